This is an optimization exercise on Yosys and OpenROAD, whose aim is small area, a short achievable clock period and few clock cycles per item, not a production implementation. RTL that was checked went through simulation tests only; none was proved equivalent to the original. Order is by start time. A run may have started before the one above it ended, and the first run may already hold edits. The series may have gaps, and a smaller design here may also do less where the tests do not look. Function not checked in runs 1 to 4 and 7: the RTL went through the layout flow alone. Power is estimated from default activity; no workload was simulated.

==> flow/design.v <==
`timescale 1ns / 1ps
module ALU_unit( ctrl_sig,in1,in2,result,clk);
    input clk;
    input [3:0] ctrl_sig;
    input signed [31:0] in1;
    input signed [31:0] in2;
    output reg signed [31:0] result;
    always@(posedge clk)
        case(ctrl_sig)
            4'b0001: result<=in1 + in2;
            4'b0010: result<=in1 - in2;
            4'b0011: result<=in1 << in2[4:0];
            4'b0100:    begin
                            if(in1[31]==0 && in2[31]==0)
                                begin
                                    if(in1 < in2)
                                    result<=32'b1;
                                    else
                                    result<=32'b0;
                                end
                                else if(in1[31]==1 && in2[31]==0)
                                      result<=32'b1;
                                else if(in1[31]==0 && in2[31]==1)
                                      result<=32'b0;
                                 else if(in1[31]==1&&in2[31]==1)
                                    begin
                                    if(in1[30:0] > in2[30:0])
                                    result<=32'b1;
                                    else
                                    result<=32'b0;
                                    end
                         end
            4'b0101:  if(in1[31:0] < in2[31:0])
                        result<=32'b1;
                        else
                        result<=32'b0;
            4'b0110: result<=in1 ^ in2;
            4'b0111: result<=in1 >> in2[4:0];
            4'b1000: result<=in1 >>> in2[4:0];
            4'b1001: result<=in1 | in2;
            4'b1010: result<=in1 & in2;
        endcase
endmodule
`timescale 1ns / 1ps
module control_unit(instr,func,opcode,ctrl_sig);
    input [31:0] instr;
    input [2:0] func;
    input [6:0] opcode; 
    output reg [3:0] ctrl_sig;   
    always@(*)
        if( instr[31:25]==7'b0)
            case(func) 
                3'b000: ctrl_sig=4'b0001;
                3'b001: ctrl_sig=4'b0011;
                3'b010: ctrl_sig=4'b0100;
                3'b011: ctrl_sig=4'b0101;
                3'b100: ctrl_sig=4'b0110;
                3'b101: ctrl_sig=4'b0111;
                3'b110: ctrl_sig=4'b1001;
                3'b111: ctrl_sig=4'b1010;
                default:ctrl_sig=4'b0000;
             endcase
         else
            if( func==3'b000)
             ctrl_sig=4'b0010;
             else
             ctrl_sig=4'b1000;
endmodule
`timescale 1ns / 1ps
module reg_bank(rs1_addr,rs2_addr,rs1_data,rs2_data,rd_addr,rd_data,rd_we,clk);
input  clk;  	
input [4:0] rs1_addr;	
input [4:0] rs2_addr;	
output [31:0] rs1_data;	
output [31:0] rs2_data;	
input [4:0] rd_addr;	
input [31:0] rd_data;	
input rd_we;
 reg [31:0] Reg[0:31];
		assign rs1_data = Reg[rs1_addr];
		assign rs2_data = Reg[rs2_addr];
	always@ (posedge clk)
		begin
		 if (rd_we)
		   Reg[rd_addr] <= rd_data;
		end	
endmodule
`timescale 1ns / 1ps
module fetch_decode_unit(clk,rst,in_valid,in_load,in_instr,in_data,
                         instr,d_valid,d_load,d_data,opcode,rs1_addr,rs2_addr,rd_addr,func,f7);
    input clk;
    input rst;
    input in_valid;
    input in_load;
    input [31:0] in_instr;
    input [31:0] in_data;
    output reg [31:0] instr;
    output reg d_valid;
    output reg d_load;
    output reg [31:0] d_data;
    output reg [6:0] opcode;
    output reg [4:0] rs1_addr;
    output reg [4:0] rs2_addr;
    output reg [4:0] rd_addr;
    output reg [2:0] func;
    output reg [6:0] f7;
     reg f_valid;
     reg f_load;
     reg [31:0] f_data;
     always@(posedge clk)
     begin
      if (rst)
        f_valid <= 1'b0;
      else
        f_valid <= in_valid;
      f_load <= in_load;
      instr <= in_instr;
      f_data <= in_data;
     end
 always@(posedge clk)
 begin
    if (rst)
      d_valid <= 1'b0;
    else
      d_valid <= f_valid;
    d_load <= f_load;
    d_data <= f_data;
    opcode <= instr[6:0];
	rs1_addr <= instr[19:15];
	rs2_addr <= instr[24:20];
	rd_addr <= instr[11:7];
	func <= instr[14:12];
	f7 <= instr[31:25];
 end
endmodule
`timescale 1ns / 1ps
module mips_rtype_core(clk,rst,in_valid,in_ready,in_load,in_instr,in_data,
                       out_valid,out_rd,out_data);
    input clk;
    input rst;
    input in_valid;
    output in_ready;
    input in_load;
    input [31:0] in_instr;
    input [31:0] in_data;
    output out_valid;
    output [4:0] out_rd;
    output [31:0] out_data;
    wire [31:0] instr;
    wire d_valid;
    wire d_load;
    wire [31:0] d_data;
    wire [6:0] opcode;
    wire [4:0] rs1_addr;
    wire [4:0] rs2_addr;
    wire [4:0] rd_addr;
    wire [2:0] func;
    wire [6:0] f7;
    wire [3:0] ctrl_sig;
    wire [31:0] rs1_data;
    wire [31:0] rs2_data;
    wire [31:0] rd_data;
    reg e_valid;
    reg [4:0] e_rd;
    fetch_decode_unit IF_ID(clk,rst,in_valid,in_load,in_instr,in_data,
                            instr,d_valid,d_load,d_data,opcode,rs1_addr,rs2_addr,rd_addr,func,f7);
    control_unit IC({f7,25'b0},func,opcode,ctrl_sig);
    reg_bank Register(rs1_addr,rs2_addr,rs1_data,rs2_data,e_rd,rd_data,e_valid,clk);
    wire [31:0] op1 = (e_valid && e_rd == rs1_addr) ? rd_data : rs1_data;
    wire [31:0] op2 = (e_valid && e_rd == rs2_addr) ? rd_data : rs2_data;
    wire [31:0] alu_in1 = d_load ? d_data : op1;
    wire [31:0] alu_in2 = d_load ? 32'b0 : op2;
    wire [3:0] alu_ctrl = d_load ? 4'b0001 : ctrl_sig;
    ALU_unit IE(alu_ctrl,alu_in1,alu_in2,rd_data,clk);
    always@(posedge clk)
    begin
      if (rst)
        e_valid <= 1'b0;
      else
        e_valid <= d_valid;
      e_rd <= rd_addr;
    end
    assign in_ready = 1'b1;
    assign out_valid = e_valid;
    assign out_rd = e_rd;
    assign out_data = rd_data;
endmodule
==> flow/run.sh <==
#!/bin/bash
# synth_recipe.tcl (not shown) runs the flow's synth.tcl, then flattens the netlist and writes it again
# the make line also repeats each setting of config.mk as NAME=value (left out here)
make -C /OpenROAD-flow-scripts/flow DESIGN_CONFIG=/design/flow/config.mk WORK_HOME=/design/flow/orfs CLKGATE_MAP_FILE= SYNTH_SCRIPT=/design/flow/synth_recipe.tcl finish
==> flow/config.mk <==
export PLATFORM = sky130hd
export DESIGN_NAME = mips_rtype_core
export DESIGN_NICKNAME = mips_rtype_core
export VERILOG_FILES = /design/flow/design.v
export SDC_FILE = /design/flow/constraint.sdc
export NUM_CORES = 4
export LEC_CHECK = 0
export CAP_MARGIN = 20
export CORE_MARGIN = 2
export CORE_UTILIZATION = 40
export SLEW_MARGIN = 20
==> flow/constraint.sdc <==
create_clock -name core_clock -period 8.0 [get_ports {clk}]
set_input_delay 1.6000 -clock core_clock [delete_from_list [all_inputs] [get_ports {clk}]]
set_output_delay 1.6000 -clock core_clock [all_outputs]
set_load 0.01 [all_outputs]
==> run_results.csv, run 1 <==
group,metric,value,unit
synth,synth_area_per_cell,14.8,um^2
synth,yosysWarnings,5,
clocking,cts_root_buf,"clkbuf_16",
routing,dr.pass1.iters,6,
synth,yosys.area.top_type_share,52.2,%
sta,setup-tns-final,0,ns
clocking,htree_levels,3,
place,place.port_buffers,98,
die,fp.dieH,394,um
worst_setup_path,worstReg2RegEnd,"IE.result[30]",
die,row_count,142,
die,die_w,394,um
finish,drive_gt1_share,22.0,%
outcome,status,"timing/DRC/antenna clean",
finish,n_antenna_cell,0,
power,combPwrFrac,18.4,%
worst_setup_path,r2r_cells,17,
min_path,hp-class,"register to register",
clocking,cts_buffers,121,
routing,wl,220000,um
worst_setup_path,critPathArrivalTime,7.55,ns
die,io_pins,107,
power,p_int,11.4,mW
power,seqPwrFrac,45.7,%
worst_setup_path,start_kind,"register",
worst_setup_path,crit_chain,"xnor2_1 -> and4_1 -> a21oi_1 -> buf_4 -> nand4_1 -> o311ai_0 -> inv_1 -> ha_1 -> or3_1 -> nand2b_1 -> nor2_1 -> nand3_1 -> o22a_1 -> o21ai_0 -> o41ai_1 -> o41ai_1 -> o211ai_1",
worst_setup_path,cp_max_fo,29,
global_routing,grt-ovfl-total,0,
power,swShare,28.8,%
power,power_switching,4.62,mW
worst_setup_path,cp_slowest_cell,"dfxtp_2",
power,total_power,16.1,mW
synth,synth_top_cells_by_area,"edfxtp_1 52%, mux4_2 16%, mux2i_1 6.6%",
synth,synth_edf_count,1056,
power,p_leak,23.7,nW
routing,antenna_left,0,
clocking,cts.clk_slew.worst_paths,0.07,ns
worst_setup_path,end_kind,"register",
worst_setup_path,reg2reg_slack,0.87,ns
synth,synth_top_cell_by_area,"edfxtp_1",
power,power_density,232,nW/um^2
clocking,cts_resized,0,
finish,num-nets-final,4410,
clocking,hold_buffers,0,
sta,finalSetupViolCount,0,
routing,drt-initial-drc-count,6063,
global_routing,grt_pass1_wl,306000,um
clocking,cts_tree,"done",
global_routing,grtUsageTotal,27.7,%
clocking,clk_latency,0.79,ns
sta,slew_headroom,18.7,%
die,die_area,155000,um^2
global_routing,antenna_found_initial,10,
die,start_util,40.4,%
synth,synthTopCellsByCount,"1,056 x edfxtp_1, 419 x mux4_2, 400 x mux2i_1",
clocking,clock_path_buffers,3,
min_path,hold_start,"IF_ID.f_data[7]",
finish,stdcell_area,69200,um^2
min_path,holdPathEnd,"IF_ID.d_data[7]",
die,core_area,150000,um^2
worst_setup_path,cpMostUsedCell,"o41ai_1",
worst_setup_path,reg2reg_from,"IF_ID.rs1_addr[4]",
worst_setup_path,cp_slowest_stage_delay,0.89,ns
worst_setup_path,cp.required,8.41,ns
routing,vias_per_cell,6.51,
sta,finalCritPeriodShare,89.2,%
sta,fmax,0.140,GHz
power,clkPwrFrac,35.9,%
finish,syn_to_final_growth,14.0,%
sta,min_period,7.13,ns
synth,yosysMostFrequentCell,"edfxtp_1",
global_routing,grt_max_degree,82,
sta,slew_violations,0,
min_path,min_path_cells,0,
synth,synth.distinct_cells,102,
synth,syn_inst,4093,
global_routing,grt_pass1_vias,40500,
routing,wl_per_cell,34.6,um
worst_setup_path,path_class,"register to register",
place,dpl_cell_area,65100,um^2
sta,rsz0062_at_grt,"no",
synth,synth-seq-area-share,56.5,%
synth,ys_ff_latch,1184,
place,gp_congestion,0.997,
synth,async_reset_ff_share,0,%
place,dp_hpwl,144000,um
sta,hold_violations,0,
power,ir_worst_vdd,0.183,mV
sta,finClkSkew,0.0869,ns
routing,vias,41400,
job,maxCapViolCount,0,
routing,route.detailed.drc,0,
sta,tightest_slew,1.21,ns
clocking,postCtsSetupRepairBufs,0,
synth,netlist_area,60700,um^2
synth,synthFlopType,"edfxtp_1",
clocking,clock-sinks,1184,
[per-layer routing]
metal / track usage, % / up-vias / wire length, um
met5: 0 / - / 34
met4: 11.7 / 6 / 10700
met3: 6.18 / 536 / 23900
met2: 44.4 / 2597 / 103000
met1: 36.4 / 21300 / 83000
li1: - / 16900 / -
[registers in the layout (all words and copies together) (netlist names), named ones only]
register / cells
IF_ID.func: 3
IF_ID.rs2_addr: 5
IF_ID.rd_addr: 5
IF_ID.d_data: 32
Register.Reg: 1024
IF_ID.instr: 25
e_valid: 1
IF_ID.f_load: 1
e_rd: 5
IF_ID.f_valid: 1
IF_ID.rs1_addr: 5
IF_ID.f_data: 32
IE.result: 32
IF_ID.d_load: 1
IF_ID.d_valid: 1
IF_ID.f7: 7
[kinds of logic after synthesis]
logic type | Yosys count | synth area share [%]
AND/OR/NAND/NOR | 688 | 5.54
multiplexers | 853 | 23.0
other | 1 | 0.00618
XOR/XNOR | 44 | 0.635
buffers and inverters | 416 | 3.04
adder cells (fa/ha/maj) | 106 | 2.21
flip-flops | 1184 | 56.5
AO/OA/AOI/OAI | 801 | 9.07
[stage by stage]
stage / utilization, % / std cells / hold WS [ns] / worst slack [ns]
floorplan: - / 4093 / 0.310 / 1.81
global placement: 43.3 / 6125 / 0.311 / 1.28
detailed placement: 43.3 / 6126 / 0.312 / 1.20
CTS: 46.0 / 6353 / 0.323 / 1.06
global route: 46.0 / 6356 / 0.329 / 0.653
finish: 46.0 / 6356 / 0.322 / 0.866
[layout by cell type, fill, tap and decap left out, types with 24 or more instances in the layout]
cell / n
nand3_1: 100
o21ai_0: 116
ha_1: 104
nor3_1: 31
buf_4: 208
clkinv_1: 24
o22ai_1: 74
nor2_1: 176
a22oi_1: 127
clkdlybuf4s50_1: 98
a211oi_1: 44
clkbuf_16: 128
dfxtp_1: 119
nor2b_1: 25
clkinv_2: 27
nand4_1: 30
mux2i_1: 400
nor2_4: 33
edfxtp_1: 1056
inv_1: 101
a21oi_1: 140
or3_1: 29
xnor2_1: 31
o211ai_1: 37
mux4_2: 419
nand2_1: 142
a31oi_1: 24
[worst max path at each step]
stage | from | end | slack, ns | cells past startpoint
2_1_floorplan | IF_ID.rs2_addr[0] | IE.result[17] | 1.81 | 23
3_3_place_gp | IF_ID.rs1_addr[0] | IE.result[22] | 1.28 | 20
3_5_place_dp | IF_ID.rs1_addr[0] | IE.result[0] | 1.20 | 18
4_1_cts | IF_ID.rs1_addr[0] | IE.result[30] | 1.06 | 18
5_1_grt | IF_ID.rs1_addr[0] | IE.result[30] | 0.65 | 18
6_report | IF_ID.rs1_addr[4] | IE.result[30] | 0.87 | 17
[power by group through the flow]
stage          clock network [mW]  logic (mW)  registers, mW
2_1_floorplan                   0        1.37           7.68
6_report                     5.76        2.95           7.34
3_3_place_gp                    0        2.78           7.51
5_1_grt                      6.06        3.08           7.35
4_1_cts                      5.82        2.82           7.37
3_5_place_dp                    0        2.81           7.50
[area by class of cell]
| type | count | area [um^2] |
|---|---|---|
| inverters | 109 | 422 |
| well taps | 2016 | 2520 |
| clock buffers | 149 | 3320 |
| repair buffers | 327 | 2960 |
| flip-flops and latches | 1184 | 34300 |
| fillers | 13200 | 81100 |
| multi-input cells | 2493 | 24900 |
| clock inverters | 78 | 739 |
[worst max-delay path, delay by kind of cell (launching register included)]
| family | cells | cell delay [ns] |
|---|---|---|
| buffers and inverters | 2 | 0.65 |
| DFF | 1 | 0.89 |
| xor gates and xnor gates | 1 | 0.17 |
| AOI/OAI and AO/OA | 7 | 2.46 |
| adders and majority gates | 1 | 0.46 |
| and+or+nand+nor | 6 | 2.12 |
==> run 2: changes to the inputs <==
==> flow/design.v (replaced) <==
`timescale 1ns / 1ps
module ALU_unit(ctrl_sig,in1,in2,result);
    input [10:0] ctrl_sig;
    input [31:0] in1;
    input [31:0] in2;
    output [31:0] result;
    wire sub   = ctrl_sig[0];
    wire s_add = ctrl_sig[1];
    wire s_lt  = ctrl_sig[2];
    wire s_ltu = ctrl_sig[3];
    wire s_sh  = ctrl_sig[4];
    wire left  = ctrl_sig[5];
    wire arith = ctrl_sig[6];
    wire [3:0] tt = ctrl_sig[10:7];
    wire [32:0] sum = {1'b0,in1} + {1'b0,in2 ^ {32{sub}}} + {32'b0,sub};
    wire ltu = !sum[32];
    wire eq = in1 == in2;
    wire lt = (in1[31] != in2[31]) ? in1[31] : (in1[31] ? (!ltu && !eq) : ltu);
    wire cmp = (s_lt && lt) || (s_ltu && ltu);
    wire [31:0] logic_r = ({32{tt[3]}} & in1 & in2) | ({32{tt[2]}} & in1 & ~in2) |
                          ({32{tt[1]}} & ~in1 & in2);
    wire [31:0] in1_rev;
    genvar i;
    generate
      for (i = 0; i < 32; i = i + 1) begin : rev_in
        assign in1_rev[i] = in1[31-i];
      end
    endgenerate
    wire [31:0] sh_in = left ? in1_rev : in1;
    wire fill = arith && in1[31];
    wire [63:0] sh_wide = {{32{fill}}, sh_in} >> in2[4:0];
    wire [31:0] sh_r = sh_wide[31:0];
    wire [31:0] sh_rev;
    generate
      for (i = 0; i < 32; i = i + 1) begin : rev_out
        assign sh_rev[i] = sh_r[31-i];
      end
    endgenerate
    wire [31:0] sh_out = left ? sh_rev : sh_r;
    assign result = ({32{s_add}} & sum[31:0]) | ({32{s_sh}} & sh_out) |
                    logic_r | {31'b0, cmp};
endmodule
`timescale 1ns / 1ps
module control_unit(load,f7nz,func,ctrl_sig);
    input load;
    input f7nz;
    input [2:0] func;
    output reg [10:0] ctrl_sig;
    always@(*)
      if (load)
        ctrl_sig = {4'b1110,7'b0000000};         
      else if (!f7nz)
        case (func)
          3'b000: ctrl_sig = {4'b0000,7'b0000010};   
          3'b001: ctrl_sig = {4'b0000,7'b0110000};   
          3'b010: ctrl_sig = {4'b0000,7'b0000101};   
          3'b011: ctrl_sig = {4'b0000,7'b0001001};   
          3'b100: ctrl_sig = {4'b0110,7'b0000000};   
          3'b101: ctrl_sig = {4'b0000,7'b0010000};   
          3'b110: ctrl_sig = {4'b1110,7'b0000000};   
          default: ctrl_sig = {4'b1000,7'b0000000};  
        endcase
      else if (func == 3'b000)
        ctrl_sig = {4'b0000,7'b0000011};             
      else
        ctrl_sig = {4'b0000,7'b1010000};             
endmodule
`timescale 1ns / 1ps
module reg_bank(clk,rs1_addr,rs2_addr,rd1_en,rd2_en,ld_en,ld_data,fw1_en,fw2_en,
                rs1_data,rs2_data,rd_addr,rd_data,rd_we);
input  clk;
input [4:0] rs1_addr;
input [4:0] rs2_addr;
input rd1_en;
input rd2_en;
input ld_en;
input [31:0] ld_data;
input fw1_en;
input fw2_en;
output reg [31:0] rs1_data;
output reg [31:0] rs2_data;
input [4:0] rd_addr;
input [31:0] rd_data;
input rd_we;
 reg [31:0] Reg[0:31];
 integer k;
 always@(*)
   begin
     rs1_data = ({32{ld_en}} & ld_data) | ({32{fw1_en}} & rd_data);
     rs2_data = {32{fw2_en}} & rd_data;
     for (k = 0; k < 32; k = k + 1)
       begin
         rs1_data = rs1_data | ({32{rd1_en && rs1_addr == k}} & Reg[k]);
         rs2_data = rs2_data | ({32{rd2_en && rs2_addr == k}} & Reg[k]);
       end
   end
 always@ (posedge clk)
   begin
     if (rd_we)
       Reg[rd_addr] <= rd_data;
   end
endmodule
`timescale 1ns / 1ps
module fetch_decode_unit(clk,rst,in_valid,in_load,in_instr,in_data,
                         f_valid,f_load,f_data,f_rs1,f_rs2,f_rd,f_func,f_f7nz);
    input clk;
    input rst;
    input in_valid;
    input in_load;
    input [31:0] in_instr;
    input [31:0] in_data;
    output reg f_valid;
    output reg f_load;
    output reg [31:0] f_data;
    output reg [4:0] f_rs1;
    output reg [4:0] f_rs2;
    output reg [4:0] f_rd;
    output reg [2:0] f_func;
    output reg f_f7nz;
    always@(posedge clk)
    begin
      if (rst)
        f_valid <= 1'b0;
      else
        f_valid <= in_valid;
      f_load <= in_load;
      f_data <= in_data;
      f_rs1 <= in_instr[19:15];
      f_rs2 <= in_instr[24:20];
      f_rd <= in_instr[11:7];
      f_func <= in_instr[14:12];
      f_f7nz <= |in_instr[31:25];
    end
endmodule
`timescale 1ns / 1ps
module mips_rtype_core(clk,rst,in_valid,in_ready,in_load,in_instr,in_data,
                       out_valid,out_rd,out_data);
    input clk;
    input rst;
    input in_valid;
    output in_ready;
    input in_load;
    input [31:0] in_instr;
    input [31:0] in_data;
    output out_valid;
    output [4:0] out_rd;
    output [31:0] out_data;
    wire f_valid;
    wire f_load;
    wire [31:0] f_data;
    wire [4:0] f_rs1;
    wire [4:0] f_rs2;
    wire [4:0] f_rd;
    wire [2:0] f_func;
    wire f_f7nz;
    fetch_decode_unit IF_ID(clk,rst,in_valid,in_load,in_instr,in_data,
                            f_valid,f_load,f_data,f_rs1,f_rs2,f_rd,f_func,f_f7nz);
    reg x_valid;
    reg [4:0] x_rd;
    reg x_byp1;
    reg x_byp2;
    wire [31:0] r_op1;
    wire [31:0] r_op2;
    reg [31:0] x_op1;
    reg [31:0] x_op2;
    wire [10:0] ctrl_sig;
    reg [10:0] x_ctrl;
    reg w_valid;
    reg [4:0] w_rd;
    reg [31:0] w_data;
    wire m1x = x_valid && x_rd == f_rs1;
    wire m2x = x_valid && x_rd == f_rs2;
    wire m1w = w_valid && w_rd == f_rs1;
    wire m2w = w_valid && w_rd == f_rs2;
    wire use_d1 = f_load;
    wire use_w1 = !f_load && !m1x && m1w;
    wire use_r1 = !f_load && !m1x && !m1w;
    wire use_w2 = !f_load && !m2x && m2w;
    wire use_r2 = !f_load && !m2x && !m2w;
    reg_bank Register(clk,f_rs1,f_rs2,use_r1,use_r2,use_d1,f_data,use_w1,use_w2,
                      r_op1,r_op2,w_rd,w_data,w_valid);
    control_unit IC(f_load,f_f7nz,f_func,ctrl_sig);
    always@(posedge clk)
    begin
      if (rst)
        x_valid <= 1'b0;
      else
        x_valid <= f_valid;
      x_rd <= f_rd;
      x_byp1 <= !f_load && m1x;
      x_byp2 <= !f_load && m2x;
      x_ctrl <= ctrl_sig;
      x_op1 <= r_op1;
      x_op2 <= r_op2;
    end
    wire [31:0] a = x_op1 | (w_data & {32{x_byp1}});
    wire [31:0] b = x_op2 | (w_data & {32{x_byp2}});
    wire [31:0] result;
    ALU_unit IE(x_ctrl,a,b,result);
    always@(posedge clk)
    begin
      if (rst)
        w_valid <= 1'b0;
      else
        w_valid <= x_valid;
      w_rd <= x_rd;
      w_data <= result;
    end
    assign in_ready = 1'b1;
    assign out_valid = w_valid;
    assign out_rd = w_rd;
    assign out_data = w_data;
endmodule
==> run_results.csv, run 2 <==
group,metric,value,unit
routing,drt-initial-drc-count,10400,
sta,finClkSkew,0.0258,ns
clocking,cts_root_buf,"clkbuf_16",
routing,vias_per_cell,7.78,
die,io_pins,107,
sta,finalSetupViolCount,0,
power,combPwrFrac,14.8,%
finish,num-nets-final,4008,
place,gp_congestion,1.01,
finish,largest-register,"Register.Reg",
place,place.port_buffers,98,
worst_setup_path,startpoint,"x_byp2",
synth,synth-seq-area-share,63.6,%
worst_setup_path,end_kind,"register",
clocking,postCtsSetupRepairBufs,0,
sta,fmax,0.212,GHz
routing,wl_per_cell,45.3,um
min_path,holdPathEnd,"x_rd[3]",
synth,yosysWarnings,4,
power,power_density,262,nW/um^2
worst_setup_path,critPathArrivalTime,5.43,ns
worst_setup_path,start_kind,"register",
global_routing,grtUsageTotal,37.2,%
synth,netlist_area,53700,um^2
min_path,min_path_cells,0,
sta,slew_violations,0,
synth,synth_area_per_cell,14.1,um^2
routing,wl,262000,um
sta,hold_violations,0,
min_path,hold_start,"IF_ID.f_rd[3]",
clocking,cts.clk_slew.worst_paths,0.06,ns
die,fp.dieH,371,um
power,ir_worst_vdd,0.197,mV
place,place_ws,3.51,ns
global_routing,grt_pass1_wl,350000,um
synth,ys_ff_latch,1196,
synth,yosysMostFrequentCell,"edfxtp_1",
worst_setup_path,reg2reg_from,"x_byp2",
sta,slew_headroom,15.2,%
global_routing,antenna_found_initial,9,
finish,drive_gt1_share,14.9,%
power,p_leak,19.9,nW
clocking,hold_buffers,0,
finish,fillers,11800,
outcome,status,"timing/DRC/antenna clean",
power,clkPwrFrac,39.1,%
sta,whs,0.327,ns
routing,route.detailed.drc,0,
finish,syn_to_final_growth,15.5,%
synth,synth.distinct_cells,75,
clocking,cts_buffers,130,
power,p_int,11.8,mW
routing,vias,45000,
die,start_util,40.3,%
power,seqPwrFrac,46.1,%
worst_setup_path,r2r_cells,12,
worst_setup_path,reg2reg_slack,3.28,ns
synth,syn_inst,3810,
sta,rsz0062_at_grt,"no",
synth,yosys.area.top_type_share,57.2,%
global_routing,grt_pass1_vias,41800,
clocking,clk_latency,0.79,ns
synth,synth_top_cell_by_area,"edfxtp_1",
clocking,cts_tree,"done",
clocking,cts_resized,0,
clocking,clock-sinks,1196,
min_path,hp-class,"register to register",
sta,min_period,4.72,ns
place,placed_cells,5543,
finish,final_common_cell,"edfxtp_1",
synth,async_reset_ff_share,0,%
synth,synth_top_cells_by_area,"edfxtp_1 57%, dfxtp_1 6.4%, a22o_1 6.0%",
sta,setup-tns-final,0,ns
finish,layout_common_cells,"1,024 x edfxtp_1, 371 x a22o_1, 332 x a221oi_1, 303 x a22oi_1, 168 x buf_4",
global_routing,grt_max_degree,53,
place,dp_hpwl,133000,um
worst_setup_path,path_class,"register to register",
global_routing,grt-ovfl-total,0,
sta,tightest_slew,1.27,ns
power,power_switching,4.46,mW
worst_setup_path,cp_max_fo,24,
sta,finalCritPeriodShare,59.0,%
routing,dr.pass1.iters,9,
sta,layout_setup_ws,3.28,ns
synth,synthTopCellsByCount,"1,024 x edfxtp_1, 371 x a22o_1, 332 x a221oi_1",
die,die_area,137000,um^2
die,die_w,371,um
finish,largest_reg_flops,1024,
worst_setup_path,cp.required,8.71,ns
clocking,clock_path_buffers,3,
synth,synth_edf_count,1024,
die,core_area,133000,um^2
die,row_count,134,
finish,stdcell_count,5789,
job,maxCapViolCount,0,
worst_setup_path,worstReg2RegEnd,"w_data[0]",
synth,synthFlopType,"edfxtp_1",
clocking,htree_levels,4,
routing,antenna_left,0,
power,swShare,27.5,%
-- run 2: cell count changes in the layout (fill, tap and decap cells not counted), sizes merged, moves of 65 or more --
cell | before | now
a221oi | 23 | 334
mux4 | 430 | 55
ha | 104 | 31
a22oi | 127 | 303
nand4 | 30 | 134
o22ai | 74 | 6
nor2 | 211 | 107
nand2 | 145 | 80
a22o | 4 | 371
mux2i | 400 | 24
-- run 2: layer usage --
| layer | vias up | wire length [um] | GRT usage, % |
|---|---|---|---|
| met3 | 1612 | 46700 | 16.3 |
| met5 | - | 195 | 0 |
| met2 | 5195 | 107000 | 52.9 |
| met4 | 10 | 24700 | 26.1 |
| met1 | 21800 | 84300 | 45.2 |
| li1 | 16400 | - | - |
-- run 2: power by group through the flow --
stage	clock, mW	combinational [mW]	sequential, mW
after floorplan	0	0.989	7.84
after global placement	0	2.28	7.59
after detailed placement	0	2.29	7.59
after CTS	6.34	2.29	7.46
after global routing	6.56	2.49	7.48
final	6.35	2.41	7.48
-- run 2: layout make-up --
type	instances	area, um^2	share of cell area (%)
clock inverters	66	783	1.26
well taps	1768	2210	3.56
repair buffers	267	2270	3.66
multi-input cells	2270	18800	30.2
diodes	6	15.0	0.0242
inverters	43	161	0.260
flip-flops and latches	1196	34200	55.1
clock buffers	173	3670	5.92
-- run 2: worst max path at each step --
stage | slack [ns] | depth (start not counted) | to
3_5_place_dp | 3.51 | 12 | w_data[0]
4_1_cts | 3.48 | 12 | w_data[0]
5_1_grt | 3.34 | 12 | w_data[0]
6_report | 3.28 | 12 | w_data[0]
3_3_place_gp | 3.52 | 12 | w_data[0]
2_1_floorplan | 4.20 | 15 | w_data[29]
-- run 2: worst max-delay path: stages (launching register included) --
cell	delay (ns)
dfxtp_2	0.68
buf_4	0.38
a21oi_1	0.23
xnor2_1	0.19
ha_1	0.44
and4_1	0.23
nor3b_1	0.50
a21oi_1	0.17
a211oi_1	0.47
o31ai_1	0.27
o31ai_1	0.77
nand3_1	0.15
o211ai_1	0.11
-- run 2: metrics by stage --
step / utilization (%) / cell area (um^2) / power (mW)
after floorplan: - / 53700 / 8.83
after global placement: 43.1 / 57600 / 9.87
after detailed placement: 43.1 / 57600 / 9.88
after CTS: 46.5 / 62000 / 16.1
after global routing: 46.5 / 62100 / 16.5
final: 46.5 / 62100 / 16.2
-- run 2: logic make-up after synthesis --
family | share of synthesized area, %
flip-flops | 63.6
XOR/XNOR | 1.68
adder cells (fa/ha/maj) | 0.759
AO/OA/AOI/OAI | 20.8
AND/OR/NAND/NOR | 7.09
multiplexers | 2.98
buffers and inverters | 3.01
other | 0.00698
==> run 3: changes to the inputs <==
--- a/flow/design.v
+++ b/flow/design.v
@@ -67,4 +67,31 @@
 endmodule
 `timescale 1ns / 1ps
+module rd_group(d0,s0,d1,s1,d2,s2,y_n);
+input d0,s0,d1,s1,d2,s2;
+output y_n;
+assign y_n = ~((d0 & s0) | (d1 & s1) | (d2 & s2));
+endmodule
+module rd_port(regs,sel,x0,xs0,x1,xs1,data);
+input [1023:0] regs;
+input [31:0] sel;
+input [31:0] x0;
+input xs0;
+input [31:0] x1;
+input xs1;
+output [31:0] data;
+genvar j, g;
+generate
+  for (j = 0; j < 32; j = j + 1) begin : bit_
+    wire [11:0] gn;
+    for (g = 0; g < 10; g = g + 1) begin : grp
+      rd_group G(regs[(3*g)*32+j],sel[3*g],regs[(3*g+1)*32+j],sel[3*g+1],
+                 regs[(3*g+2)*32+j],sel[3*g+2],gn[g]);
+    end
+    rd_group G10(regs[30*32+j],sel[30],regs[31*32+j],sel[31],x0[j],xs0,gn[10]);
+    assign gn[11] = ~(x1[j] & xs1);
+    assign data[j] = ~&gn;
+  end
+endgenerate
+endmodule
 module reg_bank(clk,rs1_addr,rs2_addr,rd1_en,rd2_en,ld_en,ld_data,fw1_en,fw2_en,
                 rs1_data,rs2_data,rd_addr,rd_data,rd_we);
@@ -78,21 +105,23 @@
 input fw1_en;
 input fw2_en;
-output reg [31:0] rs1_data;
-output reg [31:0] rs2_data;
+output [31:0] rs1_data;
+output [31:0] rs2_data;
 input [4:0] rd_addr;
 input [31:0] rd_data;
 input rd_we;
  reg [31:0] Reg[0:31];
- integer k;
- always@(*)
-   begin
-     rs1_data = ({32{ld_en}} & ld_data) | ({32{fw1_en}} & rd_data);
-     rs2_data = {32{fw2_en}} & rd_data;
-     for (k = 0; k < 32; k = k + 1)
-       begin
-         rs1_data = rs1_data | ({32{rd1_en && rs1_addr == k}} & Reg[k]);
-         rs2_data = rs2_data | ({32{rd2_en && rs2_addr == k}} & Reg[k]);
-       end
+ wire [1023:0] regs;
+ wire [31:0] sel1;
+ wire [31:0] sel2;
+ genvar i;
+ generate
+   for (i = 0; i < 32; i = i + 1) begin : flat
+     assign regs[i*32+31:i*32] = Reg[i];
+     assign sel1[i] = rd1_en && rs1_addr == i;
+     assign sel2[i] = rd2_en && rs2_addr == i;
    end
+ endgenerate
+ rd_port P1(regs,sel1,rd_data,fw1_en,ld_data,ld_en,rs1_data);
+ rd_port P2(regs,sel2,rd_data,fw2_en,32'b0,1'b0,rs2_data);
  always@ (posedge clk)
    begin
@@ -158,6 +187,5 @@
     reg x_valid;
     reg [4:0] x_rd;
-    reg x_byp1;
-    reg x_byp2;
+    wire [31:0] result;
     wire [31:0] r_op1;
     wire [31:0] r_op2;
@@ -188,14 +216,9 @@
         x_valid <= f_valid;
       x_rd <= f_rd;
-      x_byp1 <= !f_load && m1x;
-      x_byp2 <= !f_load && m2x;
       x_ctrl <= ctrl_sig;
-      x_op1 <= r_op1;
-      x_op2 <= r_op2;
-    end
-    wire [31:0] a = x_op1 | (w_data & {32{x_byp1}});
-    wire [31:0] b = x_op2 | (w_data & {32{x_byp2}});
-    wire [31:0] result;
-    ALU_unit IE(x_ctrl,a,b,result);
+      x_op1 <= r_op1 | (result & {32{!f_load && m1x}});
+      x_op2 <= r_op2 | (result & {32{!f_load && m2x}});
+    end
+    ALU_unit IE(x_ctrl,x_op1,x_op2,result);
     always@(posedge clk)
     begin
--- a/flow/config.mk
+++ b/flow/config.mk
@@ -8,4 +8,8 @@
 export CAP_MARGIN = 20
 export CORE_MARGIN = 2
-export CORE_UTILIZATION = 40
+export CORE_UTILIZATION = 50
+export CTS_BUF_LIST = sky130_fd_sc_hd__clkbuf_4 sky130_fd_sc_hd__clkbuf_8
+export CTS_CLUSTER_SIZE = 20
+export SETUP_SLACK_MARGIN = 4.8
 export SLEW_MARGIN = 20
+export SYNTH_HIERARCHICAL = 1
==> run_results.csv, run 3 <==
group,metric,value,unit
sta,slew_headroom,30.8,%
finish,drive_gt1_share,27.7,%
clocking,htree_levels,4,
worst_setup_path,worstReg2RegEnd,"x_op2[4]",
sta,finClkSkew,0.0690,ns
worst_setup_path,cp_max_fo,8,
global_routing,grt_max_degree,48,
die,row_count,117,
outcome,status,"timing/DRC/antenna clean",
clocking,cts.clk_slew.worst_paths,0.06,ns
die,core_area,102000,um^2
global_routing,grtUsageTotal,44.2,%
min_path,hp-class,"register to register",
sta,finalCritPeriodShare,48.0,%
worst_setup_path,r2r_cells,12,
sta,min_period,3.84,ns
worst_setup_path,reg2reg_slack,4.16,ns
routing,drt-initial-drc-count,10800,
worst_setup_path,reg2reg_from,"IF_ID.f_rs2[3]",
clocking,clock-sinks,1195,
worst_setup_path,end_kind,"register",
power,p_leak,22.7,nW
place,dp_hpwl,119000,um
finish,layout_common_cells,"1,024 x edfxtp_1, 704 x a222oi_1, 252 x buf_4, 219 x clkbuf_8, 148 x nand4_1",
worst_setup_path,cp_slowest_cell,"nand4_1",
min_path,holdPathEnd,"x_rd[3]",
clocking,hold_buffers,0,
clocking,cts_root_buf,"clkbuf_8",
finish,fillers,7375,
power,ir_worst_vdd,0.182,mV
sta,hold_violations,0,
clocking,cts_buffers,191,
synth,syn_inst,3282,
worst_setup_path,crit_chain,"xor2_1 -> nor4_1 -> nand3_1 -> nor3b_4 -> nand4b_1 -> buf_4 -> nor2_4 -> buf_12 -> a222oi_1 -> nand4_1 -> a2111o_1 -> a21o_1",
place,gp_congestion,0.970,
synth,synth_area_per_cell,15.6,um^2
routing,wl,238000,um
routing,antenna_left,0,
finish,num-nets-final,4073,
global_routing,grt_pass1_vias,40700,
die,fp.dieH,324,um
routing,vias,43300,
synth,netlist_area,51200,um^2
global_routing,antenna_found_initial,23,
worst_setup_path,path_class,"register to register",
routing,dr.pass1.iters,15,
finish,largest-register,"Register.Reg",
min_path,hold_start,"IF_ID.f_rd[3]",
power,total_power,16.3,mW
worst_setup_path,cp.required,8.77,ns
power,power_density,250,nW/um^2
job,maxCapViolCount,0,
sta,tightest_slew,1.04,ns
finish,largest_reg_flops,1024,
die,die_area,105000,um^2
finish,final_common_cell,"edfxtp_1",
clocking,cts_tree,"done",
clocking,clk_latency,0.94,ns
global_routing,grt_pass1_wl,318000,um
place,place.port_buffers,98,
die,io_pins,107,
global_routing,grt-ovfl-total,0,
clocking,clock_path_buffers,3,
routing,route.detailed.drc,0,
sta,finalSetupViolCount,0,
finish,multi_input_area,17800,um^2
routing,wl_per_cell,43.2,um
worst_setup_path,start_kind,"register",
routing,vias_per_cell,7.84,
die,die_w,324,um
sta,slew_violations,0,
sta,fmax,0.260,GHz
worst_setup_path,critPathArrivalTime,4.61,ns
sta,setup-tns-final,0,ns
die,start_util,50.4,%
finish,syn_to_final_growth,27.2,%
worst_setup_path,cp_slowest_stage_delay,0.66,ns
min_path,min_path_cells,0,
synth,yosysWarnings,10,
sta,rsz0062_at_grt,"yes",
finish,regArea,34400,um^2
## run 3: worst max path at each step
stage                              start  slack [ns]                  end  cells past startpoint
final                     IF_ID.f_rs2[3]        4.16             x_op2[4]                     12
after global routing             x_rd[2]        4.17             x_op2[4]                     13
after CTS                      x_ctrl[0]        4.51             x_op1[0]                     13
after detailed placement        x_op2[0]        3.24            x_op2[24]                     13
after global placement          x_op2[0]        3.24            x_op2[24]                     13
after floorplan                  w_rd[3]        4.38  Register.Reg[28][0]                      3
## run 3: worst max-delay path, delay by kind of cell (launching register included)
kind                   cells  cell delay [ns]
AND/OR/NAND/NOR            6             1.69
flip-flops                 1             0.36
buffers and inverters      2             0.32
XOR/XNOR                   1             0.16
AO/OA/AOI/OAI              3             1.20
## run 3: layout make-up
type	instances	area share, %
flip-flops and latches	1195	52.7
multi-input cells	2006	27.4
repair buffers	563	10.9
clock buffers	302	5.58
well taps	1368	2.63
clock inverters	45	0.670
inverters	16	0.0921
diodes	20	0.0768
## run 3: where the power goes
| part | total [mW] | internal, mW | switching (mW) |
|---|---|---|---|
| Sequential | 7.48 | 7.26 | 0.225 |
| Clock | 5.57 | 3.01 | 2.56 |
| Combinational | 3.24 | 1.30 | 1.94 |
## run 3: per-layer routing
metal / up-vias / track usage, % / part of all wire, %
li1: 16600 / - / -
met1: 21400 / 54.6 / 33
met2: 4314 / 64.2 / 42
met3: 921 / 19.0 / 17
met4: 18 / 27.1 / 7.8
met5: - / 0 / 0.065
## run 3: repair_timing
item,CTS,global route
gates resized for setup,576,80
buffers inserted,184,73
endpoints found under the setup margin,129,73
pin swaps,240,139
gates cloned,60,5
## run 3: stage by stage
stage	instances	instance area, um^2	setup WS [ns]	hold WS [ns]	utilization, %
finish	5515	65200	4.16	0.322	64.1
global route	5498	65200	4.17	0.333	64.0
CTS	5417	64000	4.51	0.326	63.0
detailed placement	4826	55100	3.24	0.312	54.2
global placement	4826	55100	3.24	0.315	54.2
floorplan	3318	51700	4.38	0.310	-
==> run 4: changes to the inputs <==
--- a/flow/design.v
+++ b/flow/design.v
@@ -13,8 +13,8 @@
     wire arith = ctrl_sig[6];
     wire [3:0] tt = ctrl_sig[10:7];
-    wire [32:0] sum = {1'b0,in1} + {1'b0,in2 ^ {32{sub}}} + {32'b0,sub};
+    wire [32:0] sum = {1'b0,in1} + {1'b0,in2} + {32'b0,sub};
     wire ltu = !sum[32];
-    wire eq = in1 == in2;
-    wire lt = (in1[31] != in2[31]) ? in1[31] : (in1[31] ? (!ltu && !eq) : ltu);
+    wire eq = &(in1 ^ in2);
+    wire lt = (in1[31] == in2[31]) ? in1[31] : (in1[31] ? (!ltu && !eq) : ltu);
     wire cmp = (s_lt && lt) || (s_ltu && ltu);
     wire [31:0] logic_r = ({32{tt[3]}} & in1 & in2) | ({32{tt[2]}} & in1 & ~in2) |
@@ -197,13 +197,21 @@
     reg [4:0] w_rd;
     reg [31:0] w_data;
-    wire m1x = x_valid && x_rd == f_rs1;
-    wire m2x = x_valid && x_rd == f_rs2;
-    wire m1w = w_valid && w_rd == f_rs1;
-    wire m2w = w_valid && w_rd == f_rs2;
+    wire [4:0] in_rs1 = in_instr[19:15];
+    wire [4:0] in_rs2 = in_instr[24:20];
+    wire p1x = f_valid && f_rd == in_rs1;
+    wire p2x = f_valid && f_rd == in_rs2;
+    wire p1w = x_valid && x_rd == in_rs1;
+    wire p2w = x_valid && x_rd == in_rs2;
+    reg m1x, m2x, use_w1, use_w2, use_r1, use_r2;
+    always@(posedge clk)
+    begin
+      m1x <= !in_load && p1x;
+      m2x <= !in_load && p2x;
+      use_w1 <= !in_load && !p1x && p1w;
+      use_w2 <= !in_load && !p2x && p2w;
+      use_r1 <= !in_load && !p1x && !p1w;
+      use_r2 <= !in_load && !p2x && !p2w;
+    end
     wire use_d1 = f_load;
-    wire use_w1 = !f_load && !m1x && m1w;
-    wire use_r1 = !f_load && !m1x && !m1w;
-    wire use_w2 = !f_load && !m2x && m2w;
-    wire use_r2 = !f_load && !m2x && !m2w;
     reg_bank Register(clk,f_rs1,f_rs2,use_r1,use_r2,use_d1,f_data,use_w1,use_w2,
                       r_op1,r_op2,w_rd,w_data,w_valid);
@@ -217,6 +225,6 @@
       x_rd <= f_rd;
       x_ctrl <= ctrl_sig;
-      x_op1 <= r_op1 | (result & {32{!f_load && m1x}});
-      x_op2 <= r_op2 | (result & {32{!f_load && m2x}});
+      x_op1 <= r_op1 | (result & {32{m1x}});
+      x_op2 <= (r_op2 | (result & {32{m2x}})) ^ {32{ctrl_sig[0]}};
     end
     ALU_unit IE(x_ctrl,x_op1,x_op2,result);
--- a/flow/config.mk
+++ b/flow/config.mk
@@ -8,5 +8,5 @@
 export CAP_MARGIN = 20
 export CORE_MARGIN = 2
-export CORE_UTILIZATION = 50
+export CORE_UTILIZATION = 40
 export CTS_BUF_LIST = sky130_fd_sc_hd__clkbuf_4 sky130_fd_sc_hd__clkbuf_8
 export CTS_CLUSTER_SIZE = 20
==> run_results.csv, run 4 <==
group,metric,value,unit
power,power_density,262,nW/um^2
job,maxCapViolCount,0,
power,p_leak,21.0,nW
sta,fmax,0.297,GHz
global_routing,grt_max_degree,41,
clocking,hold_buffers,0,
place,place_ws,3.72,ns
clocking,clk_latency,0.96,ns
finish,layout_common_cells,"1,024 x edfxtp_1, 705 x a222oi_1, 213 x buf_4, 209 x clkbuf_8, 139 x nand4_1",
global_routing,met1_usage,41.1,%
worst_setup_path,reg2reg_from,"x_op2[0]",
place,dp_hpwl,113000,um
global_routing,grt_pass1_vias,39800,
synth,syn_inst,3233,
sta,slew_violations,0,
routing,dr.pass1.iters,13,
worst_setup_path,reg2reg_slack,4.63,ns
place,place.port_buffers,98,
global_routing,met2_usage,46.5,%
clocking,cts_buffers,195,
sta,finalSetupViolCount,0,
power,swShare,28.9,%
worst_setup_path,start_kind,"register",
finish,stdcell_count,5575,
min_path,holdPathEnd,"w_rd[1]",
synth,netlist_area,50900,um^2
clocking,cts_tree,"done",
die,start_util,40.4,%
clocking,cts_root_buf,"clkbuf_8",
clocking,clock-sinks,1201,
finish,largest-register,"Register.Reg",
sta,tightest_slew,0.952,ns
die,core_area,126000,um^2
routing,vias,41300,
die,die_area,130000,um^2
outcome,status,"timing/DRC/antenna clean",
routing,antenna_left,0,
sta,layout_setup_ws,4.63,ns
finish,final_common_cell,"edfxtp_1",
finish,num-nets-final,3859,
routing,drt-initial-drc-count,9847,
sta,finalCritPeriodShare,42.1,%
min_path,min_path_cells,0,
synth,yosysWarnings,10,
die,die_w,361,um
die,fp.dieH,361,um
sta,setup-tns-final,0,ns
sta,rsz0062_at_grt,"yes",
finish,drive_gt1_share,24.3,%
die,row_count,130,
power,combPwrFrac,20.0,%
global_routing,busiest_layer,"met2",
power,ir_worst_vdd,0.197,mV
global_routing,use_met3,14.8,%
worst_setup_path,path_class,"register to register",
place,placed_cells,5069,
finish,syn_to_final_growth,22.4,%
routing,wl,217000,um
global_routing,antenna_found_initial,17,
worst_setup_path,r2r_cells,17,
sta,finClkSkew,0.0810,ns
clocking,htree_levels,4,
routing,route.detailed.drc,0,
power,seqPwrFrac,46.3,%
min_path,hp-class,"register to register",
clocking,clock_path_buffers,3,
die,io_pins,107,
clocking,cts.clk_slew.worst_paths,0.06,ns
worst_setup_path,worstReg2RegEnd,"x_op2[0]",
power,p_int,11.6,mW
worst_setup_path,cp.required,8.76,ns
sta,min_period,3.37,ns
sta,hold_violations,0,
place,gp_congestion,0.912,
synth,synth_area_per_cell,15.7,um^2
power,power_switching,4.71,mW
power,clkPwrFrac,33.8,%
global_routing,grt-ovfl-total,0,
worst_setup_path,end_kind,"register",
routing,wl_per_cell,38.9,um
min_path,hold_start,"x_rd[1]",
finish,largest_reg_flops,1024,
power,total_power,16.3,mW
worst_setup_path,cp_max_fo,3,
sta,slew_headroom,36.5,%
worst_setup_path,critPathArrivalTime,4.13,ns
global_routing,grt_pass1_wl,298000,um
routing,vias_per_cell,7.40,
global_routing,grtUsageTotal,32.3,%
==> run 4: repair_timing <==
item / 4_1_cts / 5_1_grt
endpoints found under the hold margin: 0 / 0
setup buffers: 86 / 19
gates resized for setup: 383 / 71
cloned: 35 / 1
endpoints found under the setup margin: 129 / 70
pin swaps: 20 / 32
==> run 4: how the worst max path moves through the flow <==
stage	start	end	slack (ns)	cells past startpoint
after global placement	x_op2[0]	x_op2[28]	3.81	14
after global routing	x_op2[0]	x_op2[0]	4.55	17
final	x_op2[0]	x_op2[0]	4.63	17
after CTS	x_op2[0]	x_op2[0]	4.60	17
after floorplan	w_rd[3]	Register.Reg[12][0]	4.45	3
after detailed placement	x_op2[0]	x_op2[28]	3.72	14
==> run 4: cell type report <==
type                       count  area (um^2)
clock inverter                72          527
timing repair inverter         1         5.00
tap                         1650         2060
multi-input combinational   1957        17200
timing repair buffer         383         4400
antenna                       10         25.0
inverter                      18         88.8
sequential                  1201        34500
fill                       10800        63700
clock buffer                 283         3430
==> run 4: metal layers <==
metal  vias to the layer above  routed length, um  share of wire [%]
met2                      3779              91400                 42
met1                     20600              75500                 35
li1                      16200                  -                  -
met4                        12              11600                5.3
met3                       752              38400                 18
met5                         -                 71              0.033
==> run 4: critical path, stage by stage (launching register included) <==
cell	delay (ns)
dfxtp_4	0.35
buf_12	0.12
fa_2	0.39
inv_2	0.06
fa_2	0.21
nor2b_2	0.05
o31a_1	0.32
nor3_2	0.14
o211ai_1	0.10
buf_4	0.16
a311oi_4	0.25
buf_6	0.17
o31ai_4	0.09
buf_4	0.16
a311o_1	0.32
nand3_2	0.12
a21oi_2	0.07
xnor2_1	0.14
==> run 4: power by group through the flow <==
stage,sequential [mW],clock [mW],combinational (mW)
after CTS,7.53,5.51,3.03
after global routing,7.55,5.80,3.35
after global placement,7.61,0,2.17
after floorplan,7.79,0,1.02
final,7.54,5.50,3.25
after detailed placement,7.61,0,2.18
==> run 4: metrics by stage <==
| step | utilization [%] | area (um^2) | hold WS [ns] |
|---|---|---|---|
| 3_3_place_gp | 43.9 | 55300 | 0.379 |
| 3_5_place_dp | 44.0 | 55400 | 0.385 |
| 2_1_floorplan | - | 51000 | 0.373 |
| 6_report | 49.4 | 62200 | 0.383 |
| 4_1_cts | 49.1 | 61800 | 0.382 |
| 5_1_grt | 49.4 | 62200 | 0.382 |
==> run 5: changes to the inputs <==
--- a/flow/design.v
+++ b/flow/design.v
@@ -13,5 +13,6 @@
     wire arith = ctrl_sig[6];
     wire [3:0] tt = ctrl_sig[10:7];
-    wire [32:0] sum = {1'b0,in1} + {1'b0,in2} + {32'b0,sub};
+    wire [33:0] sum_w = {1'b0,in1,1'b1} + {1'b0,in2,sub};
+    wire [32:0] sum = sum_w[33:1];
     wire ltu = !sum[32];
     wire eq = &(in1 ^ in2);
--- a/flow/config.mk
+++ b/flow/config.mk
@@ -11,5 +11,5 @@
 export CTS_BUF_LIST = sky130_fd_sc_hd__clkbuf_4 sky130_fd_sc_hd__clkbuf_8
 export CTS_CLUSTER_SIZE = 20
-export SETUP_SLACK_MARGIN = 4.8
+export SETUP_SLACK_MARGIN = 4.4
 export SLEW_MARGIN = 20
 export SYNTH_HIERARCHICAL = 1
==> run_results.csv, run 5 <==
group,metric,value,unit
finish,num-nets-final,3756,
finish,layout_common_cells,"1,024 x edfxtp_1, 706 x a222oi_1, 197 x clkbuf_8, 146 x dfxtp_1, 141 x nand4_1",
global_routing,grt-ovfl-total,0,
sta,min_period,3.58,ns
sta,finClkSkew,0.0928,ns
finish,syn_to_final_growth,18.0,%
worst_setup_path,cp_max_fo,2,
worst_setup_path,cp.required,6.40,ns
worst_setup_path,cp_slowest_cell,"clkdlybuf4s50_1",
place,gp_congestion,0.951,
worst_setup_path,path_class,"register to output pin",
synth,syn_inst,3255,
routing,wl_per_cell,37.8,um
routing,antenna_left,0,
power,ir_worst_vdd,0.194,mV
global_routing,grt_max_degree,42,
global_routing,grtUsageTotal,30.7,%
synth,yosysWarnings,10,
power,p_int,11.1,mW
clocking,clk_latency,0.95,ns
sta,slew_headroom,36.8,%
finish,drive_gt1_share,18.9,%
worst_setup_path,path_buf_inv,1,
power,swShare,28.4,%
power,combPwrFrac,16.5,%
power,clkPwrFrac,34.9,%
sta,hold_violations,0,
clocking,cts_buffers,191,
clocking,hold_buffers,0,
global_routing,grt_pass1_wl,286000,um
finish,fillers,11100,
routing,drt-initial-drc-count,10000,
worst_setup_path,critPathArrivalTime,1.98,ns
finish,largest-register,"Register.Reg",
routing,route.detailed.drc,0,
global_routing,antenna_found_initial,13,
routing,vias_per_cell,7.30,
die,die_w,362,um
clocking,cts_tree,"done",
min_path,hold_start,"x_rd[0]",
routing,dr.pass1.iters,15,
die,die_area,131000,um^2
sta,setup-tns-final,0,ns
clocking,clock-sinks,1201,
job,maxCapViolCount,0,
clocking,cts_root_buf,"clkbuf_8",
place,dp_hpwl,115000,um
place,place.port_buffers,98,
sta,finalSetupViolCount,0,
worst_setup_path,startpoint,"w_data[11]",
worst_setup_path,start_kind,"register",
finish,largest_reg_flops,1024,
power,seqPwrFrac,48.6,%
clocking,clock_path_buffers,3,
synth,synth_area_per_cell,15.7,um^2
finish,utilization,47.5,%
sta,rsz0062_at_grt,"yes",
worst_setup_path,end_kind,"output pin",
routing,vias,40100,
clocking,htree_levels,4,
worst_setup_path,reg2reg_from,"x_op2[4]",
die,core_area,127000,um^2
outcome,status,"timing/DRC/antenna clean",
finish,stdcell_count,5488,
power,total_power,15.5,mW
clocking,cts.clk_slew.worst_paths,0.06,ns
sta,slew_violations,0,
worst_setup_path,crit_chain,"clkdlybuf4s50_1",
die,start_util,40.2,%
routing,wl,207000,um
sta,tightest_slew,0.948,ns
synth,netlist_area,51200,um^2
die,row_count,131,
global_routing,grt_pass1_vias,38400,
min_path,hp-class,"register to register",
worst_setup_path,cp_slowest_stage_delay,0.60,ns
power,p_leak,20.1,nW
worst_setup_path,path_delay_family,"buffers and inverters",
sta,finalCritPeriodShare,44.7,%
power,power_switching,4.42,mW
sta,fmax,0.279,GHz
die,io_pins,107,
die,fp.dieH,362,um
power,power_density,258,nW/um^2
finish,final_common_cell,"edfxtp_1",
place,placed_cells,5103,
-- run 5: worst paths after layout --
path	to	slack [ns]	depth (start not counted)
setup / recovery	out_data[11]	4.42	1
hold reg to reg	w_rd[0]	0.38	0
hold / removal	w_rd[0]	0.38	0
setup reg to reg	x_op2[24]	4.50	12
-- run 5: routing by layer --
metal | wire (um) | GRT usage (%) | up-vias
met3 | 34400 | 11.7 | 679
met1 | 73500 | 40.2 | 19900
met4 | 10400 | 13.3 | 14
li1 | - | - | 16000
met2 | 88900 | 45.4 | 3574
met5 | 281 | 0.185 | -
-- run 5: area by class of cell --
| cell class | count | area (um^2) | share of cell area [%] |
|---|---|---|---|
| Timing Repair Buffer | 262 | 2780 | 4.60 |
| Clock inverter | 111 | 858 | 1.42 |
| Inverter | 22 | 86.3 | 0.143 |
| Tap cell | 1662 | 2080 | 3.45 |
| Timing Repair inverter | 1 | 5.00 | 0.00829 |
| Clock buffer | 244 | 3060 | 5.08 |
| Sequential cell | 1201 | 34400 | 57.0 |
| Antenna cell | 9 | 22.5 | 0.0373 |
| Multi-Input combinational cell | 1976 | 17100 | 28.3 |
-- run 5: metrics by stage --
stage	setup slack [ns]	hold slack, ns	instance area, um^2
3_5_place_dp	3.77	0.386	55500
4_1_cts	4.27	0.383	60200
6_report	4.42	0.379	60400
3_3_place_gp	3.81	0.380	55500
5_1_grt	4.38	0.393	60300
2_1_floorplan	4.45	0.373	51300
-- run 5: what timing repair did --
| item | in CTS | in global routing |
|---|---|---|
| buffers inserted | 3 | 6 |
| pin swaps | 0 | 4 |
| cloned | 11 | 1 |
| resized for setup | 151 | 24 |
| setup endpoints to repair | 92 | 34 |
-- run 5: power groups by stage --
stage / clock (mW) / combinational [mW] / sequential [mW]
floorplan: 0 / 1.06 / 7.79
global placement: 0 / 2.20 / 7.64
detailed placement: 0 / 2.22 / 7.64
CTS: 5.46 / 2.44 / 7.55
global route: 5.73 / 2.66 / 7.56
finish: 5.43 / 2.56 / 7.56
Testbench counts for the RTL of run 5, summed over its fixed seeds: cycles 24,016, items 24,000.
==> run 6: changes to the inputs <==
--- a/flow/config.mk
+++ b/flow/config.mk
@@ -11,5 +11,5 @@
 export CTS_BUF_LIST = sky130_fd_sc_hd__clkbuf_4 sky130_fd_sc_hd__clkbuf_8
 export CTS_CLUSTER_SIZE = 20
-export SETUP_SLACK_MARGIN = 4.4
+export SETUP_SLACK_MARGIN = 4.8
 export SLEW_MARGIN = 20
 export SYNTH_HIERARCHICAL = 1
==> run_results.csv, run 6 <==
group,metric,value,unit
power,combPwrFrac,19.8,%
die,start_util,40.2,%
routing,wl_per_cell,38.9,um
sta,slew_headroom,37.4,%
worst_setup_path,path_depth,8,
worst_setup_path,critPathArrivalTime,3.96,ns
power,clkPwrFrac,33.6,%
clocking,clock-sinks,1201,
clocking,clock_path_buffers,3,
min_path,hp-class,"register to register",
clocking,cts_root_buf,"clkbuf_8",
sta,tightest_slew,0.940,ns
clocking,cts_buffers,191,
worst_setup_path,cp_slowest_stage_delay,0.62,ns
worst_setup_path,cp_slowest_cell,"a2111o_1",
clocking,cts.clk_slew.worst_paths,0.06,ns
power,p_int,11.5,mW
place,place_ws,3.77,ns
sta,min_period,3.24,ns
finish,syn_to_final_growth,21.5,%
routing,vias_per_cell,7.35,
global_routing,grt-ovfl-total,0,
worst_setup_path,startpoint,"IF_ID.f_rs2[4]",
clocking,cts_tree,"done",
place,place.port_buffers,98,
worst_setup_path,reg2reg_slack,4.76,ns
global_routing,grt_max_degree,42,
power,p_leak,20.9,nW
global_routing,grtUsageTotal,32.1,%
worst_setup_path,end_kind,"register",
sta,whs,0.380,ns
sta,finClkSkew,0.0913,ns
worst_setup_path,reg2reg_from,"IF_ID.f_rs2[4]",
outcome,status,"timing/DRC/antenna clean",
worst_setup_path,r2r_cells,8,
worst_setup_path,crit_chain,"nand4bb_2 -> nor2_2 -> buf_4 -> a222oi_1 -> nand4_1 -> a2111o_1 -> a21oi_2 -> xnor2_1",
power,swShare,29.0,%
sta,layout_setup_ws,4.76,ns
min_path,hold_start,"x_rd[0]",
finish,num-nets-final,3857,
sta,setup-tns-final,0,ns
routing,antenna_left,0,
finish,stdcell_area,62200,um^2
place,dp_hpwl,115000,um
clocking,clk_latency,0.93,ns
synth,synth_area_per_cell,15.7,um^2
routing,dr.pass1.iters,14,
worst_setup_path,worstReg2RegEnd,"x_op2[30]",
job,maxCapViolCount,0,
worst_setup_path,crit_path_end,"x_op2[30]",
sta,hold_violations,0,
place,gp_congestion,0.951,
die,die_w,362,um
sta,slew_violations,0,
die,fp.dieH,362,um
sta,fmax,0.309,GHz
routing,route.detailed.drc,0,
power,seqPwrFrac,46.6,%
clocking,htree_levels,4,
finish,largest-register,"Register.Reg",
routing,vias,41100,
die,core_area,127000,um^2
finish,layout_common_cells,"1,024 x edfxtp_1, 706 x a222oi_1, 199 x buf_4, 197 x clkbuf_8, 141 x nand4_1",
die,row_count,131,
finish,largest_reg_flops,1024,
worst_setup_path,path_delay_family,"compound AO/OA/AOI/OAI gates",
power,ir_worst_vdd,0.194,mV
global_routing,grt_pass1_wl,296000,um
worst_setup_path,path_buf_inv,1,
synth,yosysWarnings,10,
die,die_area,131000,um^2
power,power_switching,4.70,mW
sta,finalSetupViolCount,0,
worst_setup_path,start_kind,"register",
worst_setup_path,cp.required,8.72,ns
routing,drt-initial-drc-count,10600,
finish,drive_gt1_share,24.4,%
synth,netlist_area,51200,um^2
place,dpl_cell_area,55500,um^2
die,io_pins,107,
routing,wl,217000,um
global_routing,antenna_found_initial,25,
finish,final_common_cell,"edfxtp_1",
synth,syn_inst,3255,
global_routing,grt_pass1_vias,39100,
worst_setup_path,path_class,"register to register",
sta,rsz0062_at_grt,"yes",
power,power_density,261,nW/um^2
sta,finalCritPeriodShare,40.5,%
worst_setup_path,cp_max_fo,32,
[run 6: through the flow]
| step | cells | util, % | total power [mW] |
|---|---|---|---|
| global route | 5582 | 48.8 | 16.6 |
| floorplan | 3291 | - | 8.85 |
| finish | 5590 | 48.9 | 16.2 |
| global placement | 5103 | 43.7 | 9.84 |
| detailed placement | 5103 | 43.7 | 9.85 |
| CTS | 5555 | 48.4 | 16.0 |
[run 6: final cells by class]
cell class                      instances  area, um^2
Clock buffer                          244        3060
Fill cell                           10900       65000
Timing Repair inverter                  1        5.00
Multi-Input combinational cell       1976       17500
Inverter                               22        90.1
Tap cell                             1662        2080
Antenna cell                           10        25.0
Sequential cell                      1201       34500
Timing Repair Buffer                  363        4060
Clock inverter                        111         858
[run 6: power by group through the flow]
stage | combinational [mW] | clock [mW] | sequential (mW)
global route | 3.30 | 5.72 | 7.56
floorplan | 1.06 | 0 | 7.79
CTS | 2.96 | 5.46 | 7.54
detailed placement | 2.22 | 0 | 7.64
finish | 3.21 | 5.44 | 7.56
global placement | 2.20 | 0 | 7.64
[run 6: worst min path at each step]
stage                    to  slack [ns]  cells after the start
finish              w_rd[0]        0.38                      0
global route        w_rd[0]        0.39                      0
CTS                 w_rd[0]        0.38                      0
detailed placement  w_rd[3]        0.39                      0
global placement    w_rd[0]        0.38                      0
floorplan           w_rd[1]        0.37                      0
[run 6: what timing repair did]
| action | CTS | global route |
|---|---|---|
| endpoints found under the hold margin | 0 | 0 |
| resized for setup | 373 | 99 |
| pin swaps | 8 | 27 |
| hold buffers | 0 | 0 |
| setup buffers | 68 | 23 |
| gates cloned | 29 | 2 |
| setup endpoints to repair | 133 | 55 |
[run 6: metal layers]
| layer | part of all wire (%) | GRT usage [%] |
|---|---|---|
| met1 | 35 | 41.1 |
| met5 | 0.11 | 0.185 |
| met4 | 5.7 | 15.3 |
| met2 | 41 | 45.7 |
| met3 | 18 | 15.1 |
==> run 7: changes to the inputs <==
--- a/flow/design.v
+++ b/flow/design.v
@@ -239,7 +239,19 @@
       w_data <= result;
     end
+    reg o_valid;
+    reg [4:0] o_rd;
+    reg [31:0] o_data;
+    always@(posedge clk)
+    begin
+      if (rst)
+        o_valid <= 1'b0;
+      else
+        o_valid <= x_valid;
+      o_rd <= x_rd;
+      o_data <= result;
+    end
     assign in_ready = 1'b1;
-    assign out_valid = w_valid;
-    assign out_rd = w_rd;
-    assign out_data = w_data;
-endmodule
+    assign out_valid = o_valid;
+    assign out_rd = o_rd;
+    assign out_data = o_data;
+endmodule
==> flow/flow/run.sh (new file) <==
#!/bin/bash
# The standard layout, with clock tree synthesis told not to add dummy loads,
# to cluster more registers under each leaf buffer and to use a strong root.
cd "$(dirname "$0")/.."
sed -n '1,200p' standard.sh > standard_sh_copy.log
export CTS_ARGS="-sink_clustering_enable -repair_clock_nets -dont_use_dummy_load -sink_clustering_size 16 -sink_clustering_max_diameter 60 -buf_list {sky130_fd_sc_hd__clkbuf_8 sky130_fd_sc_hd__clkbuf_16} -root_buf sky130_fd_sc_hd__clkbuf_16 -sink_clustering_buffer sky130_fd_sc_hd__clkbuf_8"
bash standard.sh > standard.log 2>&1
==> flow/standard.sh (new file) <==
#!/bin/bash
# synth_recipe.tcl (not shown) runs the flow's synth.tcl, then flattens the netlist and writes it again
# the make line also repeats each setting of config.mk as NAME=value (left out here)
make -C /OpenROAD-flow-scripts/flow DESIGN_CONFIG=/design/flow/config.mk WORK_HOME=/design/flow/orfs CLKGATE_MAP_FILE= SYNTH_SCRIPT=/design/flow/synth_recipe.tcl "${@:-finish}"
removed: flow/run.sh
==> run_results.csv, run 7 <==
group,metric,value,unit
synth,yosysWarnings,10,
finish,drive_gt1_share,18.0,%
sta,finClkSkew,0.147,ns
worst_setup_path,end_kind,"register",
worst_setup_path,cp_max_fo,32,
place,place_ws,3.90,ns
finish,largest-register,"Register.Reg",
power,p_leak,19.2,nW
power,seqPwrFrac,55.8,%
die,core_area,127000,um^2
clocking,clk_latency,0.74,ns
sta,rsz0062_at_grt,"yes",
finish,utilization,46.5,%
global_routing,grt_max_degree,42,
place,dp_hpwl,115000,um
clocking,hold_buffers,0,
power,swShare,28.9,%
die,row_count,131,
finish,syn_to_final_growth,15.5,%
die,io_pins,107,
place,place.port_buffers,98,
routing,wl,210000,um
finish,layout_common_cells,"1,024 x edfxtp_1, 706 x a222oi_1, 150 x buf_4, 141 x nand4_1, 124 x a21oi_1",
sta,min_period,3.24,ns
sta,slew_violations,0,
clocking,cts_buffers,101,
routing,vias_per_cell,7.52,
finish,num-nets-final,3711,
die,die_area,131000,um^2
finish,multi_input_area,17500,um^2
worst_setup_path,critPathArrivalTime,3.75,ns
sta,setup-tns-final,0,ns
finish,regArea,34500,um^2
worst_setup_path,cp_slowest_stage_delay,0.61,ns
clocking,cts.clk_slew.worst_paths,0.08,ns
clocking,clock_path_buffers,3,
sta,hold_violations,0,
routing,dr.pass1.iters,14,
clocking,cts_tree,"done",
global_routing,antenna_found_initial,17,
outcome,status,"timing/DRC/antenna clean",
clocking,htree_levels,3,
place,gp_congestion,0.943,
finish,largest_reg_flops,1024,
worst_setup_path,path_class,"register to register",
global_routing,grt_pass1_vias,38000,
sta,slew_headroom,38.6,%
worst_setup_path,crit_chain,"or4b_4 -> nor2_4 -> buf_4 -> a222oi_1 -> nand4_1 -> a2111o_1 -> a21oi_1 -> xnor2_1",
routing,wl_per_cell,39.8,um
min_path,hp-class,"register to register",
power,power_density,230,nW/um^2
clocking,cts_root_buf,"clkbuf_16",
routing,drt-initial-drc-count,9085,
job,maxCapViolCount,0,
power,ir_worst_vdd,0.170,mV
power,p_int,9.66,mW
routing,route.detailed.drc,0,
power,power_switching,3.93,mW
power,clkPwrFrac,23.7,%
die,start_util,40.2,%
finish,fillers,11100,
sta,finalSetupViolCount,0,
routing,antenna_left,0,
die,fp.dieH,362,um
synth,synth_area_per_cell,15.7,um^2
worst_setup_path,cp.required,8.51,ns
global_routing,grt-ovfl-total,0,
finish,final_common_cell,"edfxtp_1",
sta,finalCritPeriodShare,40.5,%
sta,fmax,0.309,GHz
power,combPwrFrac,20.5,%
die,die_w,362,um
synth,syn_inst,3255,
global_routing,grtUsageTotal,30.8,%
worst_setup_path,cp_slowest_cell,"dfxtp_1",
clocking,clock-sinks,1201,
synth,netlist_area,51200,um^2
routing,vias,39700,
worst_setup_path,start_kind,"register",
sta,tightest_slew,0.919,ns
sta,layout_setup_ws,4.76,ns
global_routing,grt_pass1_wl,286000,um
[run 7: final timing paths]
| kind | from | endpoint | slack (ns) | depth (start not counted) |
|---|---|---|---|---|
| setup / recovery | use_r2 | x_op2[16] | 4.76 | 8 |
| hold / removal | x_rd[4] | w_rd[4] | 0.36 | 0 |
| setup reg to reg | use_r2 | x_op2[16] | 4.76 | 8 |
| hold reg to reg | x_rd[4] | w_rd[4] | 0.36 | 0 |
[run 7: power by group through the flow]
stage	Clock, mW	Combinational, mW	Sequential, mW
after floorplan	0	1.06	7.79
after global placement	0	2.16	7.65
after detailed placement	0	2.17	7.65
after CTS	3.23	2.57	7.56
after global routing	3.43	2.90	7.59
final	3.22	2.79	7.58
[run 7: repair_timing]
action | 4_1_cts | 5_1_grt
setup endpoints to repair | 133 | 68
gates cloned | 18 | 4
gates resized for setup | 262 | 87
buffers inserted | 23 | 23
pin swaps | 9 | 18
[run 7: layout make-up]
| cell class | instances | share of cell area (%) |
|---|---|---|
| sequential | 1201 | 58.3 |
| multi-input combinational | 1976 | 29.7 |
| timing repair buffer | 307 | 5.81 |
| tap | 1662 | 3.52 |
| clock buffer | 101 | 2.52 |
| inverter | 22 | 0.152 |
| antenna | 5 | 0.0212 |
| timing repair inverter | 1 | 0.00847 |
[run 7: metrics by stage]
step	hold WS (ns)	power (mW)	cell area [um^2]	std cells
final	0.364	13.6	59100	5275
after global routing	0.365	13.9	59100	5270
after global placement	0.379	9.81	55600	5099
after floorplan	0.373	8.85	51300	3291
after CTS	0.357	13.4	58600	5243
after detailed placement	0.380	9.83	55700	5101
[run 7: worst max-delay path, delay by kind of cell (launching register included)]
family                    cells  cell delay [ns]
buffers and inverters         1             0.49
xor gates and xnor gates      1             0.15
and+or+nand+nor               3             1.09
AOI/OAI and AO/OA             3             0.66
DFF                           1             0.61
[run 7: routing by layer]
metal  global-route usage (%)  wire length, um  vias up
met4                     13.9            10400       23
met2                     44.8            88800     3474
met3                     12.7            35400      679
met1                     40.1            74800    19800
met5                    0.333              261        -
li1                         -                -    15700
==> run 8: changes to the inputs <==
--- a/flow/design.v
+++ b/flow/design.v
@@ -95,11 +95,11 @@
 endgenerate
 endmodule
-module reg_bank(clk,rs1_addr,rs2_addr,rd1_en,rd2_en,ld_en,ld_data,fw1_en,fw2_en,
+module reg_bank(clk,rs1_hi,rs1_lo,rs2_hi,rs2_lo,ld_en,ld_data,fw1_en,fw2_en,
                 rs1_data,rs2_data,rd_addr,rd_data,rd_we);
 input  clk;
-input [4:0] rs1_addr;
-input [4:0] rs2_addr;
-input rd1_en;
-input rd2_en;
+input [3:0] rs1_hi;
+input [7:0] rs1_lo;
+input [3:0] rs2_hi;
+input [7:0] rs2_lo;
 input ld_en;
 input [31:0] ld_data;
@@ -119,6 +119,6 @@
    for (i = 0; i < 32; i = i + 1) begin : flat
      assign regs[i*32+31:i*32] = Reg[i];
-     assign sel1[i] = rd1_en && rs1_addr == i;
-     assign sel2[i] = rd2_en && rs2_addr == i;
+     assign sel1[i] = rs1_hi[i/8] && rs1_lo[i%8];
+     assign sel2[i] = rs2_hi[i/8] && rs2_lo[i%8];
    end
  endgenerate
@@ -133,5 +133,5 @@
 `timescale 1ns / 1ps
 module fetch_decode_unit(clk,rst,in_valid,in_load,in_instr,in_data,
-                         f_valid,f_load,f_data,f_rs1,f_rs2,f_rd,f_func,f_f7nz);
+                         f_valid,f_load,f_data,f_rd,f_func,f_f7nz);
     input clk;
     input rst;
@@ -143,6 +143,4 @@
     output reg f_load;
     output reg [31:0] f_data;
-    output reg [4:0] f_rs1;
-    output reg [4:0] f_rs2;
     output reg [4:0] f_rd;
     output reg [2:0] f_func;
@@ -156,6 +154,4 @@
       f_load <= in_load;
       f_data <= in_data;
-      f_rs1 <= in_instr[19:15];
-      f_rs2 <= in_instr[24:20];
       f_rd <= in_instr[11:7];
       f_func <= in_instr[14:12];
@@ -179,11 +175,9 @@
     wire f_load;
     wire [31:0] f_data;
-    wire [4:0] f_rs1;
-    wire [4:0] f_rs2;
     wire [4:0] f_rd;
     wire [2:0] f_func;
     wire f_f7nz;
     fetch_decode_unit IF_ID(clk,rst,in_valid,in_load,in_instr,in_data,
-                            f_valid,f_load,f_data,f_rs1,f_rs2,f_rd,f_func,f_f7nz);
+                            f_valid,f_load,f_data,f_rd,f_func,f_f7nz);
     reg x_valid;
     reg [4:0] x_rd;
@@ -204,5 +198,12 @@
     wire p1w = x_valid && x_rd == in_rs1;
     wire p2w = x_valid && x_rd == in_rs2;
-    reg m1x, m2x, use_w1, use_w2, use_r1, use_r2;
+    wire rd1 = !in_load && !p1x && !p1w;
+    wire rd2 = !in_load && !p2x && !p2w;
+    reg m1x, m2x, use_w1, use_w2;
+    reg [3:0] rs1_hi;
+    reg [7:0] rs1_lo;
+    reg [3:0] rs2_hi;
+    reg [7:0] rs2_lo;
+    integer k;
     always@(posedge clk)
     begin
@@ -211,9 +212,17 @@
       use_w1 <= !in_load && !p1x && p1w;
       use_w2 <= !in_load && !p2x && p2w;
-      use_r1 <= !in_load && !p1x && !p1w;
-      use_r2 <= !in_load && !p2x && !p2w;
+      for (k = 0; k < 4; k = k + 1)
+        begin
+          rs1_hi[k] <= rd1 && in_rs1[4:3] == k;
+          rs2_hi[k] <= rd2 && in_rs2[4:3] == k;
+        end
+      for (k = 0; k < 8; k = k + 1)
+        begin
+          rs1_lo[k] <= in_rs1[2:0] == k;
+          rs2_lo[k] <= in_rs2[2:0] == k;
+        end
     end
     wire use_d1 = f_load;
-    reg_bank Register(clk,f_rs1,f_rs2,use_r1,use_r2,use_d1,f_data,use_w1,use_w2,
+    reg_bank Register(clk,rs1_hi,rs1_lo,rs2_hi,rs2_lo,use_d1,f_data,use_w1,use_w2,
                       r_op1,r_op2,w_rd,w_data,w_valid);
     control_unit IC(f_load,f_f7nz,f_func,ctrl_sig);
==> run_results.csv, run 8 <==
group,metric,value,unit
global_routing,grt_pass1_wl,283000,um
finish,fillers,11100,
worst_setup_path,end_kind,"register",
min_path,hp-class,"register to register",
clocking,hold_buffers,0,
synth,syn_inst,3268,
sta,hold_violations,0,
clocking,clk_latency,0.73,ns
clocking,cts_root_buf,"clkbuf_16",
sta,layout_setup_ws,4.80,ns
die,core_area,128000,um^2
sta,finalSetupViolCount,0,
finish,final_common_cell,"edfxtp_1",
sta,slew_violations,0,
finish,stdcell_count,5262,
routing,wl,205000,um
worst_setup_path,critPathArrivalTime,3.71,ns
die,die_w,363,um
finish,layout_common_cells,"1,024 x edfxtp_1, 706 x a222oi_1, 142 x dfxtp_1, 140 x nand4_1, 134 x buf_4",
finish,largest_reg_flops,1024,
sta,slew_headroom,15.0,%
finish,largest-register,"Register.Reg",
power,power_density,231,nW/um^2
global_routing,grt_max_degree,41,
sta,min_period,3.20,ns
clocking,cts_tree,"done",
finish,num-nets-final,3698,
power,p_leak,19.2,nW
sta,tightest_slew,1.28,ns
die,die_area,132000,um^2
place,gp_congestion,0.943,
sta,rsz0062_at_grt,"yes",
global_routing,grt_pass1_vias,38000,
worst_setup_path,path_class,"register to register",
finish,drive_gt1_share,15.3,%
routing,vias_per_cell,7.51,
sta,fmax,0.312,GHz
die,row_count,131,
job,maxCapViolCount,0,
place,placed_cells,5107,
clocking,cts.clk_slew.worst_paths,0.10,ns
die,io_pins,107,
power,ir_worst_vdd,0.159,mV
routing,drt-initial-drc-count,9026,
sta,setup-tns-final,0,ns
die,fp.dieH,363,um
routing,antenna_left,0,
routing,wl_per_cell,39.0,um
routing,vias,39500,
die,start_util,40.4,%
worst_setup_path,cp_max_fo,10,
outcome,status,"timing/DRC/antenna clean",
global_routing,antenna_found_initial,11,
clocking,clock_path_buffers,3,
power,total_power,13.5,mW
sta,finalCritPeriodShare,40.0,%
synth,synth_area_per_cell,15.8,um^2
sta,finClkSkew,0.140,ns
clocking,htree_levels,3,
finish,syn_to_final_growth,13.8,%
worst_setup_path,cp.required,8.51,ns
clocking,cts_buffers,101,
place,dp_hpwl,114000,um
worst_setup_path,start_kind,"register",
place,place.port_buffers,98,
global_routing,grt-ovfl-total,0,
clocking,clock-sinks,1213,
synth,netlist_area,51500,um^2
routing,route.detailed.drc,0,
place,place_ws,3.89,ns
synth,yosysWarnings,10,
routing,dr.pass1.iters,12,
global_routing,grtUsageTotal,30.2,%
-- run 8: power breakdown --
group	switching, mW	internal [mW]
logic	1.66	1.04
registers	0.238	7.38
clock network	1.98	1.23
-- run 8: worst paths after layout --
| kind | endpoint | cells past startpoint | from | slack [ns] |
|---|---|---|---|---|
| worst min register to register | w_rd[3] | 0 | x_rd[3] | 0.39 |
| worst max-delay path | x_op2[6] | 10 | x_op1[8] | 4.80 |
| worst min-delay path | w_rd[3] | 0 | x_rd[3] | 0.39 |
| worst max register to register | x_op2[6] | 10 | x_op1[8] | 4.80 |
-- run 8: metal layers --
metal  global-route usage, %  vias up  share of wire, %
li1                        -    15700                 -
met1                    39.9    19800                36
met2                    44.7     3422                43
met3                    10.6      621                16
met4                    13.3       10               5.0
met5                   0.908        -              0.10
-- run 8: critical path: stages (launching register included) --
cell,delay [ns]
dfxtp_1,0.66
mux2i_1,0.13
mux4_2,0.51
mux2_2,0.33
nor2_1,0.13
a211oi_2,0.07
a21o_1,0.24
mux2_2,0.31
o21ai_2,0.37
a21oi_1,0.16
xnor2_1,0.16
-- run 8: through the flow --
stage,hold slack (ns),cell area [um^2],utilization (%)
3_3_place_gp,0.382,55600,43.5
2_1_floorplan,0.373,51700,-
3_5_place_dp,0.384,55600,43.5
5_1_grt,0.401,58600,45.9
6_report,0.386,58700,45.9
4_1_cts,0.388,58300,45.6
-- run 8: layout make-up --
class	instances	area (um^2)	share of cell area (%)
timing repair buffer	281	3090	5.26
sequential	1213	34700	59.1
timing repair inverter	1	5.00	0.00853
tap	1662	2080	3.55
multi-input combinational	1977	17200	29.4
antenna	5	12.5	0.0213
inverter	22	90.1	0.154
clock buffer	101	1490	2.54
-- run 8: what timing repair did --
item | in CTS | in global routing
endpoints found under the setup margin | 132 | 51
cloned | 15 | 2
buffers inserted | 15 | 17
resized for setup | 249 | 64
pin swaps | 7 | 10
Testbench counts for the RTL of run 8, summed over its fixed seeds: cycles 24,016, items 24,000.
==> run 9: changes to the inputs <==
--- a/flow/design.v
+++ b/flow/design.v
@@ -254,9 +254,15 @@
     begin
       if (rst)
-        o_valid <= 1'b0;
-      else
-        o_valid <= x_valid;
-      o_rd <= x_rd;
-      o_data <= result;
+        begin
+          o_valid <= 1'b0;
+          o_rd <= 5'b0;
+          o_data <= 32'b0;
+        end
+      else
+        begin
+          o_valid <= x_valid;
+          o_rd <= x_rd;
+          o_data <= result;
+        end
     end
     assign in_ready = 1'b1;
==> run_results.csv, run 9 <==
group,metric,value,unit
outcome,status,"timing/DRC/antenna clean",
finish,stdcell_area,59300,um^2
synth,synth_area_per_cell,15.7,um^2
routing,dr.pass1.iters,11,
power,p_leak,19.4,nW
worst_setup_path,critPathArrivalTime,3.81,ns
clocking,htree_levels,3,
finish,final_common_cell,"edfxtp_1",
worst_setup_path,path_class,"register to register",
power,ir_worst_vdd,0.157,mV
synth,netlist_area,52500,um^2
finish,largest-register,"Register.Reg",
global_routing,grt-ovfl-total,0,
clocking,clk_latency,0.74,ns
global_routing,grtUsageTotal,29.3,%
sta,whs,0.399,ns
sta,finalSetupViolCount,0,
synth,yosysWarnings,10,
routing,drt-initial-drc-count,9246,
routing,wl_per_cell,37.7,um
finish,drive_gt1_share,15.3,%
die,io_pins,107,
global_routing,grt_max_degree,42,
routing,vias,39700,
finish,num-nets-final,3776,
die,fp.dieH,366,um
sta,fmax,0.308,GHz
sta,setup-tns-final,0,ns
place,dpl_cell_area,56700,um^2
die,core_area,130000,um^2
routing,route.detailed.drc,0,
place,dp_hpwl,113000,um
worst_setup_path,start_kind,"register",
place,placed_cells,5265,
worst_setup_path,cp.required,8.56,ns
worst_setup_path,end_kind,"register",
min_path,min_path_cells,0,
clocking,clock_path_buffers,3,
finish,fillers,11400,
routing,vias_per_cell,7.33,
finish,largest_reg_flops,1024,
clocking,cts_tree,"done",
clocking,cts.clk_slew.worst_paths,0.10,ns
die,die_w,366,um
finish,stdcell_count,5422,
min_path,hp-class,"register to register",
sta,slew_headroom,17.4,%
global_routing,grt_pass1_wl,282000,um
sta,rsz0062_at_grt,"yes",
finish,layout_common_cells,"1,024 x edfxtp_1, 706 x a222oi_1, 190 x dfxtp_1, 175 x buf_4, 140 x nand4_1",
global_routing,antenna_found_initial,7,
global_routing,grt_pass1_vias,38400,
place,gp_congestion,0.930,
die,die_area,134000,um^2
die,row_count,132,
routing,antenna_left,0,
clocking,clock-sinks,1250,
place,place.port_buffers,98,
power,power_density,228,nW/um^2
clocking,hold_buffers,0,
sta,min_period,3.24,ns
job,maxCapViolCount,0,
die,start_util,40.4,%
clocking,cts_root_buf,"clkbuf_16",
power,total_power,13.5,mW
worst_setup_path,cp_max_fo,8,
sta,finalCritPeriodShare,40.6,%
synth,syn_inst,3346,
sta,slew_violations,0,
worst_setup_path,r2r_cells,10,
finish,syn_to_final_growth,12.9,%
sta,hold_violations,0,
routing,wl,204000,um
sta,tightest_slew,1.24,ns
sta,finClkSkew,0.127,ns
clocking,cts_buffers,99,
-- run 9: cell type report --
class / count / area, um^2 / area share (%)
Timing Repair inverter: 1 / 5.00 / 0.00844
Tap cell: 1742 / 2180 / 3.67
Antenna cell: 7 / 17.5 / 0.0295
Sequential cell: 1250 / 35300 / 59.6
Multi-Input combinational cell: 2014 / 17700 / 29.8
Inverter: 22 / 90.1 / 0.152
Timing Repair Buffer: 287 / 2560 / 4.31
Clock buffer: 99 / 1460 / 2.47
-- run 9: where the power goes --
group	internal [mW]	leakage, nW	switching, mW
clock network	1.21	0.758	2.01
logic	0.885	7.53	1.51
registers	7.59	11.1	0.309
-- run 9: worst paths after layout --
check                     start         to  slack (ns)
setup / recovery      x_ctrl[5]  x_op1[19]        4.76
hold / removal    IF_ID.f_rd[2]    x_rd[2]        0.40
setup reg to reg      x_ctrl[5]  x_op1[19]        4.76
hold reg to reg   IF_ID.f_rd[2]    x_rd[2]        0.40
-- run 9: metrics by stage --
step,worst slack [ns],utilization (%)
after floorplan,5.06,-
after global placement,3.57,43.6
after detailed placement,3.58,43.6
after CTS,4.73,45.2
after global routing,4.68,45.6
final,4.76,45.6
-- run 9: per-layer routing --
metal	part of all wire, %	GRT usage, %	up-vias
met4	5.4	14.1	6
met5	0.020	0	-
li1	-	-	15900
met1	35	37.5	19700
met2	43	43.9	3451
met3	16	11.1	713
-- run 9: what timing repair did --
item,4_1_cts,5_1_grt
buffers inserted,31,18
hold endpoints to repair,0,0
pin swaps,13,16
gates resized for setup,106,82
cloned,2,0
setup endpoints to repair,134,72
-- run 9: worst max-delay path: stages, from the launching register on --
cell,delay [ns]
dfxtp_4,0.40
buf_12,0.14
mux4_2,0.54
mux4_2,0.54
and2_1,0.20
o31a_1,0.26
mux2_4,0.28
a221oi_2,0.24
o21ai_2,0.17
buf_4,0.21
a21o_1,0.15
Testbench counts for the RTL of run 9, summed over its fixed seeds: cycles 24,016, items 24,000.
==> run 10: changes to the inputs <==
--- a/flow/design.v
+++ b/flow/design.v
@@ -254,15 +254,9 @@
     begin
       if (rst)
-        begin
-          o_valid <= 1'b0;
-          o_rd <= 5'b0;
-          o_data <= 32'b0;
-        end
-      else
-        begin
-          o_valid <= x_valid;
-          o_rd <= x_rd;
-          o_data <= result;
-        end
+        o_valid <= 1'b0;
+      else
+        o_valid <= x_valid;
+      o_rd <= x_rd;
+      o_data <= result;
     end
     assign in_ready = 1'b1;
--- a/flow/config.mk
+++ b/flow/config.mk
@@ -11,5 +11,5 @@
 export CTS_BUF_LIST = sky130_fd_sc_hd__clkbuf_4 sky130_fd_sc_hd__clkbuf_8
 export CTS_CLUSTER_SIZE = 20
-export SETUP_SLACK_MARGIN = 4.8
+export SETUP_SLACK_MARGIN = 5.0
 export SLEW_MARGIN = 20
 export SYNTH_HIERARCHICAL = 1
==> run_results.csv, run 10 <==
group,metric,value,unit
outcome,status,"timing/DRC/antenna clean",
worst_setup_path,cp.required,8.47,ns
min_path,hp-class,"register to register",
routing,wl,213000,um
clocking,hold_buffers,0,
finish,fillers,11000,
power,ir_worst_vdd,0.169,mV
clocking,clock_path_buffers,3,
sta,finalSetupViolCount,0,
place,place.port_buffers,98,
global_routing,grt_pass1_vias,38500,
sta,hold_violations,0,
finish,final_common_cell,"edfxtp_1",
job,maxCapViolCount,0,
die,fp.dieH,363,um
finish,multi_input_area,17700,um^2
routing,wl_met3,36000,um
worst_setup_path,cp_max_fo,6,
clocking,cts_tree,"done",
routing,vias_per_cell,7.55,
sta,finClkSkew,0.138,ns
die,row_count,131,
sta,rsz0062_at_grt,"yes",
die,io_pins,107,
place,dp_hpwl,114000,um
synth,synth_area_per_cell,15.8,um^2
finish,largest-register,"Register.Reg",
worst_setup_path,path_class,"register to register",
global_routing,grt-ovfl-total,0,
finish,largest_reg_flops,1024,
clocking,cts_root_buf,"clkbuf_16",
routing,vias,40400,
routing,met2_length,89900,um
routing,drt-initial-drc-count,9984,
clocking,cts_buffers,101,
power,p_leak,20.0,nW
die,core_area,128000,um^2
synth,syn_inst,3268,
routing,met1Wirelength,75800,um
min_path,min_path_cells,0,
clocking,clk_latency,0.73,ns
clocking,htree_levels,3,
min_path,hold_start,"x_rd[3]",
sta,setup-tns-final,0,ns
finish,regArea,34700,um^2
global_routing,antenna_found_initial,23,
worst_setup_path,reg2reg_slack,4.90,ns
sta,min_period,3.10,ns
worst_setup_path,start_kind,"register",
finish,drive_gt1_share,20.3,%
sta,finalCritPeriodShare,38.8,%
worst_setup_path,r2r_cells,12,
global_routing,grtUsageTotal,31.3,%
routing,antenna_left,0,
synth,yosysWarnings,10,
global_routing,grt_pass1_wl,291000,um
finish,num-nets-final,3789,
die,start_util,40.4,%
routing,wl_per_cell,39.8,um
synth,netlist_area,51500,um^2
power,total_power,14.2,mW
worst_setup_path,reg2reg_from,"x_op2[0]",
die,die_w,363,um
finish,syn_to_final_growth,17.1,%
clocking,cts.clk_slew.worst_paths,0.07,ns
place,gp_congestion,0.943,
routing,dr.pass1.iters,11,
sta,slew_headroom,11.9,%
routing,top_layer_used,"met5",
min_path,holdPathEnd,"w_rd[3]",
die,die_area,132000,um^2
routing,route.detailed.drc,0,
sta,slew_violations,0,
global_routing,grt_max_degree,41,
worst_setup_path,worstReg2RegEnd,"x_op2[27]",
clocking,clock-sinks,1213,
worst_setup_path,end_kind,"register",
power,power_density,235,nW/um^2
finish,layout_common_cells,"1,024 x edfxtp_1, 706 x a222oi_1, 207 x buf_4, 140 x nand4_1, 123 x dfxtp_1",
sta,fmax,0.322,GHz
sta,tightest_slew,1.32,ns
worst_setup_path,critPathArrivalTime,3.57,ns
run 10: worst max-delay path, stage by stage, from the launching register on:
cell,delay [ns]
dfxtp_4,0.44
buf_16,0.16
mux4_2,0.48
mux2_4,0.29
mux4_2,0.52
buf_4,0.16
nand2_2,0.06
o21ai_4,0.08
a21oi_4,0.20
o221a_1,0.22
nand3_2,0.10
a21oi_2,0.16
xnor2_1,0.08
run 10: layer usage:
metal / vias to the layer above / global-route usage [%]
li1: 15800 / -
met1: 20300 / 41.2
met2: 3579 / 45.4
met3: 699 / 12.7
met4: 30 / 13.7
met5: - / 1.16
run 10: final cells by class:
class	count	area share [%]
Antenna cell	6	0.0249
Clock buffer	101	2.47
Inverter	22	0.156
Multi-Input combinational cell	1977	29.3
Sequential cell	1213	57.6
Tap cell	1662	3.45
Timing Repair Buffer	372	7.00
Timing Repair inverter	1	0.00829
run 10: repair_timing:
action,in CTS,in global routing
buffers inserted,75,31
pin swaps,31,54
gates cloned,33,1
gates resized for setup,452,82
setup endpoints to repair,134,61
run 10: where the power goes:
| group | total [mW] | switching [mW] | internal, mW |
|---|---|---|---|
| sequential | 7.61 | 0.225 | 7.39 |
| clock | 3.23 | 2.00 | 1.23 |
| combinational | 3.33 | 1.93 | 1.40 |
run 10: how the worst max path moves through the flow:
stage                      to     start  cells past startpoint  slack (ns)
finish              x_op2[27]  x_op2[0]                     12        4.90
global route        x_op2[19]  x_op2[0]                     11        4.83
CTS                 x_op2[19]  x_op2[0]                     11        4.92
detailed placement  x_op2[31]  x_op1[8]                      8        3.89
global placement    x_op2[31]  x_op1[8]                      8        3.96
floorplan           x_op2[21]  x_op2[0]                     13        5.08
run 10: through the flow:
step	cell area, um^2	instances	utilization, %	hold WS (ns)	setup slack [ns]
after floorplan	51700	3304	-	0.373	5.08
after global placement	55600	5107	43.5	0.382	3.96
after detailed placement	55600	5107	43.5	0.384	3.89
after CTS	59700	5316	46.8	0.388	4.92
after global routing	60300	5348	47.2	0.401	4.83
final	60300	5354	47.3	0.386	4.90
Testbench counts for the RTL of run 10, summed over its fixed seeds: cycles 24,016, items 24,000.
==> run 11: changes to the inputs <==
--- a/flow/config.mk
+++ b/flow/config.mk
@@ -8,8 +8,8 @@
 export CAP_MARGIN = 20
 export CORE_MARGIN = 2
-export CORE_UTILIZATION = 40
+export CORE_UTILIZATION = 48
 export CTS_BUF_LIST = sky130_fd_sc_hd__clkbuf_4 sky130_fd_sc_hd__clkbuf_8
 export CTS_CLUSTER_SIZE = 20
-export SETUP_SLACK_MARGIN = 5.0
+export SETUP_SLACK_MARGIN = 4.8
 export SLEW_MARGIN = 20
 export SYNTH_HIERARCHICAL = 1
==> run_results.csv, run 11 <==
group,metric,value,unit
routing,dr.pass1.iters,14,
worst_setup_path,reg2reg_slack,4.68,ns
finish,largest_reg_flops,1024,
clocking,cts_buffers,99,
routing,drt-initial-drc-count,9506,
place,gp_congestion,0.947,
outcome,status,"timing/DRC/antenna clean",
global_routing,grt_pass1_wl,291000,um
routing,antenna_left,0,
sta,finClkSkew,0.134,ns
finish,utilization,55.1,%
power,power_density,234,nW/um^2
worst_setup_path,cp_max_fo,9,
global_routing,grt_max_degree,42,
sta,tightest_slew,0.873,ns
clocking,cts_root_buf,"clkbuf_16",
clocking,hold_buffers,0,
clocking,clk_latency,0.69,ns
die,core_area,107000,um^2
finish,layout_common_cells,"1,024 x edfxtp_1, 706 x a222oi_1, 151 x buf_4, 140 x nand4_1, 133 x dfxtp_1",
worst_setup_path,path_class,"register to register",
clocking,clock-sinks,1213,
routing,vias_per_cell,7.93,
power,ir_worst_vdd,0.179,mV
place,placed_cells,4857,
die,die_w,332,um
finish,num-nets-final,3721,
sta,rsz0062_at_grt,"yes",
die,start_util,48.3,%
power,p_leak,19.5,nW
finish,stdcell_count,5027,
synth,syn_inst,3268,
global_routing,antenna_found_initial,10,
finish,largest-register,"Register.Reg",
global_routing,grt-ovfl-total,0,
sta,finalSetupViolCount,0,
routing,wl_per_cell,42.2,um
die,row_count,120,
worst_setup_path,start_kind,"register",
clocking,cts_tree,"done",
routing,route.detailed.drc,0,
worst_setup_path,critPathArrivalTime,3.77,ns
synth,netlist_area,51500,um^2
global_routing,grt_pass1_vias,38600,
routing,wl,212000,um
finish,syn_to_final_growth,14.2,%
worst_setup_path,cp.required,8.45,ns
clocking,htree_levels,3,
sta,whs,0.385,ns
sta,min_period,3.32,ns
die,die_area,110000,um^2
place,place_ws,3.86,ns
die,io_pins,107,
min_path,hp-class,"register to register",
clocking,clock_path_buffers,3,
sta,setup-tns-final,0,ns
synth,synth_area_per_cell,15.8,um^2
sta,hold_violations,0,
global_routing,grtUsageTotal,37.3,%
sta,fmax,0.301,GHz
sta,slew_headroom,41.7,%
die,fp.dieH,332,um
place,dp_hpwl,119000,um
sta,layout_setup_ws,4.68,ns
finish,drive_gt1_share,16.3,%
synth,yosysWarnings,10,
place,place.port_buffers,98,
routing,vias,39900,
worst_setup_path,end_kind,"register",
clocking,cts.clk_slew.worst_paths,0.10,ns
job,maxCapViolCount,0,
sta,slew_violations,0,
sta,finalCritPeriodShare,41.5,%
finish,final_common_cell,"edfxtp_1",
run 11: stage by stage:
step / cell area, um^2 / total power [mW]
2_1_floorplan: 51700 / 8.91
3_3_place_gp: 55300 / 9.92
3_5_place_dp: 55300 / 9.97
4_1_cts: 58400 / 13.5
5_1_grt: 58800 / 14.1
6_report: 58800 / 13.8
run 11: path summary, 6_finish.rpt:
check	startpoint	endpoint	depth (start not counted)
hold / removal	x_rd[3]	w_rd[3]	0
setup reg to reg	x_op2[0]	x_op1[15]	12
setup / recovery	x_op2[0]	x_op1[15]	12
hold reg to reg	x_rd[3]	w_rd[3]	0
run 11: where the power goes:
group          internal, mW  total (mW)  switching [mW]
clock                  1.21        3.15            1.94
sequential             7.38        7.64           0.265
combinational          1.15        2.96            1.81
total                  9.74        13.8            4.02
run 11: area by class of cell:
type / instances / area (um^2)
fill: 8498 / 47900
sequential: 1213 / 34700
multi-input combinational: 1977 / 17400
timing repair buffer: 306 / 3490
tap: 1403 / 1760
clock buffer: 99 / 1460
inverter: 22 / 87.6
antenna: 6 / 15.0
timing repair inverter: 1 / 5.00
run 11: what timing repair did:
| item | CTS | global route |
|---|---|---|
| pin swaps | 10 | 19 |
| setup buffers | 27 | 13 |
| gates resized for setup | 257 | 73 |
| endpoints found under the setup margin | 131 | 52 |
| gates cloned | 22 | 3 |
run 11: critical path, stage by stage (launching register included):
cell and delay (ns):
dfxtp_4 0.37, buf_12 0.15, bufbuf_16 0.30, mux4_2 0.50, mux2_4 0.31, mux2i_2 0.19
nor2_1 0.08, a211oi_2 0.28, a21o_1 0.21, o21ai_2 0.11, a221o_1 0.36, buf_4 0.16
a21o_1 0.14
run 11: per-layer routing:
metal	part of all wire, %	vias to the layer above	global-route usage, %
li1	-	15700	-
met5	0.0085	-	0
met1	35	19800	49.4
met3	16	671	11.2
met4	5.9	4	19.6
met2	43	3743	55.7
==> run 12: changes to the inputs <==
--- a/flow/config.mk
+++ b/flow/config.mk
@@ -8,8 +8,8 @@
 export CAP_MARGIN = 20
 export CORE_MARGIN = 2
-export CORE_UTILIZATION = 48
+export CORE_UTILIZATION = 35
 export CTS_BUF_LIST = sky130_fd_sc_hd__clkbuf_4 sky130_fd_sc_hd__clkbuf_8
 export CTS_CLUSTER_SIZE = 20
-export SETUP_SLACK_MARGIN = 4.8
+export SETUP_SLACK_MARGIN = 5.0
 export SLEW_MARGIN = 20
 export SYNTH_HIERARCHICAL = 1
==> run_results.csv, run 12 <==
group,metric,value,unit
routing,vias,40500,
sta,finalSetupViolCount,0,
min_path,hp-class,"register to register",
sta,setup-tns-final,0,ns
place,place.port_buffers,98,
routing,wl,217000,um
global_routing,grtUsageTotal,27.6,%
sta,tightest_slew,0.955,ns
worst_setup_path,cp_max_fo,6,
worst_setup_path,startpoint,"x_op2[0]",
finish,layout_common_cells,"1,024 x edfxtp_1, 706 x a222oi_1, 220 x buf_4, 140 x nand4_1, 118 x dfxtp_1",
worst_setup_path,path_class,"register to register",
clocking,clk_latency,0.76,ns
routing,antenna_left,0,
die,io_pins,107,
worst_setup_path,reg2reg_from,"x_op2[0]",
worst_setup_path,cp.required,8.44,ns
power,power_density,234,nW/um^2
finish,regArea,34800,um^2
finish,largest_reg_flops,1024,
clocking,cts_root_buf,"clkbuf_16",
finish,num-nets-final,3809,
global_routing,grt_max_degree,41,
finish,final_common_cell,"edfxtp_1",
sta,finalCritPeriodShare,40.2,%
outcome,status,"timing/DRC/antenna clean",
clocking,htree_levels,3,
power,ir_worst_vdd,0.149,mV
die,fp.dieH,388,um
global_routing,grt-ovfl-total,0,
place,dp_hpwl,115000,um
global_routing,antenna_found_initial,20,
finish,drive_gt1_share,20.3,%
synth,netlist_area,51500,um^2
worst_setup_path,end_kind,"register",
global_routing,grt_pass1_wl,295000,um
worst_setup_path,critPathArrivalTime,3.66,ns
power,p_leak,20.1,nW
clocking,clock_path_buffers,3,
sta,slew_headroom,36.4,%
finish,syn_to_final_growth,17.8,%
clocking,cts_buffers,101,
die,row_count,140,
sta,slew_violations,0,
die,die_area,150000,um^2
die,start_util,35.3,%
synth,syn_inst,3268,
routing,route.detailed.drc,0,
routing,vias_per_cell,7.19,
place,place_ws,3.93,ns
sta,layout_setup_ws,4.78,ns
sta,fmax,0.311,GHz
worst_setup_path,worstReg2RegEnd,"x_op2[4]",
sta,min_period,3.22,ns
die,core_area,146000,um^2
sta,finClkSkew,0.164,ns
synth,yosysWarnings,10,
clocking,clock-sinks,1213,
global_routing,grt_pass1_vias,38000,
worst_setup_path,crit_path_end,"x_op2[4]",
sta,hold_violations,0,
synth,synth_area_per_cell,15.8,um^2
worst_setup_path,start_kind,"register",
finish,fillers,13100,
finish,multi_input_area,17600,um^2
job,maxCapViolCount,0,
place,gp_congestion,0.948,
clocking,cts_tree,"done",
worst_setup_path,reg2reg_slack,4.78,ns
routing,wl_per_cell,38.5,um
sta,rsz0062_at_grt,"yes",
clocking,cts.clk_slew.worst_paths,0.09,ns
finish,largest-register,"Register.Reg",
worst_setup_path,r2r_cells,11,
clocking,hold_buffers,0,
die,die_w,388,um
routing,drt-initial-drc-count,9678,
routing,dr.pass1.iters,15,
[run 12: layout make-up]
cell class / instances / area share, %
repair inverters: 1 / 0.00824
inverters: 22 / 0.144
multi-input cells: 1977 / 28.9
flip-flops and latches: 1213 / 57.2
well taps: 1917 / 3.95
diodes: 8 / 0.0330
clock buffers: 101 / 2.46
repair buffers: 392 / 7.24
[run 12: where the power goes]
part	total, mW	switching [mW]	internal [mW]
sequential	7.63	0.239	7.39
combinational	3.33	1.93	1.40
clock	3.24	2.01	1.23
[run 12: timing repair]
action / 4_1_cts / 5_1_grt
setup buffers: 90 / 31
setup endpoints to repair: 178 / 61
cloned: 31 / 1
gates resized for setup: 441 / 103
pin swaps: 21 / 41
[run 12: through the flow]
step                      instance area [um^2]  std cells  util, %  hold WS, ns  power [mW]
final                                    60700       5631     41.6        0.343        14.2
after floorplan                          51700       3304        -        0.373        8.91
after CTS                                60000       5590     41.1        0.348        13.9
after global routing                     60700       5624     41.6        0.353        14.5
after global placement                   55900       5368     38.3        0.387        9.90
after detailed placement                 55900       5368     38.3        0.385        9.91
[run 12: layer usage]
layer / wire length, um / up-vias / GRT usage, %
li1: - / 15900 / -
met1: 75800 / 20200 / 35.2
met2: 92400 / 3669 / 40.5
met3: 37500 / 642 / 12.5
met4: 10600 / 26 / 11.2
met5: 514 / - / 1.88
[run 12: critical path: stages (launching register included)]
cell	delay, ns
dfxtp_4	0.49
buf_12	0.16
mux4_2	0.48
mux2_4	0.31
mux4_2	0.54
nand2_2	0.09
o21ai_2	0.07
nor2_2	0.13
a21oi_2	0.05
a221o_1	0.41
a21oi_2	0.21
xnor2_2	0.10
[run 12: worst min path at each step]
stage,end,slack (ns),cells past startpoint,start
6_report,x_rd[3],0.34,0,IF_ID.f_rd[3]
5_1_grt,w_rd[4],0.35,0,x_rd[4]
2_1_floorplan,x_rd[1],0.37,0,IF_ID.f_rd[1]
4_1_cts,w_rd[4],0.35,0,x_rd[4]
3_5_place_dp,x_rd[3],0.38,0,IF_ID.f_rd[3]
3_3_place_gp,w_rd[4],0.39,0,x_rd[4]
==> run 13: changes to the inputs <==
==> flow/flow/run.sh (replaced) <==
#!/bin/bash
# The standard layout, with clock tree synthesis told not to add dummy loads,
# to cluster more registers under each leaf buffer and to use a strong root.
cd "$(dirname "$0")/.."
sed -n '1,200p' standard.sh > standard_sh_copy.log
export CTS_ARGS="-sink_clustering_enable -repair_clock_nets -dont_use_dummy_load -sink_clustering_size 12 -sink_clustering_max_diameter 50 -buf_list {sky130_fd_sc_hd__clkbuf_8 sky130_fd_sc_hd__clkbuf_16} -root_buf sky130_fd_sc_hd__clkbuf_16 -sink_clustering_buffer sky130_fd_sc_hd__clkbuf_8"
bash standard.sh > standard.log 2>&1
--- a/flow/config.mk
+++ b/flow/config.mk
@@ -8,5 +8,5 @@
 export CAP_MARGIN = 20
 export CORE_MARGIN = 2
-export CORE_UTILIZATION = 35
+export CORE_UTILIZATION = 40
 export CTS_BUF_LIST = sky130_fd_sc_hd__clkbuf_4 sky130_fd_sc_hd__clkbuf_8
 export CTS_CLUSTER_SIZE = 20
==> run_results.csv, run 13 <==
group,metric,value,unit
worst_setup_path,cp_slowest_stage_delay,0.52,ns
job,maxCapViolCount,0,
worst_setup_path,r2r_cells,12,
place,dp_hpwl,114000,um
worst_setup_path,cp_max_fo,15,
sta,slew_headroom,10.8,%
die,die_area,132000,um^2
power,ir_worst_vdd,0.141,mV
power,swShare,29.0,%
die,row_count,131,
die,die_w,363,um
clocking,clock_path_buffers,3,
routing,vias,40900,
finish,largest-register,"Register.Reg",
finish,num-nets-final,3859,
clocking,clk_latency,0.77,ns
finish,fillers,10800,
worst_setup_path,worstReg2RegEnd,"x_op2[19]",
min_path,min_path_cells,0,
routing,antenna_left,0,
worst_setup_path,crit_chain,"buf_4 -> buf_16 -> nand3b_1 -> o31ai_4 -> mux4_2 -> and2_1 -> o31a_1 -> mux2_4 -> a221oi_2 -> o21ai_2 -> a21oi_2 -> xnor2_1",
worst_setup_path,end_kind,"register",
power,power_density,242,nW/um^2
global_routing,antenna_found_initial,21,
die,fp.dieH,363,um
routing,drt-initial-drc-count,9755,
finish,syn_to_final_growth,18.9,%
sta,finalCritPeriodShare,39.6,%
worst_setup_path,critPathArrivalTime,3.76,ns
global_routing,grtUsageTotal,31.8,%
min_path,holdPathEnd,"w_rd[2]",
finish,final_common_cell,"edfxtp_1",
synth,yosysWarnings,10,
sta,whs,0.368,ns
routing,vias_per_cell,7.54,
sta,finClkSkew,0.0994,ns
worst_setup_path,reg2reg_slack,4.83,ns
power,p_int,10.5,mW
die,io_pins,107,
clocking,cts_root_buf,"clkbuf_16",
finish,layout_common_cells,"1,024 x edfxtp_1, 706 x a222oi_1, 230 x buf_4, 140 x nand4_1, 122 x dfxtp_1",
place,place.port_buffers,98,
clocking,htree_levels,4,
sta,tightest_slew,1.34,ns
routing,wl_per_cell,39.8,um
routing,wl,216000,um
clocking,cts_tree,"done",
clocking,hold_buffers,0,
min_path,hold_start,"x_rd[2]",
sta,rsz0062_at_grt,"yes",
sta,fmax,0.316,GHz
die,start_util,40.4,%
power,clkPwrFrac,25.5,%
die,core_area,128000,um^2
worst_setup_path,reg2reg_from,"x_op2[0]",
synth,synth_area_per_cell,15.8,um^2
global_routing,grt_pass1_vias,38900,
clocking,clock-sinks,1213,
min_path,hp-class,"register to register",
power,seqPwrFrac,51.3,%
finish,utilization,48.0,%
global_routing,grt-ovfl-total,0,
sta,hold_violations,0,
clocking,cts.clk_slew.worst_paths,0.08,ns
outcome,status,"timing/DRC/antenna clean",
sta,min_period,3.17,ns
synth,syn_inst,3268,
sta,finalSetupViolCount,0,
clocking,cts_buffers,134,
place,gp_congestion,0.943,
power,power_switching,4.31,mW
power,p_leak,20.5,nW
power,combPwrFrac,23.2,%
finish,drive_gt1_share,22.1,%
worst_setup_path,path_class,"register to register",
sta,setup-tns-final,0,ns
global_routing,grt_pass1_wl,295000,um
synth,netlist_area,51500,um^2
routing,dr.pass1.iters,14,
routing,route.detailed.drc,0,
global_routing,grt_max_degree,41,
finish,largest_reg_flops,1024,
worst_setup_path,cp_slowest_cell,"mux4_2",
worst_setup_path,start_kind,"register",
worst_setup_path,cp.required,8.59,ns
sta,slew_violations,0,
[run 13: worst max path at each step]
stage	from	end	slack (ns)	depth (start not counted)
2_1_floorplan	x_op2[0]	x_op2[21]	5.08	13
3_3_place_gp	x_op1[8]	x_op2[31]	3.96	8
3_5_place_dp	x_op1[8]	x_op2[31]	3.89	8
4_1_cts	x_op2[0]	x_op2[19]	4.87	11
5_1_grt	x_op2[0]	x_op2[19]	4.75	12
6_report	x_op2[0]	x_op2[19]	4.83	12
[run 13: power by group through the flow]
| stage | sequential (mW) | clock, mW | combinational, mW |
|---|---|---|---|
| 3_3_place_gp | 7.71 | 0 | 2.18 |
| 5_1_grt | 7.62 | 4.04 | 3.54 |
| 2_1_floorplan | 7.85 | 0 | 1.06 |
| 6_report | 7.62 | 3.78 | 3.45 |
| 4_1_cts | 7.60 | 3.79 | 3.13 |
| 3_5_place_dp | 7.71 | 0 | 2.19 |
[run 13: per-stage QoR]
stage | cells | total power, mW | area [um^2] | setup slack, ns
finish | 5422 | 14.8 | 61300 | 4.83
global route | 5418 | 15.2 | 61300 | 4.75
CTS | 5374 | 14.5 | 60600 | 4.87
detailed placement | 5107 | 9.90 | 55600 | 3.89
global placement | 5107 | 9.89 | 55600 | 3.96
floorplan | 3304 | 8.91 | 51700 | 5.08
[run 13: area by class of cell]
cell class | instances | area, um^2 | area share [%]
sequential | 1213 | 34700 | 56.7
multi-input combinational | 1977 | 17700 | 28.9
timing repair buffer | 409 | 4590 | 7.49
tap | 1662 | 2080 | 3.39
clock buffer | 134 | 2040 | 3.32
inverter | 22 | 87.6 | 0.143
antenna | 4 | 10.0 | 0.0163
timing repair inverter | 1 | 5.00 | 0.00816
[run 13: repair_timing]
| item | in CTS | in global routing |
|---|---|---|
| pin swaps | 30 | 44 |
| gates resized for setup | 480 | 96 |
| setup buffers | 99 | 43 |
| gates cloned | 34 | 1 |
| endpoints found under the setup margin | 134 | 70 |
[run 13: worst max-delay path: cells and delay by family, from the launching register on]
family | cells | cell delay (ns)
mux | 2 | 0.83
buf+inv | 2 | 0.36
flops | 1 | 0.46
compound gates | 5 | 0.97
simple gates | 2 | 0.35
xor+xnor | 1 | 0.07
[run 13: layer usage]
metal | vias up | track usage (%) | share of wire, %
li1 | 16000 | - | -
met1 | 20500 | 41.8 | 35
met2 | 3707 | 46.5 | 43
met3 | 642 | 12.4 | 17
met4 | 16 | 14.0 | 5.0
met5 | - | 0.254 | 0.12

re-timing with driven ports:
In the flow no input, the clock included, has a driving cell. The finished layouts below were timed again as built, in two steps. Step 1 sets driving cells, clkbuf_16 on the clock port and buf_2 on the other inputs (assumed; they add their load-dependent delay and slew). Step 2 times the ports against the registers' clock, not the clock port: input delays grow and output delays shrink by t, the midpoint of the rising clock arrivals with the driver on. Slacks: ideal / step 1 / step 2; pairs: ideal / step 1.
run | t (ns) | setup slack, ns | latest minus earliest clock arrival (ns)
run 1 | 0.819 | 0.866 / 0.866 / 0.866 | 0.089 / 0.089
run 2 | 0.851 | 3.278 / 3.278 / 3.278 | 0.032 / 0.033
run 3 | 0.964 | 4.159 / 4.159 / 4.159 | 0.094 / 0.094
run 4 | 1.001 | 4.630 / 4.630 / 4.630 | 0.084 / 0.084
run 5 | 0.974 | 4.422 / 4.348 / 4.501 | 0.093 / 0.093
run 6 | 0.961 | 4.760 / 4.760 / 4.740 | 0.091 / 0.091
run 7 | 0.750 | 4.762 / 4.739 / 4.683 | 0.154 / 0.154
run 8 | 0.733 | 4.798 / 4.751 / 4.609 | 0.143 / 0.144
run 9 | 0.752 | 4.756 / 4.756 / 4.642 | 0.128 / 0.128
run 10 | 0.735 | 4.898 / 4.898 / 4.608 | 0.140 / 0.140
run 11 | 0.708 | 4.682 / 4.682 / 4.651 | 0.134 / 0.134
run 12 | 0.756 | 4.785 / 4.785 / 4.641 | 0.172 / 0.172
run 13 | 0.799 | 4.835 / 4.835 / 4.604 | 0.114 / 0.114
After both steps every run listed still meets setup and hold. For run 10, which loses most, drivers alone change the setup slack by 0.000 ns; drivers and shift together by -0.290 ns.
